Source: an optimization exercise on an open RTL-to-GDS flow (aim: small area). Production flows keep margins and buffers that such runs may drop. Where RTL was checked, it was by simulation tests only, not by an equivalence proof against the original. Order is by start time. A run may have started before the one above it ended, and the first run may already hold edits. Some runs may be left out. An edit can pass the tests and still lose a function that they never use. Function not checked in runs 1 and 4 to 7: the RTL went through the layout flow alone.

File: design/flow/design.v
module xtea_top(
    input clock, reset, cfg, start,
    input[127:0] data_i, key,
    output busy, ready,
    output[127:0] data_o
);
localparam [31:0] DELTA = 32'h9E3779B9;
reg busy_r, busyn_r, ready_r;
reg enc;
reg [4:0] t;
reg [6:0] P;
reg [127:0] R;       
reg [127:0] K;       
reg [1:0] c1, c2;    
reg [2:0] ck;        
assign busy = busy_r;
assign ready = ready_r;
assign data_o = R;
wire b  = busy_r;
wire bn = busyn_r;
wire pol = ~t[0];
wire last  = (t == 5'd31);
wire first = (t == 5'd0);
wire endp  = enc ? (P == 7'd66) : (P == 7'd0);
wire copy  = enc ? (P[6] & (P[1] | P[0])) : ((P == 7'd65) | (P == 7'd0));
wire fin   = enc ? (P[6] & (P[1] | P[0])) : (P[6:1] == 6'd0);
wire [5:0] r = P[6:1];
localparam [65:0] S1211 = 66'h2c6b16c5b16c1b06c;
wire [1:0] s1211 = S1211[2*r +: 2];
wire [1:0] sel = P[0] ? r[1:0] : s1211;
wire kbit = (sel == 2'd0) ? K[0] :
            (sel == 2'd1) ? K[32] :
            (sel == 2'd2) ? K[64] : K[96];
wire ktrue = kbit ^ pol;
wire [5:0] dw;
genvar gj;
generate
    for (gj = 0; gj < 6; gj = gj + 1) begin : g_dw
        localparam [31:0] DS = DELTA << gj;
        assign dw[gj] = DS[t];
    end
endgenerate
wire [2:0] ckin = first ? 3'd0 : ck;
wire [3:0] tot = (r[0] & dw[0]) + (r[1] & dw[1]) + (r[2] & dw[2]) +
                 (r[3] & dw[3]) + (r[4] & dw[4]) + (r[5] & dw[5]) +
                 ktrue + ckin;
wire kk = tot[0];
wire sub = ~enc;
wire tge4  = (t >= 5'd4);
wire tle26 = (t <= 5'd26);
wire [1:0] xn;
wire [1:0] c1n, c2n;
generate
    for (gj = 0; gj < 2; gj = gj + 1) begin : g_blk
        wire X   = R[64*gj + 0]  ^ pol;
        wire Yt  = R[64*gj + 32] ^ pol;
        wire Yp5 = R[64*gj + 37] ^ pol;
        wire Ym4 = R[64*gj + 28] ^ pol;
        wire f   = (Ym4 & tge4) ^ (Yp5 & tle26);
        wire c1i = c1[gj] & ~first;
        wire m   = f ^ Yt ^ c1i;
        assign c1n[gj] = (f & Yt) | (f & c1i) | (Yt & c1i);
        wire z   = (m ^ kk) & ~copy;
        wire zz  = z ^ sub;
        wire c2i = first ? sub : c2[gj];
        wire xv  = X ^ zz ^ c2i;
        assign c2n[gj] = (X & zz) | (X & c2i) | (zz & c2i);
        assign xn[gj] = xv ^ t[0] ^ fin;
    end
endgenerate
always @(posedge clock, posedge reset) begin
    if (reset) begin
        busy_r  <= 1'b0;
        busyn_r <= 1'b1;
        ready_r <= 1'b0;
    end else begin
        busy_r  <= b ? ~ready_r : start;
        busyn_r <= b ? ready_r : ~start;
        ready_r <= b & ~ready_r & last & endp;
    end
end
wire [127:0] Kn = {K[96], K[127:97], K[64], K[95:65], K[32], K[63:33], K[0], K[31:1]};
wire [127:0] Rn = {1'b0, R[127:65], 1'b0, R[63:1]};
wire [127:0] Rl = ~((Rn | {128{bn}}) & (data_i | {128{b}}));
always @(posedge clock) begin
    K <= ~((Kn | {128{bn}}) & (key | {128{b}}));
    R[62:0]   <= Rl[62:0];
    R[126:64] <= Rl[126:64];
    R[63]  <= b ? xn[0] : ~data_i[63];
    R[127] <= b ? xn[1] : ~data_i[127];
    if (!b) begin
        enc <= cfg;
        t   <= 5'd0;
        P   <= cfg ? 7'd1 : 7'd65;
    end else begin
        t <= t + 5'd1;
        if (last)
            P <= enc ? P + 7'd1 : P - 7'd1;
    end
    c1 <= c1n;
    c2 <= c2n;
    ck <= tot[3:1];
end
endmodule
File: design/flow/flow/run.sh
#!/bin/bash
# Standard ORFS layout (standard.sh, standard synthesis unchanged) with
# smaller port buffers and a lighter clock tree.
set -euo pipefail
export BUFFER_PORTS_ARGS="-buffer_cell sky130_fd_sc_hd__buf_1"
export CTS_ARGS="-sink_clustering_enable -repair_clock_nets -dont_use_dummy_load"
bash standard.sh > standard.log 2>&1
File: design/flow/standard.sh
#!/bin/bash
# synth_recipe.tcl (not shown) runs the flow's synth.tcl, then flattens the netlist and writes it again
# the make line also repeats each setting of config.mk as NAME=value (left out here)
make -C /OpenROAD-flow-scripts/flow DESIGN_CONFIG=/design/flow/config.mk WORK_HOME=/design/flow/orfs CLKGATE_MAP_FILE= SYNTH_SCRIPT=/design/flow/synth_recipe.tcl "${@:-finish}"
File: design/flow/config.mk
export PLATFORM = sky130hd
export DESIGN_NAME = xtea_top
export DESIGN_NICKNAME = xtea_top
export VERILOG_FILES = /design/flow/design.v
export SDC_FILE = /design/flow/constraint.sdc
export NUM_CORES = 4
export LEC_CHECK = 0
export ABC_AREA = 1
export CAP_MARGIN = 20
export CORE_MARGIN = 2
export CORE_UTILIZATION = 40
export SLEW_MARGIN = 20
File: design/flow/constraint.sdc
create_clock -name core_clock -period 10.0 [get_ports {clock}]
set_input_delay 2.0000 -clock core_clock [delete_from_list [all_inputs] [get_ports {clock}]]
set_output_delay 2.0000 -clock core_clock [all_outputs]
set_load 0.01 [all_outputs]
==> results of run 1 <==
## final timing paths
check / endpoint / slack [ns] / cells after the start
hold reg to reg: K[1]$_DFF_P_ / 0.40 / 1
min in group asynchronous: ready_r$_DFF_PP0_ / 1.30 / 2
setup reg to reg: R[127]$_DFF_P_ / 4.82 / 27
hold / removal: K[1]$_DFF_P_ / 0.40 / 1
max in group asynchronous: busyn_r$_DFF_PP1_ / 8.49 / 2
setup / recovery: R[127]$_DFF_P_ / 4.82 / 27
## cell type report
class	count	area, µm²
tap	285	356.6
fill	2214	11110
clock buffer	29	725.7
timing repair buffer	395	1505
multi-input combinational	491	3149
inverter	45	173.9
sequential	279	5689
## worst max-delay path: cells and delay by family, from the launching register on
family | cells | cell delay [ns]
xor gates and xnor gates | 4 | 0.63
adders and majority gates | 6 | 2.53
buffers and inverters | 3 | 0.29
DFF | 1 | 0.59
muxes | 1 | 0.08
and+or+nand+nor | 13 | 0.95
## kinds of logic (layout without fill, tap and decap cells)
logic type / after synthesis / in the layout / share of synthesized area
adder cells (fa/ha/maj): 38 / 38 / 0.05844
multiplexers: 1 / 1 / 0.001077
XOR/XNOR: 19 / 19 / 0.01791
flip-flops: 279 / 279 / 0.6114
buffers and inverters: 110 / 469 / 0.04968
AND/OR/NAND/NOR: 135 / 135 / 0.06247
AO/OA/AOI/OAI: 298 / 298 / 0.1990
## cell usage in the layout, fill, tap and decap left out, types with 2 or more instances in the layout
cell / instances
xnor2_1: 9
edfxtp_1: 8
clkbuf_16: 29
nor4_1: 2
xor2_1: 10
nand2_1: 71
a21oi_1: 17
o22ai_1: 254
o21ai_0: 16
ha_1: 29
nor3_1: 3
nand4_1: 2
buf_4: 6
inv_1: 40
fa_1: 9
nand2_2: 4
inv_2: 4
nor2_1: 23
dfxtp_1: 268
or2_2: 4
buf_1: 389
nand3_1: 24
## through the flow
stage                     setup WS, ns  area [µm²]  utilization  hold slack [ns]  cells
after floorplan                  5.220        9293            -           0.3988    880
after global placement           4.944       10870       0.4788           0.4004   1495
after detailed placement         4.852       10870       0.4788           0.4045   1495
after CTS                        4.856       11600       0.5108           0.4105   1524
after global routing             4.465       11600       0.5108           0.4194   1524
final                            4.817       11600       0.5108           0.4042   1524
## routing by layer
layer  vias to the layer above  global-route usage  routed length (µm)
met1                      3727              0.2913               12290
met5                         -                   0                  11
li1                       3918                   -                   -
met4                         2             0.04980                 450
met3                        31             0.06120                2151
met2                       268              0.3526               13270
## flip-flops by register name (all words and copies together) (netlist names)
signal	cells
ready_r	1
busyn_r	1
K	128
c1	2
c2	2
R	128
ck	3
t	5
P	7
enc	1
busy_r	1
==> flow_summary.toml, run 1 <==
[cts]
path_clk_slew_ns = 0.06
cts_tree = "done"
cts_buffer_depth = 3
clock-root-buffer = "clkbuf_16"
post_cts_buffers = 0
ctsHoldBuffers = 0
numCtsBuffers = 29
ctsResizeCount = 0
clock_sinks = 279
htreeDepth = 1
clk_latency_ns = 0.53

[floorplanning]
die_y_um = 156.4
rows = 55
die_area_um2 = 24470
core_um2 = 22710
pin_count = 390
start_util = 0.4092
die_w_um = 156.4

[logic_synthesis]
syn_nets = 1178
synth_top_area_cell = "dfxtp_1"
synth-edff-count = 8
synth_commonest_cells = "268 x dfxtp_1, 254 x o22ai_1, 71 x nand2_1, 40 x inv_1"
synthCells = 880
yosysSeqAreaShare = 0.6114
post-synth-top-count-cell = "dfxtp_1"
syn_avg_cell_area_um2 = 10.56
async_flop_share = 0.01075
synthFlopType = "dfxtp_1"
ys_types = 40
yosysWarnings = 1
synth_seq_cells = 279
yosys-top-cells-area = "dfxtp_1 58%, o22ai_1 17%, ha_1 3.9%"
synth_area_um2 = 9293
netlist.area_leader.share = 0.5774

[sta]
setup_tns_ns = 0
min_period_ns = 5.183
slew_violations = 0
rsz0062_at_grt = "false"
max_freq_mhz = 192.9
setup_viol_count_final = 0
relSlewSlack = 0.3035
skew_ns = 0.01588
tightest_slew_ns = 1.045
hold_viol_final = 0
finalCritPeriodShare = 0.5183

[cells_and_area]
drive_gt1_frac = 0.04358
areaGrowthSynthToFinish_pct = 24.83
fin_nets = 1539
diodes = 0

[grt]
grt_pass1_vias = 7605
overflow = 0
grt_pass1_wl_um = 41810
grtUsageTotal = 0.2182
antenna_found_initial = 1
grt_max_degree = 103

[setup_path]
path_common_cell = "nand2_1"
critical-path-max-stage-delay_ns = 0.59
critPathKind = "register to register"
worstPathRequired_ns = 10.41
cp_max_fo = 9
arrival_ns = 5.59
worstReg2RegStart = "P[2]$_SDFFCE_PN0P_"
slowest_stage = "edfxtp_1"
critPathCaptureType = "register"
cp-start-kind = "register"
crit_start = "P[2]$_SDFFCE_PN0P_"

[placed_design]
gp_congestion = 0.8686
io_buffers = 389
dp_hpwl_um = 20670

[min_path]
hp-start = "K[2]$_DFF_P_"
hp-class = "register to register"

[detailed_routing]
first_pass_iters = 5
wirelength_um = 28180
drc_errors = 0
vias_per_cell = 5.214
avgRoutedWirePerCell_um = 18.49
vias = 7946
antenna_left = 0
drt_iter0_drc = 470

[outcome]
status = "finished clean"

[run]
drv_cap = 0
Power of run 1 is not shown: the default activity estimate is doubtful for this run.
==> inputs of run 2 (changes only) <==
--- a/design/flow/design.v
+++ b/design/flow/design.v
@@ -6,3 +6,5 @@
 );
-localparam [31:0] DELTA = 32'h9E3779B9;
+localparam [31:0] DELTA  = 32'h9E3779B9;
+localparam [31:0] NDELTA = 32'h61C88647;
+localparam [31:0] DSUM0  = 32'hC6EF3720;
 reg busy_r, busyn_r, ready_r;
@@ -23,9 +25,12 @@
 wire first = (t == 5'd0);
-wire endp  = enc ? (P == 7'd66) : (P == 7'd0);
-wire copy  = enc ? (P[6] & (P[1] | P[0])) : ((P == 7'd65) | (P == 7'd0));
-wire fin   = enc ? (P[6] & (P[1] | P[0])) : (P[6:1] == 6'd0);
+wire p65   = P[6] & P[0];
+wire endp  = enc ? (P[6] & P[1]) : p65;
+wire copy  = p65 | (enc ? (P[6] & P[1]) : (P == 7'd0));
+wire fin   = P[6] & (P[1] | P[0] | ~enc);
 wire [5:0] r = P[6:1];
-localparam [65:0] S1211 = 66'h2c6b16c5b16c1b06c;
-wire [1:0] s1211 = S1211[2*r +: 2];
-wire [1:0] sel = P[0] ? r[1:0] : s1211;
+localparam [65:0] SE = 66'h2c6b16c5b16c1b06c;
+localparam [65:0] SD = 66'he4390e5394e53a4e;
+wire [1:0] selb = enc ? SE[2*r +: 2] : SD[2*r +: 2];
+wire [1:0] sela = enc ? r[1:0] : {r[1] ^ r[0], r[0]};
+wire [1:0] sel  = (P[0] ^ enc) ? selb : sela;
 wire kbit = (sel == 2'd0) ? K[0] :
@@ -39,9 +44,12 @@
         localparam [31:0] DS = DELTA << gj;
-        assign dw[gj] = DS[t];
+        localparam [31:0] NS = NDELTA << gj;
+        assign dw[gj] = enc ? DS[t] : NS[t];
     end
 endgenerate
+wire cbit = ~enc & DSUM0[t];
 wire [2:0] ckin = first ? 3'd0 : ck;
-wire [3:0] tot = (r[0] & dw[0]) + (r[1] & dw[1]) + (r[2] & dw[2]) +
-                 (r[3] & dw[3]) + (r[4] & dw[4]) + (r[5] & dw[5]) +
-                 ktrue + ckin;
+wire tm0 = (r[0] & dw[0]) | (r[5] & dw[5]);
+wire [3:0] tot = tm0 + (r[1] & dw[1]) + (r[2] & dw[2]) +
+                 (r[3] & dw[3]) + (r[4] & dw[4]) +
+                 cbit + ktrue + ckin;
 wire kk = tot[0];
@@ -92,8 +100,5 @@
         enc <= cfg;
-        t   <= 5'd0;
-        P   <= cfg ? 7'd1 : 7'd65;
+        {P, t} <= {6'd0, cfg, 5'd0};
     end else begin
-        t <= t + 5'd1;
-        if (last)
-            P <= enc ? P + 7'd1 : P - 7'd1;
+        {P, t} <= {P, t} + 12'd1;
     end
==> design/flow/flow/run.sh (replaced) <==
#!/bin/bash
# Standard ORFS layout (standard.sh, standard synthesis unchanged) with
# smaller port buffers and a lighter clock tree.
set -euo pipefail
export BUFFER_PORTS_ARGS="-buffer_cell sky130_fd_sc_hd__buf_1"
export CTS_ARGS="-sink_clustering_enable -repair_clock_nets -dont_use_dummy_load -buf_list sky130_fd_sc_hd__clkbuf_8 -root_buf sky130_fd_sc_hd__clkbuf_8 -sink_clustering_size 18 -sink_clustering_max_diameter 60"
bash standard.sh > standard.log 2>&1
==> run 2 against run 1 <==
Worst setup slack lost 0.31 ns; clock-buffer cell count is 6 lower; maximum frequency shrank 5.6%; first-iteration DRC count up 33%; via count increased by 2.7%; register-to-register slack got worse by 0.31 ns; final cell count is 2.0% higher; still clean.
==> flow_summary.toml, run 2 <==
[outcome]
status = "finished clean"

[sta]
slew_violations = 0
min_period_ns = 5.489
finalCritPeriodShare = 0.5489
setup_tns_ns = 0
tightest_slew_ns = 1.048
rsz0062_at_grt = "false"
relSlewSlack = 0.3011
hold_viol_final = 0
skew_ns = 0.06189
setup_ws_ns = 4.512
max_freq_mhz = 182.2
setup_viol_count_final = 0

[detailed_routing]
met2_length_um = 13980
drc_errors = 0
wirelength_um = 28960
drt_iter0_drc = 623
avgRoutedWirePerCell_um = 18.63
vias = 8157
wl_met3_um = 2131
wl_met1_um = 11730
antenna_left = 0
first_pass_iters = 5
vias_per_cell = 5.249
top_layer_used = "met4"

[logic_synthesis]
yosysSeqAreaShare = 0.6062
synthCells = 922
syn_nets = 1206
yosysWarnings = 1
synth_area_um2 = 9258
synth_top_area_cell = "dfxtp_1"
synth-edff-count = 1
async_flop_share = 0.01075
post-synth-top-count-cell = "dfxtp_1"
yosys-top-cells-area = "dfxtp_1 59%, o22ai_1 17%, nand2_1 3.9%"
synth_commonest_cells = "275 x dfxtp_1, 254 x o22ai_1, 95 x nand2_1, 59 x clkbuf_1, 42 x inv_1"
ys_types = 40
syn_avg_cell_area_um2 = 10.04
netlist.area_leader.share = 0.5947
synthFlopType = "dfxtp_1"
synth_seq_cells = 279

[floorplanning]
die_y_um = 156.1
die_w_um = 156.1
rows = 55
pin_count = 390
start_util = 0.4077
core_um2 = 22710
die_area_um2 = 24380

[placed_design]
io_buffers = 389
gp_congestion = 0.9008
pre_cts_ws_ns = 4.527
dpl-instance-area_um2 = 10820
dp_hpwl_um = 21160

[setup_path]
worstPathRequired_ns = 10.40
critPathKind = "register to register"
critPathCaptureType = "register"
cp_max_fo = 15
arrival_ns = 5.89
cp-start-kind = "register"

[min_path]
hp-class = "register to register"

[cts]
cts_tree = "done"
ctsResizeCount = 0
post_cts_buffers = 0
clock-root-buffer = "clkbuf_8"
clk_latency_ns = 0.57
cts_buffer_depth = 3
path_clk_slew_ns = 0.11
numCtsBuffers = 23
clock_sinks = 279
htreeDepth = 1
ctsHoldBuffers = 0

[grt]
overflow = 0
grtUsageTotal = 0.2252
grt_pass1_vias = 7836
grt_pass1_wl_um = 42810
antenna_found_initial = 1
grt_max_degree = 97

[run]
drv_cap = 0

[cells_and_area]
drive_gt1_frac = 0.02997
areaGrowthSynthToFinish_pct = 20.31
stdcell_area_um2 = 11140
register_area_um2 = 5619
num-fill-cells = 2289
fin_nets = 1554
multiInputGateArea_um2 = 3178
final_common_cell = "buf_1"
final_cell_mix = "389 x buf_1, 275 x dfxtp_1, 254 x o22ai_1"
-- run 2: layer usage --
layer  vias up  global-route usage
met5         -                   0
met4         0             0.08825
met3        69             0.06444
met2       275              0.3698
met1      3773              0.2803
li1       4040                   -
-- run 2: cells by family after synthesis --
family	Yosys count	share of synthesized area
fa+ha+maj	24	0.03892
mux	2	0.002163
xor+xnor	18	0.01703
compound gates	320	0.2122
simple gates	163	0.07298
flops	279	0.6062
buf+inv	116	0.05055
-- run 2: metrics by stage --
| stage | hold WS (ns) | cells | utilization |
|---|---|---|---|
| floorplan | 0.3988 | 922 | - |
| global placement | 0.3997 | 1530 | 0.4764 |
| detailed placement | 0.4060 | 1530 | 0.4764 |
| CTS | 0.3567 | 1553 | 0.4904 |
| global route | 0.3881 | 1554 | 0.4905 |
| finish | 0.3599 | 1554 | 0.4905 |
-- run 2: layout make-up --
type                    count  area share
diodes                      1   0.0002247
clock buffers              23     0.02842
inverters                  46     0.01573
multi-input cells         527      0.2853
flip-flops and latches    279      0.5045
well taps                 285     0.03202
repair buffers            393      0.1338
-- run 2: critical path, stage by stage (launching register included) --
cell and delay [ns]:
dfxtp_1 0.78, ha_1 0.38, nand2_1 0.15, inv_1 0.06, nor2_1 0.17, nand2_1 0.10, nand3_1 0.09, a31oi_1 0.10
nor3_1 0.24, a21oi_1 0.10, fa_1 0.50, fa_1 0.49, inv_1 0.05, fa_1 0.44, ha_1 0.33, xnor2_1 0.16
nand2_1 0.08, xor2_1 0.18, fa_1 0.55, xor2_1 0.19, xor2_1 0.16, mux2i_1 0.08
-- run 2: path summary, 6_finish.rpt --
path	cells past startpoint	slack (ns)	to	start
worst max-delay path	21	4.51	R[63]$_DFF_P_	t[0]$_SDFF_PN0_
worst min-delay path	1	0.36	K[32]$_DFF_P_	K[33]$_DFF_P_
worst max register to register	21	4.51	R[63]$_DFF_P_	t[0]$_SDFF_PN0_
worst min register to register	1	0.36	K[32]$_DFF_P_	K[33]$_DFF_P_
max in group asynchronous	2	8.46	busyn_r$_DFF_PP1_	reset
min in group asynchronous	2	1.31	ready_r$_DFF_PP0_	reset
Power of run 2 is not shown: the default activity estimate is doubtful for this run.
==> inputs of run 3 (changes only) <==
==> design/flow/flow/run.sh (replaced) <==
#!/bin/bash
# Standard ORFS layout (standard.sh, standard synthesis unchanged) with
# smaller port buffers and a lighter clock tree.
set -euo pipefail
export BUFFER_PORTS_ARGS="-buffer_cell sky130_fd_sc_hd__buf_1"
export CTS_ARGS="-sink_clustering_enable -repair_clock_nets -dont_use_dummy_load -buf_list sky130_fd_sc_hd__clkbuf_4 -root_buf sky130_fd_sc_hd__clkbuf_4 -sink_clustering_size 10 -sink_clustering_max_diameter 50"
bash standard.sh > standard.log 2>&1
==> run 3 against run 2 <==
Still clean; sequential share of layout area is 0.20 points higher; maximum frequency fell by 0.92%; core utilization down 0.19 points; worst setup slack worse by 0.051 ns; clock-buffer cell count rose by 13; sequential cell count is the same; synthesized area is the same; global-route usage up 0.27 points; first-iteration DRC count fell by 12%; non-clock buffer count did not move.
==> flow_summary.toml, run 3 <==
[detailed_routing]
drt_iter0_drc = 546
avgRoutedWirePerCell_um = 18.51
wirelength_um = 29030
antenna_left = 0
first_pass_iters = 8
drc_errors = 0
vias = 8235
vias_per_cell = 5.252

[sta]
max_freq_mhz = 180.5
slew_violations = 0
rsz0062_at_grt = "false"
skew_ns = 0.1097
setup_tns_ns = 0
setup_viol_count_final = 0
min_period_ns = 5.539
relSlewSlack = 0.3142
hold_viol_final = 0
tightest_slew_ns = 1.029
finalCritPeriodShare = 0.5539

[min_path]
hp-class = "register to register"
worstHoldPathCells = 1

[grt]
antenna_found_initial = 2
grt_pass1_wl_um = 43010
overflow = 0
grtUsageTotal = 0.2279
grt_max_degree = 97
grt_pass1_vias = 7968

[cells_and_area]
areaGrowthSynthToFinish_pct = 19.84
fin_nets = 1567
final_cell_mix = "389 x buf_1, 275 x dfxtp_1, 254 x o22ai_1"
final_common_cell = "buf_1"
num-fill-cells = 2301
drive_gt1_frac = 0.03981

[floorplanning]
die_area_um2 = 24380
rows = 55
start_util = 0.4077
pin_count = 390
die_w_um = 156.1
die_y_um = 156.1
core_um2 = 22710

[setup_path]
critPathKind = "register to register"
critPathCaptureType = "register"
reg2regPathDepth = 19
path_buf_inv = 1
path_common_cell = "fa_1"
worstPathRequired_ns = 10.46
slowest_stage = "dfxtp_1"
cp_max_fo = 15
cp.depth = 19
crit_family = "adder cells"
critical-path-max-stage-delay_ns = 0.79
cp-start-kind = "register"
path_cells = "ha_1 > o21ai_0 > nand2_1 > nand3_1 > a21oi_1 > nor3_1 > a21oi_1 > fa_1 > fa_1 > inv_1 > fa_1 > ha_1 > xnor2_1 > nand2_1 > xor2_1 > fa_1 > xor2_1 > xor2_1 > mux2i_1"
arrival_ns = 6.00

[cts]
clock_sinks = 279
cts_buffer_depth = 3
ctsResizeCount = 0
path_clk_slew_ns = 0.10
post_cts_buffers = 0
ctsHoldBuffers = 0
clock-root-buffer = "clkbuf_4"
cts_tree = "done"
numCtsBuffers = 36
htreeDepth = 2
clk_latency_ns = 0.67

[outcome]
status = "finished clean"

[logic_synthesis]
syn_avg_cell_area_um2 = 10.04
synth_top_family_by_area = "compound AO/OA/AOI/OAI gates"
synth_seq_cells = 279
async_flop_share = 0.01075
yosysWarnings = 1
post-synth-top-count-cell = "dfxtp_1"
synth_mux_area_frac = 0.002162
synthCells = 922
synthFlopType = "dfxtp_1"
synth_top_area_cell = "dfxtp_1"
netlist.area_leader.share = 0.5947
synth_area_um2 = 9258
synth_xor_area_frac = 0.01703
synth_fa_ha_area_frac = 0.03892
yosysSeqAreaShare = 0.6062
synth_compound_area_frac = 0.2122
ys_types = 40
yosys.area_share.simple = 0.07298
syn_nets = 1206
synth_commonest_cells = "275 x dfxtp_1, 254 x o22ai_1, 95 x nand2_1, 59 x clkbuf_1, 42 x inv_1"
yosys-top-cells-area = "dfxtp_1 59%, o22ai_1 17%, nand2_1 3.9%"
synth-edff-count = 1

[run]
drv_cap = 0

[placed_design]
gp_congestion = 0.9008
io_buffers = 389
dp_hpwl_um = 21160
run 3: changes by cell type in the layout (fill, tap and decap cells not counted), sizes merged:
cell	before	now
diode	1	2
clkbuf	23	36
run 3: cell type report:
cell class | instances | area (µm²) | area share
flip-flops and latches | 279 | 5619 | 0.5065
multi-input cells | 527 | 3178 | 0.2865
repair buffers | 393 | 1490 | 0.1343
well taps | 285 | 356.6 | 0.03214
clock buffers | 36 | 270.3 | 0.02436
inverters | 46 | 175.2 | 0.01579
diodes | 2 | 5.005 | 0.0004511
run 3: through the flow:
| stage | util | hold WS [ns] | setup WS (ns) | cells | instance area [µm²] |
|---|---|---|---|---|---|
| floorplan | - | 0.3988 | 5.245 | 922 | 9258 |
| global placement | 0.4764 | 0.3997 | 4.618 | 1530 | 10820 |
| detailed placement | 0.4764 | 0.4060 | 4.527 | 1530 | 10820 |
| CTS | 0.4883 | 0.3601 | 4.490 | 1566 | 11090 |
| global route | 0.4885 | 0.3876 | 4.120 | 1568 | 11090 |
| finish | 0.4885 | 0.3665 | 4.461 | 1568 | 11090 |
run 3: cells by family after synthesis:
group                    Yosys count
adder cells (fa/ha/maj)           24
XOR/XNOR                          18
flip-flops                       279
multiplexers                       2
AND/OR/NAND/NOR                  163
buffers and inverters            116
AO/OA/AOI/OAI                    320
run 3: metal layers:
layer  part of all wire  global-route usage  wire, µm
met1               0.40              0.2814     11670
met2               0.49              0.3751     14100
met3              0.075             0.06222      2188
met4              0.037             0.09830      1069
met5                  0                   0         0
run 3: worst paths after layout:
kind,startpoint,endpoint,slack [ns]
min in group asynchronous,reset,ready_r$_DFF_PP0_,1.23
worst max-delay path,t[0]$_SDFF_PN0_,R[63]$_DFF_P_,4.46
worst min-delay path,K[93]$_DFF_P_,K[92]$_DFF_P_,0.37
worst max register to register,t[0]$_SDFF_PN0_,R[63]$_DFF_P_,4.46
worst min register to register,K[93]$_DFF_P_,K[92]$_DFF_P_,0.37
max in group asynchronous,reset,busyn_r$_DFF_PP1_,8.51
Power of run 3 is not shown: the default activity estimate is doubtful for this run.
==> inputs of run 4 (changes only) <==
--- a/design/flow/design.v
+++ b/design/flow/design.v
@@ -17,2 +17,4 @@
 reg [2:0] ck;        
+reg [4:0] w;         
+reg [1:0] V;         
 assign busy = busy_r;
@@ -23,39 +25,45 @@
 wire pol = ~t[0];
-wire last  = (t == 5'd31);
-wire first = (t == 5'd0);
+wire last  = &t;
+wire first = ~|t;
+wire tge4  = t[4] | t[3] | t[2];
+wire tle26 = ~(t[4] & t[3] & (t[2] | (t[1] & t[0])));
 wire p65   = P[6] & P[0];
-wire endp  = enc ? (P[6] & P[1]) : p65;
-wire copy  = p65 | (enc ? (P[6] & P[1]) : (P == 7'd0));
+wire p66   = P[6] & P[1];
+wire endp  = enc ? p66 : p65;
+wire copy  = p65 | (enc ? p66 : ~|P);
 wire fin   = P[6] & (P[1] | P[0] | ~enc);
 wire [5:0] r = P[6:1];
-localparam [65:0] SE = 66'h2c6b16c5b16c1b06c;
-localparam [65:0] SD = 66'he4390e5394e53a4e;
-wire [1:0] selb = enc ? SE[2*r +: 2] : SD[2*r +: 2];
-wire [1:0] sela = enc ? r[1:0] : {r[1] ^ r[0], r[0]};
-wire [1:0] sel  = (P[0] ^ enc) ? selb : sela;
-wire kbit = (sel == 2'd0) ? K[0] :
-            (sel == 2'd1) ? K[32] :
-            (sel == 2'd2) ? K[64] : K[96];
+wire r4  = ~r[5] & ~r[4] & ~r[3] &  r[2] & ~r[1] & ~r[0];
+wire r8  = ~r[5] & ~r[4] &  r[3] & ~r[2] & ~r[1] & ~r[0];
+wire r9  = ~r[5] & ~r[4] &  r[3] & ~r[2] & ~r[1] &  r[0];
+wire r13 = ~r[5] & ~r[4] &  r[3] &  r[2] & ~r[1] &  r[0];
+wire r18 = ~r[5] &  r[4] & ~r[3] & ~r[2] &  r[1] & ~r[0];
+wire r22 = ~r[5] &  r[4] & ~r[3] &  r[2] &  r[1] & ~r[0];
+wire r23 = ~r[5] &  r[4] & ~r[3] &  r[2] &  r[1] &  r[0];
+wire r27 = ~r[5] &  r[4] &  r[3] & ~r[2] &  r[1] &  r[0];
+wire vhold = r4 | r13 | r18 | r27 | (enc ? (r9 | r23) : (r8 | r22));
+wire [1:0] sela = {r[1] ^ (r[0] & ~enc), r[0]};
+wire [1:0] sel  = (P[0] ^ enc) ? V : sela;
+wire kbit = sel[1] ? (sel[0] ? K[96] : K[64]) : (sel[0] ? K[32] : K[0]);
 wire ktrue = kbit ^ pol;
-wire [5:0] dw;
-genvar gj;
-generate
-    for (gj = 0; gj < 6; gj = gj + 1) begin : g_dw
-        localparam [31:0] DS = DELTA << gj;
-        localparam [31:0] NS = NDELTA << gj;
-        assign dw[gj] = enc ? DS[t] : NS[t];
-    end
-endgenerate
+wire d0   = enc ? DELTA[t] : NDELTA[t];
 wire cbit = ~enc & DSUM0[t];
-wire [2:0] ckin = first ? 3'd0 : ck;
-wire tm0 = (r[0] & dw[0]) | (r[5] & dw[5]);
-wire [3:0] tot = tm0 + (r[1] & dw[1]) + (r[2] & dw[2]) +
-                 (r[3] & dw[3]) + (r[4] & dw[4]) +
-                 cbit + ktrue + ckin;
-wire kk = tot[0];
+wire [2:0] ckin = ck & {3{~first}};
+wire a0 = (r[0] & d0) | (r[5] & w[4]);
+wire a1 = r[1] & w[0];
+wire a2 = r[2] & w[1];
+wire a3 = r[3] & w[2];
+wire a4 = r[4] & w[3];
+wire s1 = a0 ^ a1 ^ a2,       q1 = (a0 & a1) | (a0 & a2) | (a1 & a2);
+wire s2 = a3 ^ a4 ^ cbit,     q2 = (a3 & a4) | (a3 & cbit) | (a4 & cbit);
+wire s3 = ktrue ^ ckin[0] ^ s1, q3 = (ktrue & ckin[0]) | (ktrue & s1) | (ckin[0] & s1);
+wire kk = s2 ^ s3;
+wire q4 = s2 & s3;
+wire u1 = q1 ^ q2 ^ q3,       v1 = (q1 & q2) | (q1 & q3) | (q2 & q3);
+wire n0 = q4 ^ ckin[1] ^ u1,  v2 = (q4 & ckin[1]) | (q4 & u1) | (ckin[1] & u1);
+wire n1 = v1 ^ v2 ^ ckin[2],  n2 = (v1 & v2) | (v1 & ckin[2]) | (v2 & ckin[2]);
 wire sub = ~enc;
-wire tge4  = (t >= 5'd4);
-wire tle26 = (t <= 5'd26);
 wire [1:0] xn;
 wire [1:0] c1n, c2n;
+genvar gj;
 generate
@@ -100,2 +108,3 @@
         enc <= cfg;
+        V   <= {~cfg, 1'b0};
         {P, t} <= {6'd0, cfg, 5'd0};
@@ -103,2 +112,4 @@
         {P, t} <= {P, t} + 12'd1;
+        if (last & P[0] & ~vhold)
+            V <= {V[1] ^ V[0] ^ enc, ~V[0]};
     end
@@ -106,3 +117,4 @@
     c2 <= c2n;
-    ck <= tot[3:1];
+    ck <= {n2, n1, n0};
+    w  <= {w[3:0], d0} & {5{~last}};
 end
--- a/design/flow/config.mk
+++ b/design/flow/config.mk
@@ -7,3 +7,2 @@
 export LEC_CHECK = 0
-export ABC_AREA = 1
 export CAP_MARGIN = 20
==> run 4 against run 3 <==
Still clean on timing, DRC and antenna; global-route usage decreased by 1.3 points; synthesized cell count decreased by 13%; worst setup slack improved by 0.65 ns; sequential cell count increased by 7; critical path depth decreased by 3; clock skew decreased by 0.039 ns; synthesized area decreased by 2.7%; clock-buffer cell count unchanged; final cell count decreased by 8.0%; maximum frequency increased by 13%; critical path type unchanged.
==> flow_summary.toml, run 4 <==
[outcome]
status = "finished clean"

[detailed_routing]
drc_errors = 0
drt_iter0_drc = 433
antenna_left = 0
vias = 7457
first_pass_iters = 4
vias_per_cell = 5.168
avgRoutedWirePerCell_um = 18.47
wirelength_um = 26650

[logic_synthesis]
yosys-top-cells-area = "dfxtp_1 62%, o22ai_1 18%, fa_1 2.2%"
synth_seq_cells = 286
syn_nets = 1080
synth_top_area_cell = "dfxtp_1"
post-synth-top-count-cell = "dfxtp_1"
synth_commonest_cells = "281 x dfxtp_1, 255 x o22ai_1, 48 x clkbuf_1, 19 x nand2_1, 17 x inv_1"
netlist.area_leader.share = 0.6245
ys_types = 46
syn_avg_cell_area_um2 = 11.22
yosysSeqAreaShare = 0.6397
synth_area_um2 = 9007
synth-edff-count = 2
synthCells = 803
synthFlopType = "dfxtp_1"
async_flop_share = 0.01049
yosysWarnings = 1

[cts]
cts_buffer_depth = 3
clock_sinks = 286
htreeDepth = 2
clock-root-buffer = "clkbuf_4"
cts_tree = "done"
clk_latency_ns = 0.63
numCtsBuffers = 36
ctsResizeCount = 0
post_cts_buffers = 0
path_clk_slew_ns = 0.11
ctsHoldBuffers = 0

[setup_path]
crit_family = "adder cells"
path_buf_inv = 2
worstReg2RegStart = "enc$_DFFE_PN_"
crit_start = "enc$_DFFE_PN_"
arrival_ns = 5.36
critical-path-max-stage-delay_ns = 0.68
cp-start-kind = "register"
critPathKind = "register to register"
cp_max_fo = 19
path_common_cell = "fa_1"
slowest_stage = "edfxtp_1"
critPathCaptureType = "register"
worstPathRequired_ns = 10.48
path_cells = "ha_1 > nand2b_1 > a21oi_1 > o41ai_1 > o21ai_0 > fa_1 > inv_1 > fa_1 > inv_1 > ha_1 > xnor2_1 > o21ai_0 > o31a_1 > fa_1 > xor2_1 > mux2i_1"

[grt]
grt_pass1_wl_um = 40340
grt_max_degree = 108
overflow = 0
grtUsageTotal = 0.2153
grt_pass1_vias = 7349
antenna_found_initial = 2

[min_path]
hp-start = "R[17]$_DFF_P_"
hp-class = "register to register"

[run]
drv_cap = 0

[floorplanning]
rows = 54
die_y_um = 154.1
pin_count = 390
start_util = 0.4102
die_area_um2 = 23730
core_um2 = 21960
die_w_um = 154.1

[placed_design]
dp_hpwl_um = 19140
io_buffers = 389
gp_congestion = 0.8206

[cells_and_area]
fin_nets = 1440
final_cell_mix = "389 x buf_1, 281 x dfxtp_1, 255 x o22ai_1"
final_common_cell = "buf_1"
areaGrowthSynthToFinish_pct = 20.59
drive_gt1_frac = 0.04134

[sta]
finalCritPeriodShare = 0.4887
hold_viol_final = 0
relSlewSlack = 0.4056
skew_ns = 0.07022
tightest_slew_ns = 0.8916
setup_viol_count_final = 0
max_freq_mhz = 204.6
setup_tns_ns = 0
slew_violations = 0
rsz0062_at_grt = "false"
min_period_ns = 4.887
## run 4: cell count changes in the layout (fill, tap and decap cells not counted), sizes merged, moves of 4 or more
cell	delta
nand3	-23
and2	+8
dfxtp	+6
a21oi	-19
xnor2	+6
a211oi	+4
inv	-28
nor2b	+6
or3	+4
nand2	-77
nor2	-12
mux2i	+7
o21ai	-6
ha	-9
## run 4: cell families (layout without fill, tap and decap cells)
kind of cell | count (synthesis) | count (layout) | synth area share
AND/OR/NAND/NOR | 78 | 78 | 0.04542
XOR/XNOR | 24 | 24 | 0.02334
flip-flops | 286 | 286 | 0.6397
AO/OA/AOI/OAI | 297 | 297 | 0.2063
multiplexers | 11 | 11 | 0.01292
buffers and inverters | 90 | 448 | 0.04042
other | 0 | 2 | 0
adder cells (fa/ha/maj) | 17 | 17 | 0.03195
## run 4: per-stage QoR
stage	hold WS [ns]	util	cell area [µm²]	worst slack, ns	instances
floorplan	0.3988	-	9007	5.882	803
global placement	0.4010	0.4809	10560	5.214	1404
detailed placement	0.4061	0.4809	10560	5.143	1404
CTS	0.3850	0.4932	10830	5.084	1440
global route	0.4051	0.4945	10860	4.856	1442
finish	0.3907	0.4946	10860	5.113	1443
## run 4: final timing paths
check | to | cells past startpoint | slack [ns]
max | R[127]$_DFF_P_ | 16 | 5.11
min | R[16]$_DFF_P_ | 1 | 0.39
max reg2reg | R[127]$_DFF_P_ | 16 | 5.11
min reg2reg | R[16]$_DFF_P_ | 1 | 0.39
max in group asynchronous | busyn_r$_DFF_PP1_ | 2 | 8.61
min in group asynchronous | busy_r$_DFF_PP0_ | 2 | 1.20
## run 4: per-layer routing
layer | vias to the layer above | track usage | share of wire
met4 | 2 | 0.08144 | 0.031
met3 | 62 | 0.06793 | 0.073
met2 | 244 | 0.3485 | 0.48
met1 | 3460 | 0.2698 | 0.42
met5 | - | 0 | 0.00053
li1 | 3689 | - | -
## run 4: layout make-up
class | count | area [µm²]
tap | 280 | 350.3
antenna | 2 | 5.005
sequential | 286 | 5769
timing repair buffer | 394 | 1518
multi-input combinational | 427 | 2882
clock buffer | 36 | 270.3
inverter | 18 | 67.56
fill | 2123 | 11100
Power of run 4 is not shown: the default activity estimate is doubtful for this run.
==> inputs of run 5 (changes only) <==
--- a/design/flow/config.mk
+++ b/design/flow/config.mk
@@ -7,2 +7,3 @@
 export LEC_CHECK = 0
+export ABC_AREA = 1
 export CAP_MARGIN = 20
==> run 5 against run 4 <==
Still clean on timing, DRC and antenna; sequential share of layout area is 0.22 points lower; first-iteration DRC count up 4.4%; maximum frequency grew 6.4%; design area is 0.41% higher; worst setup slack gained 0.29 ns; hold slack worse by 0.035 ns; critical endpoint unchanged; largest cell class unchanged.
==> flow_summary.toml, run 5 <==
[outcome]
status = "finished clean"

[setup_path]
critPathCaptureType = "register"
path_common_cell = "nand2_1"
r2r_slack_ns = 5.41
worstPathRequired_ns = 10.49
path_cells = "ha_1 > inv_1 > nand2_1 > o21ai_0 > nand2_1 > nand4_1 > nand2_1 > nand2_1 > nand2_1 > fa_1 > inv_1 > fa_1 > inv_1 > ha_1 > xor2_1 > nand2_1 > nand2_1 > nand2_1 > fa_1 > xnor2_1 > xnor2_1 > mux2i_1"
cp_max_fo = 14
critPathKind = "register to register"
critical-path-max-stage-delay_ns = 0.75
slowest_stage = "dfxtp_1"
arrival_ns = 5.08
cp-start-kind = "register"

[cts]
post_cts_buffers = 0
clock_sinks = 286
cts_tree = "done"
numCtsBuffers = 37
htreeDepth = 2
clk_latency_ns = 0.66
cts_buffer_depth = 3
ctsResizeCount = 0
ctsHoldBuffers = 0
path_clk_slew_ns = 0.10
clock-root-buffer = "clkbuf_4"

[placed_design]
dp_hpwl_um = 19060
io_buffers = 389
pre_cts_ws_ns = 5.400
gp_congestion = 0.9148

[detailed_routing]
drc_errors = 0
drt_iter0_drc = 452
first_pass_iters = 4
avgRoutedWirePerCell_um = 17.44
vias_per_cell = 5.110
wirelength_um = 26430
antenna_left = 0
vias = 7747

[floorplanning]
core_um2 = 22430
die_y_um = 154.6
pin_count = 390
die_area_um2 = 23910
die_w_um = 154.6
start_util = 0.4046
rows = 55

[logic_synthesis]
syn_avg_cell_area_um2 = 10.50
ys_types = 36
yosys-top-cells-area = "dfxtp_1 62%, o22ai_1 18%, nand2_1 3.9%"
async_flop_share = 0.01049
post-synth-top-count-cell = "dfxtp_1"
synthCells = 864
netlist.area_leader.share = 0.6198
synthFlopType = "dfxtp_1"
synth-edff-count = 2
syn_nets = 1141
yosysSeqAreaShare = 0.6348
synth_commonest_cells = "281 x dfxtp_1, 254 x o22ai_1, 94 x nand2_1, 46 x inv_1, 28 x clkbuf_1"
synth_seq_cells = 286
yosysWarnings = 1
synth_top_area_cell = "dfxtp_1"
synth_area_um2 = 9076

[grt]
overflow = 0
grtUsageTotal = 0.2108
grt_max_degree = 108
grt_pass1_vias = 7363
antenna_found_initial = 1
grt_pass1_wl_um = 39560

[sta]
tightest_slew_ns = 1.090
setup_viol_count_final = 0
slew_violations = 0
setup_tns_ns = 0
hold_viol_final = 0
max_freq_mhz = 217.7
rsz0062_at_grt = "false"
min_period_ns = 4.593
setup_ws_ns = 5.407
relSlewSlack = 0.2736
finalCritPeriodShare = 0.4593
skew_ns = 0.07543

[min_path]
hp-class = "register to register"

[run]
drv_cap = 0

[cells_and_area]
drive_gt1_frac = 0.04228
final_common_cell = "buf_1"
fin_nets = 1509
final_cell_mix = "389 x buf_1, 281 x dfxtp_1, 254 x o22ai_1"
areaGrowthSynthToFinish_pct = 20.17
[run 5: cell count changes after synthesis, sizes merged, moves of 8 or more]
cell	previous run	this run
nand2	19	94
nand3	7	25
and2	8	0
clkbuf	48	30
buf	24	34
inv	18	48
[run 5: metal layers]
layer  vias up  track usage  part of all wire
met2       263       0.3420              0.48
met3        47      0.06612             0.082
met4         0      0.06834             0.023
met1      3572       0.2684              0.42
met5         -            0                 0
li1       3865            -                 -
[run 5: worst paths after layout]
check | startpoint | end | depth (start not counted)
worst max-delay path | t[0]$_SDFF_PN0_ | R[127]$_DFF_P_ | 22
worst min-delay path | K[1]$_DFF_P_ | K[0]$_DFF_P_ | 1
worst max register to register | t[0]$_SDFF_PN0_ | R[127]$_DFF_P_ | 22
worst min register to register | K[1]$_DFF_P_ | K[0]$_DFF_P_ | 1
max in group asynchronous | reset | busyn_r$_DFF_PP1_ | 2
min in group asynchronous | reset | busy_r$_DFF_PP0_ | 2
[run 5: cell families after synthesis]
logic type	share of synthesized area
simple gates	0.07444
flops	0.6348
fa+ha+maj	0.03171
xor+xnor	0.01351
compound gates	0.1900
mux	0.002206
buf+inv	0.05335
[run 5: worst max-delay path: cells and delay by family (launching register included)]
family	cells	cell delay (ns)
DFF	1	0.75
AOI/OAI and AO/OA	1	0.15
muxes	1	0.08
xor gates and xnor gates	3	0.53
and+or+nand+nor	9	0.62
buffers and inverters	3	0.18
adders and majority gates	5	2.15
[run 5: metrics by stage]
stage	std cells	cell area (µm²)	hold WS [ns]	util
4_1_cts	1515	10900	0.3533	0.4861
3_3_place_gp	1478	10630	0.4001	0.4737
2_1_floorplan	864	9076	0.3988	-
6_report	1516	10910	0.3555	0.4862
3_5_place_dp	1478	10630	0.4046	0.4737
5_1_grt	1516	10910	0.3844	0.4862
[run 5: area by class of cell]
class	instances	area (µm²)
sequential	286	5769
clock buffer	37	277.8
antenna	1	2.502
timing repair buffer	393	1490
multi-input combinational	466	2830
inverter	48	180.2
tap	285	356.6
fill	2234	11530
Power of run 5 is not shown: the default activity estimate is doubtful for this run.
==> inputs of run 6 (changes only) <==
==> design/flow/flow/run.sh (replaced) <==
#!/bin/bash
# Standard ORFS layout (standard.sh, standard synthesis unchanged) with
# smaller port buffers and a lighter clock tree.
set -euo pipefail
export BUFFER_PORTS_ARGS="-buffer_cell sky130_fd_sc_hd__buf_1"
export CTS_ARGS="-sink_clustering_enable -repair_clock_nets -dont_use_dummy_load -buf_list sky130_fd_sc_hd__clkbuf_8 -root_buf sky130_fd_sc_hd__clkbuf_8 -sink_clustering_size 16 -sink_clustering_max_diameter 60"
bash standard.sh > standard.log 2>&1
--- a/design/flow/config.mk
+++ b/design/flow/config.mk
@@ -7,3 +7,2 @@
 export LEC_CHECK = 0
-export ABC_AREA = 1
 export CAP_MARGIN = 20
==> run 6 against run 5 <==
Die area down 0.74%; critical endpoint is now R[63]$_DFF_P_; maximum frequency down 5.4%; largest cell class unchanged; via count fell by 4.1%; sequential share of layout area hardly changed; final cell count shrank 5.7%; global-route usage up 0.10 points; clock skew is 0.016 ns lower; highest routed layer is now met5.
==> flow_summary.toml, run 6 <==
[outcome]
status = "finished clean"

[logic_synthesis]
synth_commonest_cells = "281 x dfxtp_1, 255 x o22ai_1, 48 x clkbuf_1, 19 x nand2_1, 17 x inv_1"
yosysSeqAreaShare = 0.6397
syn_nets = 1080
yosysWarnings = 1
synth-edff-count = 2
synthFlopType = "dfxtp_1"
synthCells = 803
synth_area_um2 = 9007
netlist.area_leader.share = 0.6245
synth_top_area_cell = "dfxtp_1"
synth_top_family_by_area = "compound AO/OA/AOI/OAI gates"
synth_xor_area_frac = 0.02334
syn_avg_cell_area_um2 = 11.22
post-synth-top-count-cell = "dfxtp_1"
ys_types = 46
synth_seq_cells = 286
async_flop_share = 0.01049
yosys-top-cells-area = "dfxtp_1 62%, o22ai_1 18%, fa_1 2.2%"
synth_compound_area_frac = 0.2063
yosys.area_share.simple = 0.04542
synth_fa_ha_area_frac = 0.03195
synth_mux_area_frac = 0.01292

[grt]
grt_max_degree = 108
grt_pass1_vias = 7240
antenna_found_initial = 1
grtUsageTotal = 0.2118
grt_pass1_wl_um = 39940
overflow = 0

[setup_path]
slowest_stage = "edfxtp_1"
path_buf_inv = 2
cp_max_fo = 19
critical-path-max-stage-delay_ns = 0.68
arrival_ns = 5.26
path_cells = "ha_1 > nand2b_1 > a21oi_1 > o41ai_1 > o21ai_0 > fa_1 > inv_1 > fa_1 > inv_1 > ha_1 > xor2_1 > o31a_1 > fa_1 > xor2_1 > mux2i_1"
crit_family = "adder cells"
path_common_cell = "fa_1"
worstPathRequired_ns = 10.40
cp-start-kind = "register"
critPathCaptureType = "register"
critPathKind = "register to register"

[cts]
ctsHoldBuffers = 0
htreeDepth = 1
post_cts_buffers = 0
clock_sinks = 286
clk_latency_ns = 0.56
numCtsBuffers = 24
path_clk_slew_ns = 0.09
cts_tree = "done"
clock-root-buffer = "clkbuf_8"
ctsResizeCount = 0
cts_buffer_depth = 3

[floorplanning]
start_util = 0.4102
die_y_um = 154.1
core_um2 = 21960
rows = 54
die_w_um = 154.1
die_area_um2 = 23730
pin_count = 390

[sta]
setup_tns_ns = 0
slew_violations = 0
min_period_ns = 4.857
whs_ns = 0.3742
rsz0062_at_grt = "false"
skew_ns = 0.05897
relSlewSlack = 0.4173
finalCritPeriodShare = 0.4857
hold_viol_final = 0
max_freq_mhz = 205.9
tightest_slew_ns = 0.8741
setup_viol_count_final = 0

[cells_and_area]
areaGrowthSynthToFinish_pct = 21.20
drive_gt1_frac = 0.03133
layout.cells.non_filler = 1429
final_common_cell = "buf_1"
num-fill-cells = 2103
diodes = 0
fin_nets = 1428
register_area_um2 = 5769
final_cell_mix = "389 x buf_1, 281 x dfxtp_1, 255 x o22ai_1"
multiInputGateArea_um2 = 2882

[detailed_routing]
avgRoutedWirePerCell_um = 18.58
antenna_left = 0
wirelength_um = 26540
drt_iter0_drc = 508
vias = 7431
drc_errors = 0
first_pass_iters = 4
vias_per_cell = 5.200

[placed_design]
gp_congestion = 0.8206
dp_hpwl_um = 19140
place_inst = 1404
io_buffers = 389

[min_path]
hp-class = "register to register"

[run]
drv_cap = 0
==> run 6: stage by stage <==
step / cell area [µm²] / util / setup WS, ns
2_1_floorplan: 9007 / - / 5.882
3_3_place_gp: 10560 / 0.4809 / 5.214
3_5_place_dp: 10560 / 0.4809 / 5.143
4_1_cts: 10890 / 0.4959 / 5.067
5_1_grt: 10920 / 0.4972 / 4.854
6_report: 10920 / 0.4972 / 5.143
==> run 6: logic make-up after synthesis <==
group / count (synthesis)
mux: 11
flops: 286
xor+xnor: 24
buf+inv: 90
compound gates: 297
fa+ha+maj: 17
simple gates: 78
==> run 6: worst paths after layout <==
kind / startpoint / end / slack [ns] / cells past startpoint
min reg2reg: K[1]$_DFF_P_ / K[0]$_DFF_P_ / 0.37 / 1
max in group asynchronous: reset / busyn_r$_DFF_PP1_ / 8.53 / 2
min in group asynchronous: reset / busy_r$_DFF_PP0_ / 1.25 / 2
max: enc$_DFFE_PN_ / R[63]$_DFF_P_ / 5.14 / 15
max reg2reg: enc$_DFFE_PN_ / R[63]$_DFF_P_ / 5.14 / 15
min: K[1]$_DFF_P_ / K[0]$_DFF_P_ / 0.37 / 1
==> run 6: area by class of cell <==
class	instances	area share
timing repair buffer	394	0.1390
inverter	18	0.006189
sequential	286	0.5285
multi-input combinational	427	0.2640
clock buffer	24	0.03026
tap	280	0.03209
==> run 6: layer usage <==
layer / up-vias / part of all wire / track usage
met5: - / 0.00045 / 0
met4: 2 / 0.033 / 0.07165
met3: 57 / 0.065 / 0.05778
met2: 232 / 0.49 / 0.3540
met1: 3490 / 0.41 / 0.2651
li1: 3650 / - / -
Power of run 6 is not shown: the default activity estimate is doubtful for this run.
==> inputs of run 7 (changes only) <==
==> design/flow/flow/run.sh (replaced) <==
#!/bin/bash
# Standard ORFS layout (standard.sh, standard synthesis unchanged) with
# smaller port buffers and a lighter clock tree.
set -euo pipefail
export BUFFER_PORTS_ARGS="-buffer_cell sky130_fd_sc_hd__buf_1"
export CTS_ARGS="-sink_clustering_enable -repair_clock_nets -dont_use_dummy_load -buf_list sky130_fd_sc_hd__clkbuf_4 -root_buf sky130_fd_sc_hd__clkbuf_4 -sink_clustering_size 8 -sink_clustering_max_diameter 50"
bash standard.sh > standard.log 2>&1
==> run 7 against run 6 <==
Clock-buffer cell count up 18; core utilization down 0.057 points; design area fell by 0.11%; hold slack gained 0.011 ns; via count rose by 1.3%; wire length up 0.77%; synthesized cell count stayed put; maximum frequency up 0.49%; synthesized area unchanged; global-route usage is 0.42 points higher; final cell count grew 1.3%; first-iteration DRC count down 4.7%; critical path type unchanged.
==> flow_summary.toml, run 7 <==
[outcome]
status = "finished clean"

[sta]
min_period_ns = 4.834
rsz0062_at_grt = "false"
setup_viol_count_final = 0
relSlewSlack = 0.4065
finalCritPeriodShare = 0.4834
slew_violations = 0
setup_tns_ns = 0
tightest_slew_ns = 0.8903
hold_viol_final = 0
whs_ns = 0.3854
max_freq_mhz = 206.9
skew_ns = 0.06828

[grt]
overflow = 0
antenna_found_initial = 2
grtUsageTotal = 0.2160
grt_pass1_wl_um = 40520
grt_pass1_vias = 7399
grt_max_degree = 108

[logic_synthesis]
synth_seq_cells = 286
netlist.area_leader.share = 0.6245
async_flop_share = 0.01049
synthCells = 803
yosysSeqAreaShare = 0.6397
synth-edff-count = 2
yosys-top-cells-area = "dfxtp_1 62%, o22ai_1 18%, fa_1 2.2%"
synth_top_area_cell = "dfxtp_1"
ys_types = 46
synth_commonest_cells = "281 x dfxtp_1, 255 x o22ai_1, 48 x clkbuf_1, 19 x nand2_1, 17 x inv_1"
post-synth-top-count-cell = "dfxtp_1"
yosysWarnings = 1
synthFlopType = "dfxtp_1"
syn_avg_cell_area_um2 = 11.22
syn_nets = 1080
synth_area_um2 = 9007

[cts]
ctsResizeCount = 0
numCtsBuffers = 42
clock-root-buffer = "clkbuf_4"
cts_buffer_depth = 3
ctsHoldBuffers = 0
post_cts_buffers = 0
clk_latency_ns = 0.65
path_clk_slew_ns = 0.09
clock_sinks = 286
htreeDepth = 2
cts_tree = "done"

[setup_path]
critPathKind = "register to register"
arrival_ns = 5.31
cp_max_fo = 19
path_cells = "ha_1 > nand2b_1 > a21oi_1 > o41ai_1 > o21ai_0 > fa_1 > inv_1 > fa_1 > inv_1 > ha_1 > xor2_1 > o31a_1 > fa_1 > xor2_1 > mux2i_1"
critPathCaptureType = "register"
critical-path-max-stage-delay_ns = 0.68
reg2regPathDepth = 15
cp-start-kind = "register"
worstPathRequired_ns = 10.47
slowest_stage = "edfxtp_1"
path_common_cell = "fa_1"

[run]
drv_cap = 0

[cells_and_area]
drive_gt1_frac = 0.04627
final_common_cell = "buf_1"
areaGrowthSynthToFinish_pct = 21.06
fin_nets = 1446
final_cell_mix = "389 x buf_1, 281 x dfxtp_1, 255 x o22ai_1"

[floorplanning]
die_y_um = 154.1
die_w_um = 154.1
pin_count = 390
core_um2 = 21960
die_area_um2 = 23730
start_util = 0.4102
rows = 54

[placed_design]
dp_hpwl_um = 19140
io_buffers = 389
gp_congestion = 0.8206

[min_path]
hp-class = "register to register"
worstHoldPathCells = 1

[detailed_routing]
drt_iter0_drc = 484
wirelength_um = 26750
vias = 7530
first_pass_iters = 4
antenna_left = 0
drc_errors = 0
vias_per_cell = 5.200
avgRoutedWirePerCell_um = 18.47
run 7: cell types whose count changed in the layout (fill, tap and decap cells not counted):
| cell | delta |
|---|---|
| clkbuf_8 | -24 |
| clkbuf_4 | +42 |
| diode_2 | +1 |
run 7: worst max-delay path, delay by kind of cell (launching register included):
family / cells / cell delay, ns
adders and majority gates: 5 / 2.38
AOI/OAI and AO/OA: 4 / 1.04
DFF: 1 / 0.68
xor gates and xnor gates: 2 / 0.29
and+or+nand+nor: 1 / 0.14
buffers and inverters: 2 / 0.09
muxes: 1 / 0.08
run 7: path summary, 6_finish.rpt:
check / startpoint / to / slack (ns)
worst max register to register: enc$_DFFE_PN_ / R[63]$_DFF_P_ / 5.17
max in group asynchronous: reset / busyn_r$_DFF_PP1_ / 8.57
worst max-delay path: enc$_DFFE_PN_ / R[63]$_DFF_P_ / 5.17
min in group asynchronous: reset / busy_r$_DFF_PP0_ / 1.17
worst min register to register: K[1]$_DFF_P_ / K[0]$_DFF_P_ / 0.39
worst min-delay path: K[1]$_DFF_P_ / K[0]$_DFF_P_ / 0.39
run 7: through the flow:
stage	setup slack, ns	area [µm²]	util	cells
detailed placement	5.143	10560	0.4809	1404
global route	4.880	10900	0.4966	1448
floorplan	5.882	9007	-	803
global placement	5.214	10560	0.4809	1404
CTS	5.095	10870	0.4952	1446
finish	5.166	10900	0.4966	1448
run 7: final cells by class:
cell class / instances / area, µm²
sequential: 286 / 5769
inverter: 18 / 67.56
timing repair buffer: 394 / 1518
fill: 2107 / 11050
tap: 280 / 350.3
antenna: 1 / 2.502
clock buffer: 42 / 315.3
multi-input combinational: 427 / 2882
run 7: cells by family after synthesis:
family	count (synthesis)	synth area share
flip-flops	286	0.6397
multiplexers	11	0.01292
AO/OA/AOI/OAI	297	0.2063
AND/OR/NAND/NOR	78	0.04542
buffers and inverters	90	0.04042
adder cells (fa/ha/maj)	17	0.03195
XOR/XNOR	24	0.02334
run 7: routing by layer:
layer	GRT usage	vias up	wire length, µm
li1	-	3703	-
met1	0.2662	3487	11010
met2	0.3549	267	12870
met3	0.06708	71	2017
met4	0.08367	2	837
met5	0	-	12
Power of run 7 is not shown: the default activity estimate is doubtful for this run.
==> inputs of run 8 (changes only) <==
--- a/design/flow/design.v
+++ b/design/flow/design.v
@@ -9,3 +9,3 @@
 localparam [31:0] DSUM0  = 32'hC6EF3720;
-reg busy_r, busyn_r, ready_r;
+reg busy_r, busyn_r;
 reg enc;
@@ -27,2 +27,3 @@
 wire first = ~|t;
+wire ready_r = busy_r & first & P[6] & P[1] & ~(P[0] ^ enc);
 wire tge4  = t[4] | t[3] | t[2];
@@ -31,3 +32,2 @@
 wire p66   = P[6] & P[1];
-wire endp  = enc ? p66 : p65;
 wire copy  = p65 | (enc ? p66 : ~|P);
@@ -90,3 +90,2 @@
         busyn_r <= 1'b1;
-        ready_r <= 1'b0;
     end else begin
@@ -94,3 +93,2 @@
         busyn_r <= b ? ready_r : ~start;
-        ready_r <= b & ~ready_r & last & endp;
     end
==> run 8 against run 7 <==
Still clean; core utilization shrank 0.27 points; synthesized area shrank 0.35%; global-route usage shrank 0.54 points; sequential cell count shrank 1; wire length shrank 2.2%; sequential share of layout area grew 0.056 points; first-iteration DRC count shrank 16%; critical path depth grew 1; register-to-register slack lost 0.07 ns; die area shrank 0.34%; clock-buffer cell count grew 1; maximum frequency shrank 1.4%; highest routed layer is now met4.
==> flow_summary.toml, run 8 <==
[logic_synthesis]
synth_seq_cells = 285
yosys-top-cells-area = "dfxtp_1 63%, o22ai_1 18%, fa_1 2.2%"
yosysWarnings = 1
synthCells = 799
netlist.area_leader.share = 0.6267
ys_types = 50
syn_avg_cell_area_um2 = 11.23
yosysSeqAreaShare = 0.6391
synth_commonest_cells = "281 x dfxtp_1, 256 x o22ai_1, 46 x clkbuf_1, 20 x buf_2, 19 x nor2_1"
synthFlopType = "dfxtp_1"
synth_top_area_cell = "dfxtp_1"
synth-edff-count = 2
syn_nets = 1076
synth_area_um2 = 8976
post-synth-top-count-cell = "dfxtp_1"
async_flop_share = 0.007018

[detailed_routing]
vias_per_cell = 5.132
drc_errors = 0
antenna_left = 0
avgRoutedWirePerCell_um = 18.11
first_pass_iters = 4
drt_iter0_drc = 406
wirelength_um = 26150
vias = 7410

[floorplanning]
die_w_um = 153.8
start_util = 0.4088
die_y_um = 153.8
rows = 54
die_area_um2 = 23650
core_um2 = 21960
pin_count = 390

[cts]
path_clk_slew_ns = 0.08
cts_buffer_depth = 3
clk_latency_ns = 0.64
ctsHoldBuffers = 0
clock-root-buffer = "clkbuf_4"
cts_tree = "done"
ctsResizeCount = 0
htreeDepth = 2
numCtsBuffers = 43
clock_sinks = 285
post_cts_buffers = 0

[grt]
grtUsageTotal = 0.2106
grt_max_degree = 222
antenna_found_initial = 1
grt_pass1_vias = 7237
overflow = 0
grt_pass1_wl_um = 39310

[setup_path]
critPathCaptureType = "register"
arrival_ns = 5.36
critPathKind = "register to register"
cp_max_fo = 18
cp-start-kind = "register"
worstPathRequired_ns = 10.46

[min_path]
hp-class = "register to register"

[sta]
setup_tns_ns = 0
max_freq_mhz = 203.9
rsz0062_at_grt = "false"
finalCritPeriodShare = 0.4903
relSlewSlack = 0.1933
hold_viol_final = 0
tightest_slew_ns = 1.210
slew_violations = 0
setup_viol_count_final = 0
min_period_ns = 4.903
skew_ns = 0.05958
setup_ws_ns = 5.097

[cells_and_area]
final_common_cell = "buf_1"
drive_gt1_frac = 0.04479
fin_nets = 1440
final_cell_mix = "389 x buf_1, 281 x dfxtp_1, 256 x o22ai_1"
areaGrowthSynthToFinish_pct = 20.83

[run]
drv_cap = 0

[placed_design]
pre_cts_ws_ns = 5.163
io_buffers = 389
dp_hpwl_um = 18450
gp_congestion = 0.8627

[outcome]
status = "finished clean"
-- run 8: cells by family (layout without fill, tap and decap cells) --
logic type               after synthesis  in the layout  share of synthesized area
buffers and inverters                 90            452                    0.04210
AND/OR/NAND/NOR                       77             77                    0.04447
multiplexers                           9              9                    0.01059
other                                  0              3                          0
XOR/XNOR                              27             27                    0.02718
adder cells (fa/ha/maj)               17             17                    0.03206
flip-flops                           285            285                     0.6391
AO/OA/AOI/OAI                        294            294                     0.2045
-- run 8: path summary, 6_finish.rpt --
check	start	endpoint	slack (ns)	depth (start not counted)
max in group asynchronous	reset	busyn_r$_DFF_PP1_	8.58	2
worst min register to register	K[44]$_DFF_P_	K[43]$_DFF_P_	0.40	1
min in group asynchronous	reset	busy_r$_DFF_PP0_	1.22	2
worst max-delay path	enc$_DFFE_PN_	R[127]$_DFF_P_	5.10	16
worst max register to register	enc$_DFFE_PN_	R[127]$_DFF_P_	5.10	16
worst min-delay path	K[44]$_DFF_P_	K[43]$_DFF_P_	0.40	1
-- run 8: critical path, stage by stage, from the launching register on --
cell and delay [ns]:
edfxtp_1 0.71, ha_1 0.52, nand2b_1 0.16, o21ai_0 0.10, o41ai_1 0.48, o21ai_0 0.18
fa_1 0.50, inv_1 0.06, fa_1 0.52, inv_1 0.04, ha_1 0.32, xnor2_1 0.15
nor2_1 0.07, xnor2_1 0.14, fa_1 0.54, xor2_1 0.15, mux2i_1 0.09
-- run 8: cell type report --
| cell class | count | area (µm²) |
|---|---|---|
| Fill cell | 2116 | 11110 |
| Sequential cell | 285 | 5744 |
| Multi-Input combinational cell | 424 | 2861 |
| Timing Repair Buffer | 392 | 1495 |
| Tap cell | 280 | 350.3 |
| Clock buffer | 43 | 322.8 |
| Inverter | 17 | 63.81 |
| Antenna cell | 3 | 7.507 |
-- run 8: metrics by stage --
step | area (µm²) | std cells | util | hold slack [ns]
after floorplan | 8976 | 799 | - | 0.3988
after global placement | 10520 | 1398 | 0.4789 | 0.4003
after detailed placement | 10520 | 1398 | 0.4789 | 0.4062
after CTS | 10840 | 1441 | 0.4936 | 0.4116
after global routing | 10850 | 1444 | 0.4939 | 0.4173
final | 10850 | 1444 | 0.4939 | 0.4042
-- run 8: per-layer routing --
metal	GRT usage	up-vias	wire length, µm
li1	-	3685	-
met1	0.2595	3409	11000
met2	0.3505	255	12520
met3	0.06454	61	1867
met4	0.07521	0	755
met5	0	-	0
Power of run 8 is not shown: the default activity estimate is doubtful for this run.
==> inputs of run 9 (changes only) <==
--- a/design/flow/config.mk
+++ b/design/flow/config.mk
@@ -9,3 +9,4 @@
 export CORE_MARGIN = 2
-export CORE_UTILIZATION = 40
+export CORE_UTILIZATION = 65
+export PLACE_DENSITY = 0.75
 export SLEW_MARGIN = 20
==> run 9 against run 8 <==
Final cell count decreased by 7.3%; clock-buffer cell count decreased by 2; critical path depth is the same; worst setup slack better by 0.065 ns; hold slack lost 0.00063 ns; sequential cell count unchanged; global-route usage increased by 13 points; first-iteration DRC count rose by 48%; synthesized area is the same.
==> flow_summary.toml, run 9 <==
[cells_and_area]
final_common_cell = "buf_1"
final_cell_mix = "389 x buf_1, 281 x dfxtp_1, 256 x o22ai_1"
areaGrowthSynthToFinish_pct = 19.18
drive_gt1_frac = 0.04479
fin_nets = 1440
fin_util = 0.8015
stdcell_area_um2 = 10700

[detailed_routing]
first_pass_iters = 5
vias_per_cell = 5.749
wirelength_um = 26080
drt_iter0_drc = 602
avgRoutedWirePerCell_um = 19.49
vias = 7692
antenna_left = 0
drc_errors = 0

[grt]
grt_pass1_vias = 7276
grt_pass1_wl_um = 37620
overflow = 0
grt_max_degree = 107
grtUsageTotal = 0.3362
antenna_found_initial = 0

[cts]
htreeDepth = 2
ctsHoldBuffers = 0
cts_buffer_depth = 3
cts_tree = "done"
path_clk_slew_ns = 0.09
clock-root-buffer = "clkbuf_4"
ctsResizeCount = 0
numCtsBuffers = 41
clock_sinks = 285
clk_latency_ns = 0.64
post_cts_buffers = 0

[setup_path]
critPathCaptureType = "register"
worstReg2RegStart = "enc$_DFFE_PN_"
worstPathRequired_ns = 10.42
arrival_ns = 5.26
critPathKind = "register to register"
cp-start-kind = "register"
crit_start = "enc$_DFFE_PN_"
cp_max_fo = 18

[logic_synthesis]
synth_seq_cells = 285
synthFlopType = "dfxtp_1"
syn_nets = 1076
yosys-top-cells-area = "dfxtp_1 63%, o22ai_1 18%, fa_1 2.2%"
netlist.area_leader.share = 0.6267
yosysWarnings = 1
synth_area_um2 = 8976
yosysSeqAreaShare = 0.6391
synth-edff-count = 2
post-synth-top-count-cell = "dfxtp_1"
synth_commonest_cells = "281 x dfxtp_1, 256 x o22ai_1, 46 x clkbuf_1, 20 x buf_2, 19 x nor2_1"
ys_types = 50
syn_avg_cell_area_um2 = 11.23
async_flop_share = 0.007018
synthCells = 799
synth_top_area_cell = "dfxtp_1"

[placed_design]
io_buffers = 389
dp_hpwl_um = 19250
dpl-instance-area_um2 = 10390
gp_congestion = 0.8718

[sta]
relSlewSlack = 0.2744
max_freq_mhz = 206.7
hold_viol_final = 0
finalCritPeriodShare = 0.4839
setup_viol_count_final = 0
min_period_ns = 4.839
whs_ns = 0.4036
setup_tns_ns = 0
rsz0062_at_grt = "false"
skew_ns = 0.06270
tightest_slew_ns = 1.088
slew_violations = 0

[floorplanning]
start_util = 0.6725
die_area_um2 = 14770
core_um2 = 13350
pin_count = 390
die_y_um = 121.5
rows = 42
die_w_um = 121.5

[min_path]
hp-start = "K[123]$_DFF_P_"
hp-class = "register to register"

[outcome]
status = "finished clean"

[run]
drv_cap = 0
run 9: cell count changes in the layout (fill, tap and decap cells not counted):
cell	change
buf_12	-1
buf_4	+3
diode_2	-2
clkbuf_4	-2
run 9: final cells by class:
type | instances | area [µm²]
Antenna cell | 1 | 2.502
Clock buffer | 41 | 307.8
Fill cell | 916 | 2650
Inverter | 17 | 63.81
Multi-Input combinational cell | 424 | 2861
Sequential cell | 285 | 5744
Tap cell | 176 | 220.2
Timing Repair Buffer | 394 | 1498
run 9: path summary, 6_finish.rpt:
kind / cells after the start / to / slack (ns)
setup / recovery: 16 / R[127]$_DFF_P_ / 5.16
hold / removal: 1 / K[122]$_DFF_P_ / 0.40
setup reg to reg: 16 / R[127]$_DFF_P_ / 5.16
hold reg to reg: 1 / K[122]$_DFF_P_ / 0.40
max in group asynchronous: 2 / busyn_r$_DFF_PP1_ / 8.61
min in group asynchronous: 2 / busy_r$_DFF_PP0_ / 1.22
run 9: layer usage:
metal	up-vias	part of all wire	global-route usage	wire length, µm
li1	3676	-	-	-
met1	3516	0.39	0.4246	10130
met2	423	0.48	0.5369	12440
met3	77	0.092	0.09492	2398
met4	0	0.042	0.1588	1107
met5	-	0	0	0
run 9: logic make-up (layout without fill, tap and decap cells):
logic type,count (synthesis),count (layout),synth area share
muxes,9,9,0.01059
buffers and inverters,90,452,0.04210
other,0,1,0
xor gates and xnor gates,27,27,0.02718
and+or+nand+nor,77,77,0.04447
DFF,285,285,0.6391
AOI/OAI and AO/OA,294,294,0.2045
adders and majority gates,17,17,0.03206
run 9: per-stage QoR:
step,std cells,setup WS (ns)
2_1_floorplan,799,5.968
3_3_place_gp,1296,5.333
3_5_place_dp,1296,5.202
4_1_cts,1337,5.137
5_1_grt,1337,4.806
6_report,1338,5.161
run 9: critical path, cell delays in order (launching register included):
cell and delay (ns):
edfxtp_1 0.70, ha_1 0.51, nand2b_1 0.15, a21oi_1 0.07, o41ai_1 0.45, o21ai_0 0.17, fa_1 0.49, inv_1 0.06
fa_1 0.53, inv_1 0.04, ha_1 0.32, xnor2_1 0.13, nor2_1 0.11, xnor2_1 0.10, fa_1 0.55, xor2_1 0.16
mux2i_1 0.10
Power of run 9 is not shown: the default activity estimate is doubtful for this run.
==> inputs of run 10 (changes only) <==
--- a/design/flow/config.mk
+++ b/design/flow/config.mk
@@ -10,2 +10,3 @@
 export CORE_UTILIZATION = 65
+export GPL_ROUTABILITY_DRIVEN = 0
 export PLACE_DENSITY = 0.75
==> run 10 against run 9 <==
Still clean on timing, DRC and antenna; highest routed layer unchanged; largest cell class unchanged; hold slack did not move; sequential cell count unchanged; wire length unchanged.
==> flow_summary.toml, run 10 <==
[outcome]
status = "finished clean"

[cells_and_area]
drive_gt1_frac = 0.04479
final_common_cell = "buf_1"
areaGrowthSynthToFinish_pct = 19.18
stdcell_area_um2 = 10700
num-fill-cells = 916
layout.cells.non_filler = 1338
final_cell_mix = "389 x buf_1, 281 x dfxtp_1, 256 x o22ai_1"
fin_nets = 1440

[setup_path]
r2r_end = "R[127]$_DFF_P_"
worstPathRequired_ns = 10.42
r2r_slack_ns = 5.16
critPathKind = "register to register"
worstReg2RegStart = "enc$_DFFE_PN_"
path_cells = "ha_1 > nand2b_1 > a21oi_1 > o41ai_1 > o21ai_0 > fa_1 > inv_1 > fa_1 > inv_1 > ha_1 > xnor2_1 > nor2_1 > xnor2_1 > fa_1 > xor2_1 > mux2i_1"
path_common_cell = "fa_1"
slowest_stage = "edfxtp_1"
cp-start-kind = "register"
critPathCaptureType = "register"
reg2regPathDepth = 16
cp_max_fo = 18
critical-path-max-stage-delay_ns = 0.70
arrival_ns = 5.26

[sta]
setup_ws_ns = 5.161
max_freq_mhz = 206.7
setup_viol_count_final = 0
finalCritPeriodShare = 0.4839
setup_tns_ns = 0
slew_violations = 0
hold_viol_final = 0
tightest_slew_ns = 1.088
min_period_ns = 4.839
relSlewSlack = 0.2744
skew_ns = 0.06270
rsz0062_at_grt = "false"

[logic_synthesis]
post-synth-top-count-cell = "dfxtp_1"
async_flop_share = 0.007018
yosys-top-cells-area = "dfxtp_1 63%, o22ai_1 18%, fa_1 2.2%"
yosysWarnings = 1
synth_seq_cells = 285
yosysSeqAreaShare = 0.6391
ys_types = 50
netlist.area_leader.share = 0.6267
syn_avg_cell_area_um2 = 11.23
synth_area_um2 = 8976
synth-edff-count = 2
synthFlopType = "dfxtp_1"
syn_nets = 1076
synth_top_area_cell = "dfxtp_1"
synthCells = 799
synth_commonest_cells = "281 x dfxtp_1, 256 x o22ai_1, 46 x clkbuf_1, 20 x buf_2, 19 x nor2_1"

[detailed_routing]
drt_iter0_drc = 602
vias = 7692
antenna_left = 0
avgRoutedWirePerCell_um = 19.49
first_pass_iters = 5
wirelength_um = 26080
vias_per_cell = 5.749
drc_errors = 0

[floorplanning]
die_y_um = 121.5
die_w_um = 121.5
pin_count = 390
rows = 42
start_util = 0.6725
die_area_um2 = 14770
core_um2 = 13350

[placed_design]
dp_hpwl_um = 19250
io_buffers = 389
place_inst = 1296
dpl-instance-area_um2 = 10390
pre_cts_ws_ns = 5.202

[cts]
cts_buffer_depth = 3
clock_sinks = 285
clk_latency_ns = 0.64
path_clk_slew_ns = 0.09
ctsHoldBuffers = 0
numCtsBuffers = 41
ctsResizeCount = 0
htreeDepth = 2
clock-root-buffer = "clkbuf_4"
cts_tree = "done"
post_cts_buffers = 0

[min_path]
whs_endpoint = "K[122]$_DFF_P_"
worstHoldPathCells = 1
hp-class = "register to register"
hp-start = "K[123]$_DFF_P_"

[grt]
grt_max_degree = 107
grt_pass1_vias = 7276
antenna_found_initial = 0
grt_pass1_wl_um = 37620
overflow = 0
grtUsageTotal = 0.3362

[run]
drv_cap = 0
## run 10: worst max-delay path: cells and delay by family (launching register included)
family | cells | cell delay (ns)
xor+xnor | 3 | 0.39
compound gates | 3 | 0.69
simple gates | 2 | 0.26
fa+ha+maj | 5 | 2.40
mux | 1 | 0.10
flops | 1 | 0.70
buf+inv | 2 | 0.10
## run 10: cells by family (layout without fill, tap and decap cells)
group | Yosys count | count (layout) | share of synthesized area
AND/OR/NAND/NOR | 77 | 77 | 0.04447
XOR/XNOR | 27 | 27 | 0.02718
AO/OA/AOI/OAI | 294 | 294 | 0.2045
other | 0 | 1 | 0
multiplexers | 9 | 9 | 0.01059
flip-flops | 285 | 285 | 0.6391
adder cells (fa/ha/maj) | 17 | 17 | 0.03206
buffers and inverters | 90 | 452 | 0.04210
## run 10: metal layers
metal / GRT usage / vias to the layer above / part of all wire
met5: 0 / - / 0
met4: 0.1588 / 0 / 0.042
met3: 0.09492 / 77 / 0.092
met2: 0.5369 / 423 / 0.48
met1: 0.4246 / 3516 / 0.39
li1: - / 3676 / -
## run 10: how the worst max path moves through the flow
stage	slack [ns]	to	from
final	5.16	R[127]$_DFF_P_	enc$_DFFE_PN_
after global routing	4.81	R[127]$_DFF_P_	enc$_DFFE_PN_
after CTS	5.14	R[127]$_DFF_P_	enc$_DFFE_PN_
after detailed placement	5.20	R[127]$_DFF_P_	enc$_DFFE_PN_
after global placement	5.33	R[63]$_DFF_P_	enc$_DFFE_PN_
after floorplan	5.97	R[63]$_DFF_P_	enc$_DFFE_PN_
## run 10: final cells by class
class	instances	area, µm²	area share
antenna	1	2.502	0.0002339
clock buffer	41	307.8	0.02877
inverter	17	63.81	0.005965
multi-input combinational	424	2861	0.2675
sequential	285	5744	0.5370
tap	176	220.2	0.02058
timing repair buffer	394	1498	0.1400
## run 10: per-stage QoR
step / hold slack, ns / util
6_report: 0.4036 / 0.8015
5_1_grt: 0.3996 / 0.8013
4_1_cts: 0.3996 / 0.8013
3_5_place_dp: 0.4050 / 0.7782
3_3_place_gp: 0.3995 / 0.7782
2_1_floorplan: 0.3988 / -
Power of run 10 is not shown: the default activity estimate is doubtful for this run.
==> inputs of run 11 (changes only) <==
==> design/flow/flow/run.sh (replaced) <==
#!/bin/bash
# Standard ORFS layout (standard.sh, standard synthesis unchanged) with
# smaller port buffers and a lighter clock tree.
set -euo pipefail
export BUFFER_PORTS_ARGS="-buffer_cell sky130_fd_sc_hd__buf_1"
export CTS_ARGS="-sink_clustering_enable -repair_clock_nets -dont_use_dummy_load -buf_list sky130_fd_sc_hd__clkbuf_4 -root_buf sky130_fd_sc_hd__clkbuf_4 -sink_clustering_size 10 -sink_clustering_max_diameter 50"
bash standard.sh > standard.log 2>&1
--- a/design/flow/config.mk
+++ b/design/flow/config.mk
@@ -10,3 +10,2 @@
 export CORE_UTILIZATION = 65
-export GPL_ROUTABILITY_DRIVEN = 0
 export PLACE_DENSITY = 0.75
==> run 11 against run 10 <==
Still clean; core utilization down 0.39 points; sequential cell count unchanged; maximum frequency down 0.40%; final cell count down 0.52%; sequential share of layout area up 0.27 points; clock-buffer cell count down 7; highest routed layer unchanged.
==> flow_summary.toml, run 11 <==
[outcome]
status = "finished clean"

[cells_and_area]
drive_gt1_frac = 0.03899
multiInputGateArea_um2 = 2861
layout.cells.non_filler = 1331
register_area_um2 = 5744
stdcell_area_um2 = 10650
num-fill-cells = 911
final_common_cell = "buf_1"
final_cell_mix = "389 x buf_1, 281 x dfxtp_1, 256 x o22ai_1"
areaGrowthSynthToFinish_pct = 18.59
fin_nets = 1433

[min_path]
hp-class = "register to register"

[cts]
htreeDepth = 2
post_cts_buffers = 0
ctsResizeCount = 0
path_clk_slew_ns = 0.11
ctsHoldBuffers = 0
clock-root-buffer = "clkbuf_4"
clk_latency_ns = 0.65
numCtsBuffers = 34
cts_tree = "done"
clock_sinks = 285
cts_buffer_depth = 3

[sta]
tightest_slew_ns = 1.099
max_freq_mhz = 205.8
setup_viol_count_final = 0
setup_tns_ns = 0
setup_ws_ns = 5.142
relSlewSlack = 0.2675
hold_viol_final = 0
rsz0062_at_grt = "false"
finalCritPeriodShare = 0.4858
slew_violations = 0
skew_ns = 0.08224
min_period_ns = 4.858

[placed_design]
dp_hpwl_um = 19250
pre_cts_ws_ns = 5.202
io_buffers = 389
place_inst = 1296
dpl-instance-area_um2 = 10390
gp_congestion = 0.8718

[floorplanning]
pin_count = 390
die_y_um = 121.5
core_um2 = 13350
die_w_um = 121.5
start_util = 0.6725
rows = 42
die_area_um2 = 14770

[logic_synthesis]
async_flop_share = 0.007018
synth_area_um2 = 8976
synthCells = 799
syn_avg_cell_area_um2 = 11.23
yosysWarnings = 1
synth_commonest_cells = "281 x dfxtp_1, 256 x o22ai_1, 46 x clkbuf_1, 20 x buf_2, 19 x nor2_1"
ys_types = 50
synthFlopType = "dfxtp_1"
yosys-top-cells-area = "dfxtp_1 63%, o22ai_1 18%, fa_1 2.2%"
synth_top_area_cell = "dfxtp_1"
post-synth-top-count-cell = "dfxtp_1"
synth-edff-count = 2
synth_seq_cells = 285
netlist.area_leader.share = 0.6267
syn_nets = 1076
yosysSeqAreaShare = 0.6391

[grt]
grt_max_degree = 107
grt_pass1_vias = 7157
antenna_found_initial = 0
overflow = 0
grtUsageTotal = 0.3341
grt_pass1_wl_um = 37350

[setup_path]
arrival_ns = 5.28
critPathKind = "register to register"
cp_max_fo = 18
cp-start-kind = "register"
worstPathRequired_ns = 10.43
critPathCaptureType = "register"

[detailed_routing]
first_pass_iters = 5
drt_iter0_drc = 582
drc_errors = 0
avgRoutedWirePerCell_um = 19.46
vias = 7639
wirelength_um = 25910
antenna_left = 0
vias_per_cell = 5.739

[run]
drv_cap = 0
==> run 11: cell counts after synthesis <==
Identical to the previous run, type by type.
==> run 11: worst max-delay path, cell delays in order, from the launching register on <==
cell      delay, ns
edfxtp_1       0.71
ha_1           0.52
nand2b_1       0.15
a21oi_1        0.07
o41ai_1        0.46
o21ai_0        0.17
fa_1           0.49
inv_1          0.06
fa_1           0.53
inv_1          0.04
ha_1           0.32
xnor2_1        0.13
nor2_1         0.11
xnor2_1        0.10
fa_1           0.55
xor2_1         0.16
mux2i_1        0.10
==> run 11: layout make-up <==
class	count	area share
diodes	1	0.0002351
flip-flops and latches	285	0.5396
inverters	17	0.005994
multi-input cells	424	0.2688
clock buffers	34	0.02398
well taps	176	0.02069
repair buffers	394	0.1407
==> run 11: path summary, 6_finish.rpt <==
| kind | cells past startpoint | slack (ns) | from | to |
|---|---|---|---|---|
| max reg2reg | 16 | 5.14 | enc$_DFFE_PN_ | R[127]$_DFF_P_ |
| min reg2reg | 1 | 0.40 | R[14]$_DFF_P_ | R[13]$_DFF_P_ |
| min in group asynchronous | 2 | 1.23 | reset | busy_r$_DFF_PP0_ |
| max | 16 | 5.14 | enc$_DFFE_PN_ | R[127]$_DFF_P_ |
| max in group asynchronous | 2 | 8.61 | reset | busyn_r$_DFF_PP1_ |
| min | 1 | 0.40 | R[14]$_DFF_P_ | R[13]$_DFF_P_ |
==> run 11: kinds of logic after synthesis <==
| kind of cell | after synthesis | synth area share |
|---|---|---|
| muxes | 9 | 0.01059 |
| AOI/OAI and AO/OA | 294 | 0.2045 |
| and+or+nand+nor | 77 | 0.04447 |
| DFF | 285 | 0.6391 |
| buffers and inverters | 90 | 0.04210 |
| xor gates and xnor gates | 27 | 0.02718 |
| adders and majority gates | 17 | 0.03206 |
==> run 11: per-stage QoR <==
stage	hold WS, ns	utilization
2_1_floorplan	0.3988	-
3_3_place_gp	0.3995	0.7782
3_5_place_dp	0.4050	0.7782
4_1_cts	0.3912	0.7973
5_1_grt	0.3945	0.7973
6_report	0.3968	0.7975
==> run 11: metal layers <==
layer / track usage / wire length, µm
met1: 0.4232 / 10110
met2: 0.5330 / 12510
met3: 0.1001 / 2322
met4: 0.1466 / 974
met5: 0 / 0
Power of run 11 is not shown: the default activity estimate is doubtful for this run.
==> inputs of run 12 (changes only) <==
==> design/flow/flow/run.sh (replaced) <==
#!/bin/bash
# Standard ORFS layout (standard.sh, standard synthesis unchanged) with
# smaller port buffers and a lighter clock tree.
set -euo pipefail
export BUFFER_PORTS_ARGS="-buffer_cell sky130_fd_sc_hd__buf_1"
export CTS_ARGS="-sink_clustering_enable -repair_clock_nets -dont_use_dummy_load -buf_list sky130_fd_sc_hd__clkbuf_4 -root_buf sky130_fd_sc_hd__clkbuf_4 -sink_clustering_size 9 -sink_clustering_max_diameter 50"
bash standard.sh > standard.log 2>&1
==> run 12 against run 11 <==
Still clean; global-route usage increased by 0.22 points; die area unchanged; wire length about the same; maximum frequency shrank 0.30%; final cell count is 0.23% higher; critical path type unchanged; critical endpoint unchanged; largest cell class unchanged.
==> flow_summary.toml, run 12 <==
[outcome]
status = "finished clean"

[setup_path]
cp_max_fo = 18
arrival_ns = 5.30
cp-start-kind = "register"
worstPathRequired_ns = 10.43
critPathKind = "register to register"
critPathCaptureType = "register"

[cts]
post_cts_buffers = 0
numCtsBuffers = 37
htreeDepth = 2
cts_buffer_depth = 3
ctsResizeCount = 0
clock_sinks = 285
cts_tree = "done"
clk_latency_ns = 0.63
clock-root-buffer = "clkbuf_4"
ctsHoldBuffers = 0
path_clk_slew_ns = 0.10

[sta]
min_period_ns = 4.873
finalCritPeriodShare = 0.4873
hold_viol_final = 0
rsz0062_at_grt = "false"
tightest_slew_ns = 1.089
max_freq_mhz = 205.2
relSlewSlack = 0.2742
slew_violations = 0
skew_ns = 0.04939
setup_tns_ns = 0
setup_viol_count_final = 0

[placed_design]
dp_hpwl_um = 19250
gp_congestion = 0.8718
io_buffers = 389

[grt]
antenna_found_initial = 0
grt_pass1_vias = 7159
grtUsageTotal = 0.3362
overflow = 0
grt_max_degree = 107
grt_pass1_wl_um = 37470

[floorplanning]
die_area_um2 = 14770
core_um2 = 13350
die_y_um = 121.5
start_util = 0.6725
die_w_um = 121.5
pin_count = 390
rows = 42

[detailed_routing]
first_pass_iters = 7
antenna_left = 0
drt_iter0_drc = 487
vias = 7631
avgRoutedWirePerCell_um = 19.44
wirelength_um = 25930
vias_per_cell = 5.720
drc_errors = 0

[logic_synthesis]
syn_nets = 1076
yosysSeqAreaShare = 0.6391
synth_commonest_cells = "281 x dfxtp_1, 256 x o22ai_1, 46 x clkbuf_1, 20 x buf_2, 19 x nor2_1"
synthFlopType = "dfxtp_1"
synth_seq_cells = 285
synth_area_um2 = 8976
ys_types = 50
netlist.area_leader.share = 0.6267
yosysWarnings = 1
synth_top_area_cell = "dfxtp_1"
async_flop_share = 0.007018
post-synth-top-count-cell = "dfxtp_1"
synth-edff-count = 2
syn_avg_cell_area_um2 = 11.23
synthCells = 799
yosys-top-cells-area = "dfxtp_1 63%, o22ai_1 18%, fa_1 2.2%"

[run]
drv_cap = 0

[cells_and_area]
final_cell_mix = "389 x buf_1, 281 x dfxtp_1, 256 x o22ai_1"
drive_gt1_frac = 0.04149
areaGrowthSynthToFinish_pct = 18.85
final_common_cell = "buf_1"
fin_util = 0.7992
fin_nets = 1436
num-fill-cells = 907

[min_path]
hp-class = "register to register"
[run 12: area by class of cell]
class	instances	area [µm²]	area share
sequential	285	5744	0.5385
clock buffer	37	277.8	0.02604
tap	176	220.2	0.02064
multi-input combinational	424	2861	0.2682
timing repair buffer	394	1498	0.1404
inverter	17	63.81	0.005982
antenna	1	2.502	0.0002346
[run 12: metal layers]
metal	wire (µm)	vias to the layer above	part of all wire	track usage
met3	2281	64	0.088	0.09962
li1	-	3671	-	-
met5	0	-	0	0
met1	10250	3541	0.40	0.4265
met4	1001	0	0.039	0.1437
met2	12400	355	0.48	0.5386
[run 12: worst paths after layout]
| check | startpoint | end | slack, ns | depth (start not counted) |
|---|---|---|---|---|
| max in group asynchronous | reset | busyn_r$_DFF_PP1_ | 8.62 | 2 |
| min reg2reg | K[123]$_DFF_P_ | K[122]$_DFF_P_ | 0.40 | 1 |
| max reg2reg | enc$_DFFE_PN_ | R[127]$_DFF_P_ | 5.13 | 16 |
| max | enc$_DFFE_PN_ | R[127]$_DFF_P_ | 5.13 | 16 |
| min | K[123]$_DFF_P_ | K[122]$_DFF_P_ | 0.40 | 1 |
| min in group asynchronous | reset | busy_r$_DFF_PP0_ | 1.21 | 2 |
[run 12: metrics by stage]
| stage | worst slack, ns | instance area [µm²] | instances | hold WS, ns |
|---|---|---|---|---|
| after floorplan | 5.968 | 8976 | 799 | 0.3988 |
| after global placement | 5.333 | 10390 | 1296 | 0.3995 |
| after detailed placement | 5.202 | 10390 | 1296 | 0.4050 |
| after CTS | 5.140 | 10670 | 1333 | 0.4058 |
| after global routing | 4.817 | 10670 | 1333 | 0.4167 |
| final | 5.127 | 10670 | 1334 | 0.4012 |
[run 12: critical path, stage by stage (launching register included)]
cell and delay, ns:
edfxtp_1 0.71, ha_1 0.52, nand2b_1 0.15, a21oi_1 0.07
o41ai_1 0.46, o21ai_0 0.17, fa_1 0.49, inv_1 0.06
fa_1 0.53, inv_1 0.04, ha_1 0.32, xnor2_1 0.13
nor2_1 0.12, xnor2_1 0.10, fa_1 0.55, xor2_1 0.16
mux2i_1 0.10
[run 12: kinds of logic (layout without fill, tap and decap cells)]
group / Yosys count / count (layout) / synth area share
flops: 285 / 285 / 0.6391
compound gates: 294 / 294 / 0.2045
buf+inv: 90 / 448 / 0.04210
mux: 9 / 9 / 0.01059
other cells: 0 / 1 / 0
simple gates: 77 / 77 / 0.04447
fa+ha+maj: 17 / 17 / 0.03206
xor+xnor: 27 / 27 / 0.02718
Power of run 12 is not shown: the default activity estimate is doubtful for this run.
==> inputs of run 13 (changes only) <==
--- a/design/flow/config.mk
+++ b/design/flow/config.mk
@@ -7,2 +7,3 @@
 export LEC_CHECK = 0
+export ABC_AREA = 1
 export CAP_MARGIN = 20
==> run 13 against run 12 <==
Worst setup slack improved by 0.062 ns; largest cell class unchanged; non-clock buffer count decreased by 1; first-iteration DRC count increased by 7.6%; wire length decreased by 0.25%; critical path type unchanged; synthesized area increased by 0.60%; critical path depth increased by 6; final cell count increased by 4.9%; sequential cell count unchanged; die area increased by 0.58%.
==> flow_summary.toml, run 13 <==
[outcome]
status = "finished clean"

[setup_path]
arrival_ns = 5.24
cp.depth = 22
r2r_slack_ns = 5.19
path_buf_inv = 3
critical-path-max-stage-delay_ns = 0.72
crit_family = "adder cells"
critPathCaptureType = "register"
cp-start-kind = "register"
slowest_stage = "dfxtp_1"
critPathKind = "register to register"
worstPathRequired_ns = 10.43
path_common_cell = "nand2_1"
reg2regPathDepth = 22
path_cells = "ha_1 > inv_1 > nand2_1 > o21ai_0 > nand2_1 > nand4_1 > nand2_1 > nand2_1 > nand2_1 > fa_1 > inv_1 > fa_1 > inv_1 > ha_1 > xnor2_1 > nand3_1 > xor2_1 > fa_1 > xnor2_1 > xor2_1 > nand2_1 > o21ai_0"
cp_max_fo = 13

[logic_synthesis]
yosysWarnings = 1
synth-edff-count = 2
post-synth-top-count-cell = "dfxtp_1"
ys_types = 35
synth_top_area_cell = "dfxtp_1"
async_flop_share = 0.007018
yosysSeqAreaShare = 0.6353
syn_avg_cell_area_um2 = 10.62
yosys.area_share.simple = 0.07524
synthCells = 850
synth_fa_ha_area_frac = 0.03187
synth_seq_cells = 285
synth_mux_area_frac = 0
synth_top_family_by_area = "compound AO/OA/AOI/OAI gates"
synth_commonest_cells = "281 x dfxtp_1, 254 x o22ai_1, 79 x nand2_1, 38 x inv_1, 33 x buf_2"
synth_compound_area_frac = 0.1908
synth_area_um2 = 9030
synth_xor_area_frac = 0.01552
syn_nets = 1127
synthFlopType = "dfxtp_1"
netlist.area_leader.share = 0.6230
yosys-top-cells-area = "dfxtp_1 62%, o22ai_1 18%, nand2_1 3.3%"

[cells_and_area]
fin_nets = 1497
final_common_cell = "buf_1"
drive_gt1_frac = 0.05255
final_cell_mix = "389 x buf_1, 281 x dfxtp_1, 254 x o22ai_1"
num-fill-cells = 991
areaGrowthSynthToFinish_pct = 18.94

[run]
drv_cap = 0

[floorplanning]
die_area_um2 = 14850
rows = 43
die_y_um = 121.9
pin_count = 390
start_util = 0.6582
core_um2 = 13720
die_w_um = 121.9

[detailed_routing]
vias = 7926
vias_per_cell = 5.665
avgRoutedWirePerCell_um = 18.49
drc_errors = 0
antenna_left = 0
drt_iter0_drc = 524
wirelength_um = 25870
first_pass_iters = 4

[sta]
setup_tns_ns = 0
finalCritPeriodShare = 0.4810
slew_violations = 0
rsz0062_at_grt = "false"
setup_viol_count_final = 0
max_freq_mhz = 207.9
skew_ns = 0.06360
hold_viol_final = 0
tightest_slew_ns = 1.039
relSlewSlack = 0.3071
min_period_ns = 4.810

[placed_design]
io_buffers = 389
gp_congestion = 0.9120
dp_hpwl_um = 19070

[grt]
grt_pass1_vias = 7252
grt_max_degree = 107
grt_pass1_wl_um = 37930
overflow = 0
antenna_found_initial = 1
grtUsageTotal = 0.3336

[cts]
ctsHoldBuffers = 0
path_clk_slew_ns = 0.10
numCtsBuffers = 37
clock-root-buffer = "clkbuf_4"
cts_tree = "done"
post_cts_buffers = 0
clock_sinks = 285
cts_buffer_depth = 3
clk_latency_ns = 0.63
ctsResizeCount = 0
htreeDepth = 2

[min_path]
worstHoldPathCells = 1
hp-class = "register to register"
run 13: changes by cell type in the layout (fill, tap and decap cells not counted), moves of 7 or more:
| cell | delta |
|---|---|
| and2_1 | -7 |
| inv_1 | +22 |
| mux2i_1 | -7 |
| nand2_1 | +61 |
| nand3_1 | +24 |
| xnor2_1 | -8 |
run 13: metrics by stage:
stage / cell area (µm²) / util / cells / setup WS [ns] / hold WS [ns]
2_1_floorplan: 9030 / - / 850 / 5.948 / 0.3988
3_3_place_gp: 10460 / 0.7624 / 1361 / 5.348 / 0.3997
3_5_place_dp: 10460 / 0.7624 / 1361 / 5.240 / 0.4054
4_1_cts: 10740 / 0.7827 / 1398 / 5.167 / 0.3856
5_1_grt: 10740 / 0.7829 / 1399 / 4.830 / 0.4195
6_report: 10740 / 0.7829 / 1399 / 5.190 / 0.3918
run 13: cell families (layout without fill, tap and decap cells):
| kind of cell | after synthesis | in the layout |
|---|---|---|
| DFF | 285 | 285 |
| AOI/OAI and AO/OA | 279 | 279 |
| and+or+nand+nor | 147 | 147 |
| buffers and inverters | 106 | 474 |
| adders and majority gates | 17 | 17 |
| xor gates and xnor gates | 16 | 16 |
| other | 0 | 1 |
run 13: cell type report:
type                    count  area (µm²)  area share
flip-flops and latches    285        5744      0.5348
multi-input cells         459        2830      0.2635
repair buffers            393        1490      0.1387
clock buffers              37       277.8     0.02586
well taps                 180       225.2     0.02097
inverters                  44       170.2     0.01584
diodes                      1       2.502   0.0002330
run 13: worst paths after layout:
check                                 from                 to
max                        t[0]$_SDFF_PN0_      R[63]$_DFF_P_
min                           K[9]$_DFF_P_       K[8]$_DFF_P_
max reg2reg                t[0]$_SDFF_PN0_      R[63]$_DFF_P_
min reg2reg                   K[9]$_DFF_P_       K[8]$_DFF_P_
max in group asynchronous            reset  busyn_r$_DFF_PP1_
min in group asynchronous            reset   busy_r$_DFF_PP0_
run 13: layer usage:
layer | GRT usage | vias up | part of all wire
met5 | 0 | - | 0
met4 | 0.1214 | 0 | 0.031
met3 | 0.09223 | 55 | 0.076
met2 | 0.5492 | 325 | 0.49
met1 | 0.4228 | 3713 | 0.40
li1 | - | 3833 | -
run 13: worst register-to-register path, stage by stage, from the launching register on:
cell     delay (ns)
dfxtp_1        0.72
ha_1           0.37
inv_1          0.10
nand2_1        0.07
o21ai_0        0.15
nand2_1        0.07
nand4_1        0.10
nand2_1        0.06
nand2_1        0.05
nand2_1        0.06
fa_1           0.48
inv_1          0.05
fa_1           0.52
inv_1          0.04
ha_1           0.34
xnor2_1        0.16
nand3_1        0.10
xor2_1         0.23
fa_1           0.47
xnor2_1        0.15
xor2_1         0.18
nand2_1        0.06
o21ai_0        0.08
Power of run 13 is not shown: the default activity estimate is doubtful for this run.
==> inputs of run 14 (changes only) <==
--- a/design/flow/config.mk
+++ b/design/flow/config.mk
@@ -7,7 +7,6 @@
 export LEC_CHECK = 0
-export ABC_AREA = 1
 export CAP_MARGIN = 20
 export CORE_MARGIN = 2
-export CORE_UTILIZATION = 65
-export PLACE_DENSITY = 0.75
+export CORE_UTILIZATION = 70
+export PLACE_DENSITY = 0.8
 export SLEW_MARGIN = 20
==> run 14 against run 13 <==
Global-route usage up 1.0 points; critical path depth down 6; final cell count down 5.0%; still clean; die area down 7.4%; clock-buffer cell count unchanged.
==> flow_summary.toml, run 14 <==
[setup_path]
critPathCaptureType = "register"
r2r_slack_ns = 5.17
worstPathRequired_ns = 10.46
reg2regPathDepth = 16
critPathKind = "register to register"
cp_max_fo = 18
worstReg2RegStart = "enc$_DFFE_PN_"
arrival_ns = 5.30
r2r_end = "R[63]$_DFF_P_"
cp-start-kind = "register"

[grt]
overflow = 0
grtUsageTotal = 0.3441
top_usage_layer = "met2"
grt_pass1_wl_um = 35760
grt_use_met3 = 0.1040
grt_pass1_vias = 7058
grt_max_degree = 111
antenna_found_initial = 1
met2_usage = 0.5655
grtUsageMet1 = 0.4265

[min_path]
hp-class = "register to register"
whs_endpoint = "K[28]$_DFF_P_"
worstHoldPathCells = 1
hp-start = "K[29]$_DFF_P_"

[floorplanning]
die_w_um = 117.2
die_area_um2 = 13750
die_y_um = 117.2
core_um2 = 12570
pin_count = 390
start_util = 0.7142
rows = 41

[sta]
rsz0062_at_grt = "false"
whs_ns = 0.4148
min_period_ns = 4.834
finalCritPeriodShare = 0.4834
max_freq_mhz = 206.9
skew_ns = 0.04775
relSlewSlack = 0.2921
slew_violations = 0
hold_viol_final = 0
setup_tns_ns = 0
setup_viol_count_final = 0
tightest_slew_ns = 1.062

[cts]
ctsResizeCount = 0
clock_sinks = 285
clock-root-buffer = "clkbuf_4"
numCtsBuffers = 37
post_cts_buffers = 0
path_clk_slew_ns = 0.10
ctsHoldBuffers = 0
clk_latency_ns = 0.62
cts_buffer_depth = 3
cts_tree = "done"
htreeDepth = 2

[logic_synthesis]
synth-edff-count = 2
netlist.area_leader.share = 0.6267
syn_avg_cell_area_um2 = 11.23
synthCells = 799
synth_area_um2 = 8976
yosys-top-cells-area = "dfxtp_1 63%, o22ai_1 18%, fa_1 2.2%"
synthFlopType = "dfxtp_1"
yosysSeqAreaShare = 0.6391
synth_seq_cells = 285
ys_types = 50
post-synth-top-count-cell = "dfxtp_1"
syn_nets = 1076
synth_top_area_cell = "dfxtp_1"
yosysWarnings = 1
synth_commonest_cells = "281 x dfxtp_1, 256 x o22ai_1, 46 x clkbuf_1, 20 x buf_2, 19 x nor2_1"
async_flop_share = 0.007018

[detailed_routing]
avgRoutedWirePerCell_um = 19.12
first_pass_iters = 5
drc_errors = 0
vias = 7690
antenna_left = 0
vias_per_cell = 5.786
drt_iter0_drc = 697
wirelength_um = 25410

[outcome]
status = "finished clean"

[cells_and_area]
register_area_um2 = 5744
areaGrowthSynthToFinish_pct = 18.71
fin_util = 0.8478
multiInputGateArea_um2 = 2861
final_common_cell = "buf_1"
final_cell_mix = "389 x buf_1, 281 x dfxtp_1, 256 x o22ai_1"
fin_nets = 1435
num-fill-cells = 742
drive_gt1_frac = 0.04066

[placed_design]
dp_hpwl_um = 18630
io_buffers = 389
gp_congestion = 0.8650

[run]
drv_cap = 0
## run 14: cell types whose count changed after synthesis, moves of 13 or more
| cell | before | now |
|---|---|---|
| nand3_1 | 29 | 5 |
| buf_2 | 33 | 20 |
| nand2_1 | 79 | 18 |
| clkbuf_1 | 13 | 46 |
| inv_1 | 38 | 16 |
## run 14: cells by family after synthesis
kind of cell / after synthesis / share of synthesized area
compound gates: 294 / 0.2045
flops: 285 / 0.6391
buf+inv: 90 / 0.04210
simple gates: 77 / 0.04447
xor+xnor: 27 / 0.02718
fa+ha+maj: 17 / 0.03206
mux: 9 / 0.01059
## run 14: per-layer routing
layer	vias up	wire length (µm)
li1	3675	-
met1	3591	9718
met2	357	12730
met3	65	2143
met4	2	806
met5	-	13
## run 14: cell type report
| class | count | area share |
|---|---|---|
| clock buffers | 37 | 0.02607 |
| diodes | 1 | 0.0002349 |
| multi-input cells | 424 | 0.2686 |
| repair buffers | 393 | 0.1399 |
| inverters | 17 | 0.005989 |
| flip-flops and latches | 285 | 0.5391 |
| well taps | 172 | 0.02020 |
## run 14: stage by stage
step | instance area, µm² | cells | worst slack (ns)
finish | 10660 | 1329 | 5.166
global route | 10650 | 1328 | 4.856
CTS | 10650 | 1328 | 5.166
detailed placement | 10380 | 1291 | 5.189
global placement | 10380 | 1291 | 5.350
floorplan | 8976 | 799 | 5.968
## run 14: worst max path at each step
stage | startpoint | to | cells after the start
after global routing | enc$_DFFE_PN_ | R[127]$_DFF_P_ | 16
after detailed placement | enc$_DFFE_PN_ | R[127]$_DFF_P_ | 16
after CTS | enc$_DFFE_PN_ | R[127]$_DFF_P_ | 16
after global placement | enc$_DFFE_PN_ | R[63]$_DFF_P_ | 16
after floorplan | enc$_DFFE_PN_ | R[63]$_DFF_P_ | 16
final | enc$_DFFE_PN_ | R[63]$_DFF_P_ | 16
## run 14: critical path, cell delays in order, from the launching register on
cell,delay (ns)
edfxtp_1,0.71
ha_1,0.51
nand2b_1,0.15
a21oi_1,0.07
o41ai_1,0.47
o21ai_0,0.17
fa_1,0.50
inv_1,0.06
fa_1,0.53
inv_1,0.04
ha_1,0.33
xor2_1,0.16
nor2_1,0.12
xnor2_1,0.17
fa_1,0.47
xor2_1,0.16
mux2i_1,0.08
Power of run 14 is not shown: the default activity estimate is doubtful for this run.

==> separate check: timing with driven ports <==
How much do the figures lean on ideal ports? The routed layouts below were timed once more, with nothing changed but the port constraints. Step 1 (the two cells are an assumption about what drives the block):
set clk [get_ports {clock}]
set_driving_cell -lib_cell sky130_fd_sc_hd__clkbuf_16 $clk
set_driving_cell -lib_cell sky130_fd_sc_hd__buf_2 [delete_from_list [all_inputs] $clk]
Step 2 moves the port delays by t, midway between the first and last clock arrival at a register: inputs arrive t later, outputs are due t later. That takes back most of the time a late clock gives input paths. Three values: no drivers, after step 1, after step 2; two values: the first two.
run	t (ns)	setup WS [ns]	slew at the worst register clock pin (ns)	worst data-port slew with drivers (ns)
run 1	0.568	4.817 / 4.817 / 4.817	0.06 / 0.06	0.10
run 2	0.566	4.511 / 4.511 / 4.511	0.11 / 0.11	0.08
run 3	0.650	4.461 / 4.461 / 4.461	0.11 / 0.11	0.10
run 4	0.644	5.113 / 5.113 / 5.113	0.12 / 0.12	0.11
run 5	0.656	5.407 / 5.407 / 5.407	0.11 / 0.11	0.07
run 6	0.575	5.143 / 5.143 / 5.143	0.10 / 0.10	0.11
run 7	0.664	5.166 / 5.166 / 5.166	0.09 / 0.09	0.11
run 8	0.655	5.097 / 5.097 / 5.097	0.10 / 0.10	0.10
run 9	0.643	5.161 / 5.161 / 5.161	0.09 / 0.09	0.09
run 10	0.643	5.161 / 5.161 / 5.161	0.09 / 0.09	0.09
run 11	0.639	5.142 / 5.142 / 5.142	0.12 / 0.12	0.08
run 12	0.635	5.127 / 5.127 / 5.127	0.11 / 0.11	0.09
run 13	0.639	5.190 / 5.190 / 5.190	0.10 / 0.10	0.10
run 14	0.632	5.166 / 5.166 / 5.166	0.10 / 0.10	0.08
After both steps setup and hold are still met in every run listed.
